Background: an optimization exercise with open tools, aiming at small area, a short achievable clock period and few clock cycles. Do not read the settings as production practice. Only simulation tests tie the RTL to the original design; equivalence was not proved. Order is by start time. A run may have started before the one above it ended, and the first run may already hold edits. The series may have gaps, and a smaller design here may also do less where the tests do not look. Power figures rest on the tool's default switching activity, not on a simulated workload.

<file path="flow/design.v">
`timescale 1ns / 1ps
module Simple_Dual_BRAM #(
    parameter BRAM_DATA_WIDTH = 96,
    parameter BRAM_DEPTH = 256,
    parameter BRAM_ADDR_WIDTH = $clog2(BRAM_DEPTH)
)
(
    input clk,
    input we_a,
    input en_a,
    input [BRAM_ADDR_WIDTH - 1 : 0] addr_a,
    input [BRAM_DATA_WIDTH - 1 : 0] din_a,
    input en_b,
    input [BRAM_ADDR_WIDTH - 1 : 0] addr_b,
    output [BRAM_DATA_WIDTH - 1 : 0] dout_b
);
reg [BRAM_DATA_WIDTH - 1 : 0] dout_b_r;
assign dout_b = dout_b_r;
(* RAM_STYLE = "BLOCK" *) reg [BRAM_DATA_WIDTH - 1 : 0] ram [BRAM_DEPTH - 1 : 0];
always @(posedge clk) begin
    if (en_a)
        if (we_a)
            ram[addr_a] <= din_a;
    if (en_b)
        dout_b_r <= ram[addr_b];
end
endmodule
`timescale 1ns/1ps
module ddr_axi_read #(
    parameter DATA_WIDTH = 64,
    parameter ADDR_WIDTH = 29,
    parameter BURST_LEN_WIDTH = 8,
    parameter NUM_BURST_WIDTH = 8
)
(
    input ACLK,
    input ARESETN,
    input rd_start,
    input [BURST_LEN_WIDTH - 1 : 0] rd_burst_len, 
    input [ADDR_WIDTH - 1 : 0] rd_start_addr,
    input [NUM_BURST_WIDTH - 1 : 0] rd_num_burst,  
    output rd_ready,  
    output [DATA_WIDTH - 1 : 0] rd_fifo_data,
    output rd_fifo_we,
    output rd_done,  
    output [3 : 0] m_axi_arid,
    output [ADDR_WIDTH - 1 : 0] m_axi_araddr,
    output [BURST_LEN_WIDTH - 1 : 0] m_axi_arlen,
    output [2 : 0] m_axi_arsize,
    output [1 : 0] m_axi_arburst,
    output [0 : 0] m_axi_arlock,
    output [3 : 0] m_axi_arcache,
    output [2 : 0] m_axi_arprot,
    output [3 : 0] m_axi_arqos,
    output m_axi_arvalid,
    input m_axi_arready,
    output m_axi_rready,
    input m_axi_rlast,
    input m_axi_rvalid,
    input [1 : 0] m_axi_rresp,
    input [3 : 0] m_axi_rid,
    input [DATA_WIDTH - 1 : 0] m_axi_rdata
);
    localparam S_RD_IDLE = 3'd0;
    localparam S_RA_START = 3'd1;
    localparam S_RA_WAIT = 3'd2;
    localparam S_RD_PROC = 3'd3;
    localparam S_RD_DONE = 3'd4;
    reg [2 : 0] rd_state;
    reg [2 : 0] rd_state_d1;
    always @(posedge ACLK) begin
        rd_state_d1 <= rd_state;
    end
    reg [ADDR_WIDTH - 1 : 0] m_axi_araddr_reg;
    reg [BURST_LEN_WIDTH - 1 : 0] m_axi_arlen_reg;
    reg m_axi_arvalid_reg;
    assign m_axi_arid = 4'b1111;
    assign m_axi_arsize = 3'b011;  
    assign m_axi_arburst = 2'b01;  
    assign m_axi_arlock = 1'b0;  
    assign m_axi_arcache = 4'b0011;  
    assign m_axi_arprot = 3'b000;  
    assign m_axi_arqos = 4'b0000;  
    assign m_axi_rready = 1'b1;
    reg [NUM_BURST_WIDTH - 1 : 0] num_burst_counter;  
    reg [NUM_BURST_WIDTH - 1 : 0] num_burst_rd_counter;  
    always @(posedge ACLK or negedge ARESETN) begin
        if (~ARESETN) begin
            num_burst_counter <= 0;
        end else if (rd_state == S_RD_IDLE & rd_start) begin
            num_burst_counter <= rd_num_burst - 1;
        end else if (rd_state == S_RA_WAIT & (m_axi_arvalid & m_axi_arready)) begin
            num_burst_counter <= num_burst_counter - 1;
        end
    end
    always @(posedge ACLK or negedge ARESETN) begin
        if (~ARESETN) begin
            num_burst_rd_counter <= 0;
        end else if (rd_state == S_RD_IDLE & rd_start) begin
            num_burst_rd_counter <= rd_num_burst;
        end else if (rd_state != S_RD_IDLE & (m_axi_rlast & m_axi_rvalid & m_axi_rready)) begin
            num_burst_rd_counter <= num_burst_rd_counter - 1;
        end
    end
    always @(posedge ACLK or negedge ARESETN) begin
        if (!ARESETN) begin
            rd_state <= S_RD_IDLE;
            m_axi_araddr_reg <= 0;
            m_axi_arlen_reg <= 0;
            m_axi_arvalid_reg <= 0;
        end else begin
            case (rd_state)
                S_RD_IDLE: begin
                    if (rd_start) begin
                        rd_state <= S_RA_START;
                        m_axi_araddr_reg <= rd_start_addr;
                        m_axi_arlen_reg <= rd_burst_len - 1;
                    end
                end
                S_RA_START: begin
                    rd_state <= S_RA_WAIT;
                    m_axi_arvalid_reg <= 1;
                end
                S_RA_WAIT: begin
                    if (m_axi_arvalid & m_axi_arready) begin
                        if (num_burst_counter == 0) begin
                            rd_state <= S_RD_PROC;
                            m_axi_arvalid_reg <= 0;
                        end else if (num_burst_counter > 0) begin
                            rd_state <= S_RA_START;
                            m_axi_arvalid_reg <= 0;
                            m_axi_araddr_reg <= m_axi_araddr_reg + ((m_axi_arlen_reg + 1) << m_axi_arsize);
                        end
                    end
                end
                S_RD_PROC: begin
                    if (num_burst_rd_counter == 0) begin
                        rd_state <= S_RD_DONE;
                    end
                end
                S_RD_DONE: begin
                    rd_state <= S_RD_IDLE;
                end
            endcase
        end
    end
    assign rd_ready = (rd_state == S_RD_IDLE);
    assign m_axi_arvalid = m_axi_arvalid_reg;
    assign m_axi_araddr = m_axi_araddr_reg;
    assign m_axi_arlen = m_axi_arlen_reg;
    assign rd_done = (rd_state == S_RD_DONE);
    assign rd_fifo_we = m_axi_rvalid & m_axi_rready;
    assign rd_fifo_data = m_axi_rdata;
endmodule
`timescale 1ns / 1ps
module pp_buffer_wrapper #(
    parameter BRAM0_DEPTH = 32,
    parameter BRAM0_DW = 64,
    parameter BRAM1_DEPTH = 32,
    parameter BRAM1_DW = 64,
    parameter BURST_LEN_WIDTH = 8,
    parameter NUM_BURST_WIDTH = 8,
    parameter DDR_ADDR_WIDTH = 29,
    parameter DDR_DW = 64,
    parameter BRAM0_ADDR_WIDTH = $clog2(BRAM0_DEPTH),
    parameter BRAM1_ADDR_WIDTH = $clog2(BRAM1_DEPTH)
)
(
    input clk,
    input rst_n,
    input rd_start,
    input [BURST_LEN_WIDTH - 1 : 0] rd_burst_len,
    input [NUM_BURST_WIDTH - 1 : 0] rd_num_burst,
    input [DDR_ADDR_WIDTH - 1 : 0] rd_start_addr,    
    output rd_ready,
    output rd_done,
    input [BRAM0_ADDR_WIDTH - 1 : 0] rd_start_bram_addr,
    input bram0_r_en,
    input bram1_r_en,
    output [BRAM0_DW - 1 : 0] bram0_rdata,
    output [BRAM1_DW - 1 : 0] bram1_rdata,
    input [BRAM0_ADDR_WIDTH - 1 : 0] bram0_r_addr,
    input [BRAM1_ADDR_WIDTH - 1 : 0] bram1_r_addr,
    output [3: 0] m_axi_arid,
    output [DDR_ADDR_WIDTH - 1 : 0] m_axi_araddr,
    output [BURST_LEN_WIDTH - 1 : 0] m_axi_arlen,
    output [2 : 0] m_axi_arsize,
    output [1 : 0] m_axi_arburst,
    output         m_axi_arlock,
    output [3 : 0] m_axi_arcache,
    output [2 : 0] m_axi_arprot,
    output [3 : 0] m_axi_arqos,
    output         m_axi_arvalid,
    input          m_axi_arready,
    output m_axi_rready,
    input m_axi_rlast,
    input m_axi_rvalid,
    input [1 : 0] m_axi_rresp,
    input [3 : 0] m_axi_rid,
    input [DDR_DW - 1 : 0] m_axi_rdata
);
reg [1 : 0] d2b_active_bram;  
reg [BRAM0_ADDR_WIDTH - 1 : 0] d2b_bram_addr;
wire [BRAM0_ADDR_WIDTH - 1 : 0] bram0_w_addr;
wire [BRAM1_ADDR_WIDTH - 1 : 0] bram1_w_addr;
wire [BRAM0_DW - 1 : 0] bram0_wdata;
wire [BRAM1_DW - 1 : 0] bram1_wdata;
wire [BRAM0_DW - 1 : 0] rd_fifo_data;
wire rd_fifo_we;
wire bram0_w_en, bram1_w_en;
wire bram0_we, bram1_we;
always @(posedge clk or negedge rst_n) begin
    if (~rst_n) begin
        d2b_active_bram <= 2'b01;  
    end else if (rd_done) begin
        d2b_active_bram <= ~d2b_active_bram;  
    end
end
always @(posedge clk or negedge rst_n) begin
    if (~rst_n) begin
        d2b_bram_addr <= 0;
    end else if (rd_start & rd_ready) begin
        d2b_bram_addr <= rd_start_bram_addr;
    end else if (rd_fifo_we) begin
        d2b_bram_addr <= d2b_bram_addr + 1;
    end
end
assign bram0_w_en = 1;
assign bram1_w_en = 1;
assign bram0_wdata = (d2b_active_bram[0])? rd_fifo_data : 0;
assign bram1_wdata = (d2b_active_bram[1])? rd_fifo_data : 0;
assign bram0_we = (d2b_active_bram[0])? rd_fifo_we : 0;
assign bram1_we = (d2b_active_bram[1])? rd_fifo_we : 0;
assign bram0_w_addr = (d2b_active_bram[0])? d2b_bram_addr : 0;
assign bram1_w_addr = (d2b_active_bram[1])? d2b_bram_addr : 0;
ddr_axi_read #(
    .DATA_WIDTH(DDR_DW), 
    .ADDR_WIDTH(DDR_ADDR_WIDTH), 
    .BURST_LEN_WIDTH(BURST_LEN_WIDTH), 
    .NUM_BURST_WIDTH(NUM_BURST_WIDTH) 
)
inst_ddr_axi_read
(
    .ACLK(clk), 
    .ARESETN(rst_n), 
    .rd_start(rd_start), 
    .rd_burst_len(rd_burst_len), 
    .rd_start_addr(rd_start_addr), 
    .rd_num_burst(rd_num_burst), 
    .rd_ready(rd_ready), 
    .rd_fifo_data(rd_fifo_data), 
    .rd_fifo_we(rd_fifo_we), 
    .rd_done(rd_done), 
    .m_axi_arid(m_axi_arid), 
    .m_axi_araddr(m_axi_araddr), 
    .m_axi_arlen(m_axi_arlen), 
    .m_axi_arsize(m_axi_arsize), 
    .m_axi_arburst(m_axi_arburst), 
    .m_axi_arlock(m_axi_arlock), 
    .m_axi_arcache(m_axi_arcache), 
    .m_axi_arprot(m_axi_arprot), 
    .m_axi_arqos(m_axi_arqos), 
    .m_axi_arvalid(m_axi_arvalid), 
    .m_axi_arready(m_axi_arready), 
    .m_axi_rready(m_axi_rready), 
    .m_axi_rlast(m_axi_rlast), 
    .m_axi_rvalid(m_axi_rvalid), 
    .m_axi_rresp(m_axi_rresp), 
    .m_axi_rid(m_axi_rid), 
    .m_axi_rdata(m_axi_rdata) 
);
Simple_Dual_BRAM #(
    .BRAM_DATA_WIDTH(BRAM0_DW),
    .BRAM_DEPTH(BRAM0_DEPTH),
    .BRAM_ADDR_WIDTH(BRAM0_ADDR_WIDTH)
)
inst0_Simple_Dual_BRAM
(
    .clk(clk),
    .we_a(bram0_we),
    .en_a(bram0_w_en),
    .addr_a(bram0_w_addr),
    .din_a(bram0_wdata),
    .en_b(bram0_r_en),
    .addr_b(bram0_r_addr),
    .dout_b(bram0_rdata)
);
Simple_Dual_BRAM #(
    .BRAM_DATA_WIDTH(BRAM1_DW),
    .BRAM_DEPTH(BRAM1_DEPTH),
    .BRAM_ADDR_WIDTH(BRAM1_ADDR_WIDTH)
)
inst1_Simple_Dual_BRAM
(
    .clk(clk),
    .we_a(bram1_we),
    .en_a(bram1_w_en),
    .addr_a(bram1_w_addr),
    .din_a(bram1_wdata),
    .en_b(bram1_r_en),
    .addr_b(bram1_r_addr),
    .dout_b(bram1_rdata)
);
endmodule
</file>
<file path="flow/run.sh">
#!/bin/bash
# synth_recipe.tcl (not shown) runs the flow's synth.tcl, then flattens the netlist and writes it again
# the make line also repeats each setting of config.mk as NAME=value (left out here)
make -C /OpenROAD-flow-scripts/flow DESIGN_CONFIG=/design/flow/config.mk WORK_HOME=/design/flow/orfs CLKGATE_MAP_FILE= SYNTH_SCRIPT=/design/flow/synth_recipe.tcl finish
</file>
<file path="flow/config.mk">
export PLATFORM = sky130hd
export DESIGN_NAME = pp_buffer_wrapper
export DESIGN_NICKNAME = pp_buffer_wrapper
export VERILOG_FILES = /design/flow/design.v
export SDC_FILE = /design/flow/constraint.sdc
export NUM_CORES = 4
export LEC_CHECK = 0
export CAP_MARGIN = 20
export CORE_MARGIN = 2
export CORE_UTILIZATION = 40
export PLACE_DENSITY = 0.6
export SLEW_MARGIN = 20
</file>
<file path="flow/constraint.sdc">
create_clock -name core_clock -period 4.0 [get_ports {clk}]
set_input_delay 0.8000 -clock core_clock [delete_from_list [all_inputs] [get_ports {clk}]]
set_output_delay 0.8000 -clock core_clock [all_outputs]
set_load 0.01 [all_outputs]
</file>
==> results of run 1 <==
stage by stage:
stage | power [W] | std cells
finish | 0.1092 | 13740
global route | 0.1126 | 13720
floorplan | 0.06365 | 7136
detailed placement | 0.07027 | 12930
CTS | 0.1099 | 13710
global placement | 0.06968 | 12930
how the worst min path moves through the flow:
stage	from	depth (start not counted)	endpoint	slack, ns
after floorplan	inst_ddr_axi_read.num_burst_counter[5]	2	inst_ddr_axi_read.num_burst_counter[5]	0.43
after global placement	inst_ddr_axi_read.m_axi_araddr_reg[0]	2	inst_ddr_axi_read.m_axi_araddr_reg[0]	0.48
after detailed placement	inst_ddr_axi_read.m_axi_araddr_reg[2]	2	inst_ddr_axi_read.m_axi_araddr_reg[2]	0.47
after CTS	rd_start_addr[2]	3	inst_ddr_axi_read.m_axi_araddr_reg[2]	0.25
after global routing	bram1_r_en	1	inst1_Simple_Dual_BRAM.dout_b_r[48]	0.27
final	rd_start_addr[2]	3	inst_ddr_axi_read.m_axi_araddr_reg[2]	0.31
power groups by stage:
stage / logic, W / registers, W / clock network (W)
5_1_grt: 0.0142 / 0.0562 / 0.0422
4_1_cts: 0.0134 / 0.0560 / 0.0406
2_1_floorplan: 0.00695 / 0.0567 / 0
6_report: 0.0132 / 0.0560 / 0.0400
3_3_place_gp: 0.0129 / 0.0567 / 0
3_5_place_dp: 0.0133 / 0.0569 / 0
cells by family (layout without fill, tap and decap cells):
family	after synthesis	count (layout)	share of synthesized area, %
other	2	42	0.004571
AOI/OAI and AO/OA	386	386	1.883
xor gates and xnor gates	31	31	0.1653
and+or+nand+nor	433	433	1.345
muxes	1540	1540	17.18
adders and majority gates	16	16	0.1264
DFF	4288	4288	78.18
buffers and inverters	420	1551	1.112
worst reg2reg max path, cell delays in order, from the launching register on:
cell and delay (ns):
dfrtp_1 0.43, ha_1 0.22, nand3_1 0.14, xnor2_1 0.17
ha_1 0.36, o211ai_1 0.10, o21bai_1 0.38, o21ai_0 0.25
a21boi_1 0.61, nand4_1 0.17, a31o_2 0.27
per-layer routing:
| layer | part of all wire (%) | GRT usage (%) |
|---|---|---|
| met5 | 0.0034 | 0 |
| met4 | 2.3 | 5.258 |
| met3 | 7.4 | 2.896 |
| met2 | 50 | 34.93 |
| met1 | 40 | 28.51 |
layout make-up:
type | count | area (µm²) | area share, %
antenna | 20 | 50.05 | 0.02595
clock inverter | 262 | 2688 | 1.394
clock buffer | 519 | 11210 | 5.813
sequential | 4288 | 128500 | 66.61
multi-input combinational | 2428 | 34690 | 17.99
tap | 5451 | 6820 | 3.537
timing repair buffer | 756 | 8889 | 4.609
inverter | 14 | 52.55 | 0.02725
Yosys cell counts, types with 18 or more instances:
| master | count | area, µm² |
|---|---|---|
| nor3_1 | 24 | 120.1 |
| nand2_1 | 83 | 311.6 |
| a221oi_1 | 128 | 1121 |
| buf_2 | 125 | 625.6 |
| nor2_1 | 100 | 375.4 |
| buf_1 | 64 | 240.2 |
| dfrtp_1 | 63 | 1577 |
| xor2_1 | 18 | 157.7 |
| edfxtp_1 | 4224 | 126800 |
| o21ai_0 | 35 | 175.2 |
| clkbuf_1 | 193 | 724.4 |
| buf_4 | 23 | 172.7 |
| nand3_1 | 28 | 140.1 |
| a21oi_1 | 27 | 135.1 |
| and2_1 | 133 | 832.1 |
| mux2i_1 | 515 | 5155 |
| a22o_1 | 130 | 1139 |
| nor2b_1 | 18 | 112.6 |
| mux4_2 | 1024 | 23060 |
==> impl_metrics.tcl, run 1 <==
set metrics [dict create \
    gp_congestion 0.7914 \
    maxCapViolCount 0 \
    clk_latency_ns 1.04 \
    path_cells "inv_1 > and3_1 > clkdlybuf4s50_1" \
    final_core_util_pct 47.12 \
    critPathLaunchType "flip-flop" \
    grt_pass1_wl_mm 614.8 \
    slew_violations 0 \
    crit_path_max_fanout 11 \
    synth_cell_types 63 \
    p_per_area_nw_per_um2 566.1 \
    hpwlAfterDp_mm 248.7 \
    ys_async_sr_fraction_pct 1.493 \
    drt_iter0_drc 9192 \
    grt_pass1_vias 80950 \
    crit_end "rd_done" \
    cp.required_ns 3.20 \
    leakage_nw 61.61 \
    ios 328 \
    rsz0062_at_grt "false" \
    fin_area_um2 192900 \
    cts_max_level 5 \
    clockBufferDepth 4 \
    tns_ns 0 \
    yosys_warnings 3 \
    ys_ff_latch 4288 \
    final_common_cell "edfxtp_1" \
    power_frac_seq_pct 51.3 \
    finalCritPeriodShare_pct 85.59 \
    drcViolationCount 0 \
    cts_resized 0 \
    portBuffers 299 \
    place_ws_ns 0.7597 \
    routedWlPerCell_um 31.79 \
    fin_crit_ns 3.424 \
    ys_seq_area_share_pct 78.18 \
    tritoncts "done" \
    hold_viol 0 \
    grt_start_max_net_pins 65 \
    crit_cells 3 \
    p_clk_share_pct 36.6 \
    ant_nets 0 \
    clkTransAtPathRegs_ns 0.06 \
    routed_wirelength_mm 436.7 \
    rrSetupSlack_ns 0.76 \
    cts_setup_buffers 0 \
    hp-class "in -> reg" \
    critPathCaptureType "primary output" \
    place_area_um2 178800 \
    worstMarginPinSlew_ns 1.087 \
    start_util_pct 40.14 \
    critPathBufInv 2 \
    die_x_um 644.9 \
    root_buffer "clkbuf_16" \
    swShare_pct 24.71 \
    r2r_cells 10 \
    core_area_um2 409300 \
    rows 235 \
    final_cell_mix "4,224 x edfxtp_1, 1,024 x mux4_2, 515 x mux2i_1" \
    synth-edff-count 4224 \
    first_pass_iters 7 \
    r2r-start "inst_ddr_axi_read.m_axi_arlen_reg[1]" \
    fmax_mhz 292.1 \
    r2r_end "inst_ddr_axi_read.m_axi_araddr_reg[26]" \
    internal_power_w 0.08220 \
    overflow 0 \
    grt_usage_pct 20.72 \
    postCtsHoldBufs 1 \
    syn_to_final_growth_pct 17.39 \
    yosys_most_used_dff "edfxtp_1" \
    antenna_found_initial 58 \
    finalSetupViolations 0 \
    skew_ns 0.06930 \
    worstSetupPathType "reg -> out" \
    vias_per_cell 5.778 \
    synth_cells 7116 \
    top_regs "inst0_Simple_Dual_BRAM.ram (2048), inst1_Simple_Dual_BRAM.ram (2048)" \
    holdWs_ns 0.3091 \
    slew_headroom_pct 27.53 \
    crit_family "buffers and inverters" \
    syn_area_um2 164300 \
    die_area_um2 415900 \
    power_switching_w 0.02698 \
    vias 79390 \
    fillers 33280 \
    layout_setup_ws_ns 0.5763 \
    p_comb_share_pct 12.1 \
    cts_sinks 4288 \
    vdd_ir_drop_max_mv 0.4527 \
    drive_gt1_share_pct 26.43 \
    final_nets 8072 \
    die_y_um 644.9 \
    crit_start "inst_ddr_axi_read.rd_state[1]" \
    slowest_stage "clkdlybuf4s50_1" \
    numCtsBuffers 430 \
    avgSynthCellArea_um2 23.09 \
    status "timing/DRC/antenna clean" \
    slowest_delay_ns 0.60 \
    worstPathArrival_ns 2.62 \
]
Testbench counts, summed over its fixed seeds: cycles 18,508.
==> run 2: changes to the inputs <==
==> flow/design.v (replaced) <==
`timescale 1ns / 1ps
module Simple_Dual_BRAM #(
    parameter BRAM_DATA_WIDTH = 96,
    parameter BRAM_DEPTH = 256,
    parameter BRAM_ADDR_WIDTH = $clog2(BRAM_DEPTH)
)
(
    input clk,
    input we_a,
    input en_a,
    input [BRAM_ADDR_WIDTH - 1 : 0] addr_a,
    input [BRAM_DATA_WIDTH - 1 : 0] din_a,
    input en_b,
    input [BRAM_ADDR_WIDTH - 1 : 0] addr_b,
    output [BRAM_DATA_WIDTH - 1 : 0] dout_b
);
reg [BRAM_DATA_WIDTH - 1 : 0] dout_b_r;
assign dout_b = dout_b_r;
(* RAM_STYLE = "BLOCK" *) reg [BRAM_DATA_WIDTH - 1 : 0] ram [BRAM_DEPTH - 1 : 0];
always @(posedge clk) begin
    if (en_a)
        if (we_a)
            ram[addr_a] <= din_a;
    if (en_b)
        dout_b_r <= ram[addr_b];
end
endmodule
`timescale 1ns/1ps
module ddr_axi_read #(
    parameter DATA_WIDTH = 64,
    parameter ADDR_WIDTH = 29,
    parameter BURST_LEN_WIDTH = 8,
    parameter NUM_BURST_WIDTH = 8,
    parameter BRAM_ADDR_WIDTH = 5,
    parameter COMB_AR = 0
)
(
    input ACLK,
    input ARESETN,
    input rd_start,
    input [BURST_LEN_WIDTH - 1 : 0] rd_burst_len,
    input [ADDR_WIDTH - 1 : 0] rd_start_addr,
    input [NUM_BURST_WIDTH - 1 : 0] rd_num_burst,
    input [BRAM_ADDR_WIDTH - 1 : 0] rd_start_bram_addr,
    output rd_ready,
    output [DATA_WIDTH - 1 : 0] rd_fifo_data,
    output rd_fifo_we,
    output [BRAM_ADDR_WIDTH - 1 : 0] rd_fifo_addr,
    output rd_fifo_bank,
    output rd_done,
    output [3 : 0] m_axi_arid,
    output [ADDR_WIDTH - 1 : 0] m_axi_araddr,
    output [BURST_LEN_WIDTH - 1 : 0] m_axi_arlen,
    output [2 : 0] m_axi_arsize,
    output [1 : 0] m_axi_arburst,
    output [0 : 0] m_axi_arlock,
    output [3 : 0] m_axi_arcache,
    output [2 : 0] m_axi_arprot,
    output [3 : 0] m_axi_arqos,
    output m_axi_arvalid,
    input m_axi_arready,
    output m_axi_rready,
    input m_axi_rlast,
    input m_axi_rvalid,
    input [1 : 0] m_axi_rresp,
    input [3 : 0] m_axi_rid,
    input [DATA_WIDTH - 1 : 0] m_axi_rdata
);
    assign m_axi_arid = 4'b1111;
    assign m_axi_arsize = 3'b011;
    assign m_axi_arburst = 2'b01;
    assign m_axi_arlock = 1'b0;
    assign m_axi_arcache = 4'b0011;
    assign m_axi_arprot = 3'b000;
    assign m_axi_arqos = 4'b0000;
    assign m_axi_rready = 1'b1;
    reg [1:0] ncmd;
    reg ar_busy;
    reg [ADDR_WIDTH - 1 : 0] ar_addr;
    reg [BURST_LEN_WIDTH - 1 : 0] ar_len;
    reg [NUM_BURST_WIDTH - 1 : 0] ar_nb;      
    reg [NUM_BURST_WIDTH - 1 : 0] h_nb;       
    reg [BRAM_ADDR_WIDTH - 1 : 0] waddr;
    reg bank;
    reg [NUM_BURST_WIDTH - 1 : 0] n_nb;
    reg [BRAM_ADDR_WIDTH - 1 : 0] n_baddr;
    assign rd_ready = ~ar_busy & ~ar_step & ~ncmd[1];
    wire acc = rd_start & rd_ready;
    wire beat = m_axi_rvalid;
    wire last = beat & m_axi_rlast;
    wire done = last & (h_nb == 1);
    wire arv, ar_hs;
    generate if (COMB_AR) begin : g_comb
        assign arv = ar_busy | acc;
        assign m_axi_araddr = ar_busy ? ar_addr : rd_start_addr;
        assign m_axi_arlen = ar_busy ? ar_len : rd_burst_len - 1'b1;
    end else begin : g_reg
        assign arv = ar_busy;
        assign m_axi_araddr = ar_addr;
        assign m_axi_arlen = ar_len;
    end endgenerate
    assign m_axi_arvalid = arv;
    assign ar_hs = arv & m_axi_arready;
    reg ar_step;
    always @(posedge ACLK or negedge ARESETN) begin
        if (~ARESETN) begin
            ar_busy <= 1'b0;
            ar_step <= 1'b0;
            ar_addr <= 0;
            ar_len <= 0;
            ar_nb <= 0;
        end else begin
            if (acc) begin
                ar_addr <= rd_start_addr;
                ar_len <= rd_burst_len - 1'b1;
                if (COMB_AR && m_axi_arready) begin
                    ar_nb <= rd_num_burst - 1'b1;
                    ar_busy <= 1'b0;
                    ar_step <= (rd_num_burst != 1);
                end else begin
                    ar_nb <= rd_num_burst;
                    ar_busy <= 1'b1;
                end
            end else if (ar_step) begin
                ar_step <= 1'b0;
                ar_busy <= 1'b1;
                ar_addr <= ar_addr + ({{(ADDR_WIDTH-BURST_LEN_WIDTH){1'b0}}, ar_len} + 1'b1) * 8;
            end else if (ar_busy & m_axi_arready) begin
                ar_nb <= ar_nb - 1'b1;
                ar_busy <= (ar_nb != 1);
                ar_addr <= ar_addr + ({{(ADDR_WIDTH-BURST_LEN_WIDTH){1'b0}}, ar_len} + 1'b1) * 8;
            end
        end
    end
    always @(posedge ACLK or negedge ARESETN) begin
        if (~ARESETN) begin
            ncmd <= 0;
            h_nb <= 0;
            waddr <= 0;
            bank <= 1'b0;
            n_nb <= 0;
            n_baddr <= 0;
        end else begin
            ncmd <= ncmd + acc - done;
            if (done)
                bank <= ~bank;
            if (acc & (ncmd == 0 | (ncmd == 1 & done))) begin
                h_nb <= rd_num_burst;
                waddr <= rd_start_bram_addr;
            end else if (done) begin
                h_nb <= n_nb;
                waddr <= n_baddr;
            end else begin
                if (last)
                    h_nb <= h_nb - 1'b1;
                if (beat)
                    waddr <= waddr + 1'b1;
            end
            if (acc) begin
                n_nb <= rd_num_burst;
                n_baddr <= rd_start_bram_addr;
            end
        end
    end
    assign rd_done = done;
    assign rd_fifo_we = beat;
    assign rd_fifo_addr = waddr;
    assign rd_fifo_bank = bank;
    assign rd_fifo_data = m_axi_rdata;
endmodule
`timescale 1ns / 1ps
module pp_buffer_wrapper #(
    parameter BRAM0_DEPTH = 32,
    parameter BRAM0_DW = 64,
    parameter BRAM1_DEPTH = 32,
    parameter BRAM1_DW = 64,
    parameter BURST_LEN_WIDTH = 8,
    parameter NUM_BURST_WIDTH = 8,
    parameter DDR_ADDR_WIDTH = 29,
    parameter DDR_DW = 64,
    parameter BRAM0_ADDR_WIDTH = $clog2(BRAM0_DEPTH),
    parameter BRAM1_ADDR_WIDTH = $clog2(BRAM1_DEPTH)
)
(
    input clk,
    input rst_n,
    input rd_start,
    input [BURST_LEN_WIDTH - 1 : 0] rd_burst_len,
    input [NUM_BURST_WIDTH - 1 : 0] rd_num_burst,
    input [DDR_ADDR_WIDTH - 1 : 0] rd_start_addr,    
    output rd_ready,
    output rd_done,
    input [BRAM0_ADDR_WIDTH - 1 : 0] rd_start_bram_addr,
    input bram0_r_en,
    input bram1_r_en,
    output [BRAM0_DW - 1 : 0] bram0_rdata,
    output [BRAM1_DW - 1 : 0] bram1_rdata,
    input [BRAM0_ADDR_WIDTH - 1 : 0] bram0_r_addr,
    input [BRAM1_ADDR_WIDTH - 1 : 0] bram1_r_addr,
    output [3: 0] m_axi_arid,
    output [DDR_ADDR_WIDTH - 1 : 0] m_axi_araddr,
    output [BURST_LEN_WIDTH - 1 : 0] m_axi_arlen,
    output [2 : 0] m_axi_arsize,
    output [1 : 0] m_axi_arburst,
    output         m_axi_arlock,
    output [3 : 0] m_axi_arcache,
    output [2 : 0] m_axi_arprot,
    output [3 : 0] m_axi_arqos,
    output         m_axi_arvalid,
    input          m_axi_arready,
    output m_axi_rready,
    input m_axi_rlast,
    input m_axi_rvalid,
    input [1 : 0] m_axi_rresp,
    input [3 : 0] m_axi_rid,
    input [DDR_DW - 1 : 0] m_axi_rdata
);
wire [DDR_DW - 1 : 0] rd_fifo_data;
wire rd_fifo_we;
wire [BRAM0_ADDR_WIDTH - 1 : 0] rd_fifo_addr;
wire rd_fifo_bank;
ddr_axi_read #(
    .DATA_WIDTH(DDR_DW),
    .ADDR_WIDTH(DDR_ADDR_WIDTH),
    .BURST_LEN_WIDTH(BURST_LEN_WIDTH),
    .NUM_BURST_WIDTH(NUM_BURST_WIDTH),
    .BRAM_ADDR_WIDTH(BRAM0_ADDR_WIDTH)
)
inst_ddr_axi_read
(
    .ACLK(clk),
    .ARESETN(rst_n),
    .rd_start(rd_start),
    .rd_burst_len(rd_burst_len),
    .rd_start_addr(rd_start_addr),
    .rd_num_burst(rd_num_burst),
    .rd_start_bram_addr(rd_start_bram_addr),
    .rd_ready(rd_ready),
    .rd_fifo_data(rd_fifo_data),
    .rd_fifo_we(rd_fifo_we),
    .rd_fifo_addr(rd_fifo_addr),
    .rd_fifo_bank(rd_fifo_bank),
    .rd_done(rd_done),
    .m_axi_arid(m_axi_arid),
    .m_axi_araddr(m_axi_araddr),
    .m_axi_arlen(m_axi_arlen),
    .m_axi_arsize(m_axi_arsize),
    .m_axi_arburst(m_axi_arburst),
    .m_axi_arlock(m_axi_arlock),
    .m_axi_arcache(m_axi_arcache),
    .m_axi_arprot(m_axi_arprot),
    .m_axi_arqos(m_axi_arqos),
    .m_axi_arvalid(m_axi_arvalid),
    .m_axi_arready(m_axi_arready),
    .m_axi_rready(m_axi_rready),
    .m_axi_rlast(m_axi_rlast),
    .m_axi_rvalid(m_axi_rvalid),
    .m_axi_rresp(m_axi_rresp),
    .m_axi_rid(m_axi_rid),
    .m_axi_rdata(m_axi_rdata)
);
Simple_Dual_BRAM #(
    .BRAM_DATA_WIDTH(BRAM0_DW),
    .BRAM_DEPTH(BRAM0_DEPTH),
    .BRAM_ADDR_WIDTH(BRAM0_ADDR_WIDTH)
)
inst0_Simple_Dual_BRAM
(
    .clk(clk),
    .we_a(rd_fifo_we & ~rd_fifo_bank),
    .en_a(1'b1),
    .addr_a(rd_fifo_addr),
    .din_a(rd_fifo_data),
    .en_b(bram0_r_en),
    .addr_b(bram0_r_addr),
    .dout_b(bram0_rdata)
);
Simple_Dual_BRAM #(
    .BRAM_DATA_WIDTH(BRAM1_DW),
    .BRAM_DEPTH(BRAM1_DEPTH),
    .BRAM_ADDR_WIDTH(BRAM1_ADDR_WIDTH)
)
inst1_Simple_Dual_BRAM
(
    .clk(clk),
    .we_a(rd_fifo_we & rd_fifo_bank),
    .en_a(1'b1),
    .addr_a(rd_fifo_addr),
    .din_a(rd_fifo_data),
    .en_b(bram1_r_en),
    .addr_b(bram1_r_addr),
    .dout_b(bram1_rdata)
);
endmodule
==> impl_metrics.tcl, run 2 <==
set metrics [dict create \
    drt_iter0_drc 9938 \
    grt_pass1_vias 80220 \
    fin_crit_ns 3.865 \
    drive_gt1_share_pct 29.63 \
    final_cell_mix "4,224 x edfxtp_1, 1,032 x mux4_2, 432 x clkbuf_16" \
    syn_to_final_growth_pct 16.56 \
    fin_area_um2 191300 \
    netlist.area_leader.share_pct 77.29 \
    die_y_um 644.5 \
    vdd_ir_drop_max_mv 0.3770 \
    maxCapViolCount 0 \
    crit_path_max_fanout 18 \
    final_nets 7985 \
    worstMarginPinSlew_ns 1.147 \
    gp_congestion 0.7886 \
    power_w 0.09954 \
    rows 235 \
    final_common_cell "edfxtp_1" \
    yosysMostFrequentCell "edfxtp_1" \
    leakage_nw 60.46 \
    critPathCaptureType "primary output" \
    crit_family "simple AND/OR/NAND/NOR gates" \
    p_per_area_nw_per_um2 520.4 \
    hold_viol 0 \
    slew_headroom_pct 23.56 \
    place_area_um2 177700 \
    finalSetupViolations 0 \
    synth_top_cell_by_area "edfxtp_1" \
    vias 78160 \
    cts_max_level 5 \
    rsz0062_at_grt "false" \
    yosys_most_used_dff "edfxtp_1" \
    tritoncts "done" \
    hp-class "in -> reg" \
    cts_sinks 4300 \
    die_x_um 644.5 \
    synth_cell_types 58 \
    vias_per_cell 5.736 \
    critPathLaunchType "flip-flop" \
    syn_area_um2 164100 \
    ys_seq_area_share_pct 78.45 \
    fillers 33280 \
    antenna_found_initial 40 \
    clk_latency_ns 0.98 \
    slew_violations 0 \
    core_area_um2 409000 \
    root_buffer "clkbuf_16" \
    finalCritPeriodShare_pct 96.63 \
    worstSetupPathType "reg -> out" \
    fmax_mhz 258.7 \
    ys_ff_latch 4300 \
    grt_usage_pct 20.26 \
    synth_cells 7051 \
    path_cells "or4_4 > or3_4 > clkinv_4 > clkdlybuf4s50_1" \
    ys_async_sr_fraction_pct 1.767 \
    skew_ns 0.02939 \
    drcViolationCount 0 \
    numCtsBuffers 429 \
    ant_nets 0 \
    cp.required_ns 3.20 \
    worstPathArrival_ns 3.07 \
    synthTopCellsByArea "edfxtp_1 77%, mux4_2 14%, mux2i_1 1.9%, mux2_2 1.3%, dfrtp_1 1.2%" \
    grt_start_max_net_pins 77 \
    first_pass_iters 5 \
    synth-edff-count 4224 \
    clockBufferDepth 4 \
    routed_wirelength_mm 428.0 \
    synth_commonest_cells "4,224 x edfxtp_1, 1,032 x mux4_2, 317 x mux2i_1" \
    status "timing/DRC/antenna clean" \
    start_util_pct 40.12 \
    grt_pass1_wl_mm 600.3 \
    ios 328 \
    slowest_stage "or4_4" \
    avgSynthCellArea_um2 23.27 \
    clkTransAtPathRegs_ns 0.06 \
    hpwlAfterDp_mm 236.8 \
    slowest_delay_ns 0.57 \
    portBuffers 299 \
    die_area_um2 415400 \
    critPathBufInv 2 \
    yosys_warnings 2 \
    overflow 0 \
    routedWlPerCell_um 31.41 \
    top_regs "inst0_Simple_Dual_BRAM.ram (2048), inst1_Simple_Dual_BRAM.ram (2048)" \
    final_core_util_pct 46.77 \
]
-- run 2: cell types whose count changed in the layout (fill, tap and decap cells not counted), moves of 19 or more --
cell,previous run,this run
buf_2,1,24
clkdlybuf4s50_1,288,224
or2_2,0,32
nand2_1,83,102
buf_12,192,169
o22ai_1,3,156
a22o_1,130,8
mux2_2,1,186
a221oi_1,128,95
buf_4,261,293
mux2i_1,515,317
and2_1,118,1
-- run 2: where the power goes --
part | internal (W) | switching, W
registers | 0.0514 | 0.000750
clock network | 0.0219 | 0.0169
logic | 0.00333 | 0.00517
-- run 2: worst paths after layout --
path,startpoint,endpoint,slack [ns],cells past startpoint
max in group asynchronous,rst_n,inst_ddr_axi_read.h_nb[0],2.98,2
setup / recovery,inst_ddr_axi_read.h_nb[2],rd_done,0.13,4
min in group asynchronous,rst_n,inst_ddr_axi_read.ar_addr[6],0.43,2
hold reg to reg,inst_ddr_axi_read.n_nb[4],inst_ddr_axi_read.n_nb[4],0.48,2
hold / removal,m_axi_rdata[38],inst0_Simple_Dual_BRAM.ram[18][38],0.07,1
setup reg to reg,inst_ddr_axi_read.ar_len[0],inst_ddr_axi_read.ar_addr[27],0.78,9
-- run 2: stage by stage --
step / cells / hold WS (ns) / TNS, ns / worst slack (ns)
global route: 13620 / 0.04879 / 0 / 0.04330
CTS: 13610 / 0.01452 / 0 / 0.002294
global placement: 12840 / 0.4708 / 0 / 0.3941
floorplan: 7072 / 0.4401 / -3079.39 / -0.8425
finish: 13630 / 0.07347 / 0 / 0.1349
detailed placement: 12840 / 0.4703 / 0 / 0.3850
-- run 2: cell families after synthesis --
group                    Yosys count  share of synthesized area [%]
adder cells (fa/ha/maj)           22                         0.1723
other                              2                       0.004576
AO/OA/AOI/OAI                    396                          1.671
XOR/XNOR                          27                         0.1441
AND/OR/NAND/NOR                  350                          1.007
multiplexers                    1535                          17.37
buffers and inverters            419                          1.173
flip-flops                      4300                          78.45
-- run 2: area by class of cell --
| cell class | count | area [µm²] | share of cell area [%] |
|---|---|---|---|
| multi-input combinational | 2353 | 34080 | 17.82 |
| sequential | 4300 | 128700 | 67.31 |
| tap | 5451 | 6820 | 3.566 |
| clock inverter | 269 | 2362 | 1.235 |
| timing repair buffer | 720 | 8085 | 4.227 |
| clock buffer | 502 | 11070 | 5.789 |
| inverter | 21 | 83.83 | 0.04383 |
| antenna | 11 | 27.53 | 0.01439 |
-- run 2: repair_timing --
action | in CTS | in global routing
hold endpoints to repair | 38 | 0
resized for setup | 2 | 1
hold buffers | 1 | 0
pin swaps | 0 | 1
buffers inserted | 0 | 1
setup endpoints to repair | 1 | 1
-- run 2: per-layer routing --
layer | track usage (%) | wire (µm)
met1 | 27.42 | 169700
met2 | 34.14 | 213600
met3 | 2.993 | 31860
met4 | 5.959 | 12770
met5 | 0 | 35
Testbench counts for the RTL of run 2, summed over its fixed seeds: cycles 15,498.
==> run 3: changes to the inputs <==
--- a/flow/design.v
+++ b/flow/design.v
@@ -9,5 +9,5 @@
     input we_a,
     input en_a,
-    input [BRAM_ADDR_WIDTH - 1 : 0] addr_a,
+    input [BRAM_DEPTH - 1 : 0] addr_a,        
     input [BRAM_DATA_WIDTH - 1 : 0] din_a,
     input en_b,
@@ -17,12 +17,21 @@
 reg [BRAM_DATA_WIDTH - 1 : 0] dout_b_r;
 assign dout_b = dout_b_r;
-(* RAM_STYLE = "BLOCK" *) reg [BRAM_DATA_WIDTH - 1 : 0] ram [BRAM_DEPTH - 1 : 0];
-always @(posedge clk) begin
-    if (en_a)
-        if (we_a)
-            ram[addr_a] <= din_a;
-    if (en_b)
-        dout_b_r <= ram[addr_b];
+reg [BRAM_DATA_WIDTH - 1 : 0] ram [BRAM_DEPTH - 1 : 0];
+genvar i;
+generate for (i = 0; i < BRAM_DEPTH; i = i + 1) begin : g_word
+    always @(posedge clk)
+        if (en_a & we_a & addr_a[i])
+            ram[i] <= din_a;
+end endgenerate
+reg [BRAM_DATA_WIDTH - 1 : 0] rd;
+integer k;
+always @* begin
+    rd = {BRAM_DATA_WIDTH{1'b0}};
+    for (k = 0; k < BRAM_DEPTH; k = k + 1)
+        rd = rd | ({BRAM_DATA_WIDTH{addr_b == k}} & ram[k]);
 end
+always @(posedge clk)
+    if (en_b)
+        dout_b_r <= rd;
 endmodule
 `timescale 1ns/1ps
@@ -32,6 +41,5 @@
     parameter BURST_LEN_WIDTH = 8,
     parameter NUM_BURST_WIDTH = 8,
-    parameter BRAM_ADDR_WIDTH = 5,
-    parameter COMB_AR = 0
+    parameter BRAM_ADDR_WIDTH = 5
 )
 (
@@ -46,5 +54,5 @@
     output [DATA_WIDTH - 1 : 0] rd_fifo_data,
     output rd_fifo_we,
-    output [BRAM_ADDR_WIDTH - 1 : 0] rd_fifo_addr,
+    output [(1 << BRAM_ADDR_WIDTH) - 1 : 0] rd_fifo_addr,    
     output rd_fifo_bank,
     output rd_done,
@@ -76,4 +84,5 @@
     assign m_axi_rready = 1'b1;
     reg [1:0] ncmd;
+    reg rdy;                                      
     reg ar_busy;
     reg [ADDR_WIDTH - 1 : 0] ar_addr;
@@ -81,79 +90,82 @@
     reg [NUM_BURST_WIDTH - 1 : 0] ar_nb;      
     reg [NUM_BURST_WIDTH - 1 : 0] h_nb;       
-    reg [BRAM_ADDR_WIDTH - 1 : 0] waddr;
+    reg h_last;                               
+    reg [(1 << BRAM_ADDR_WIDTH) - 1 : 0] waddr;   
     reg bank;
     reg [NUM_BURST_WIDTH - 1 : 0] n_nb;
     reg [BRAM_ADDR_WIDTH - 1 : 0] n_baddr;
-    assign rd_ready = ~ar_busy & ~ar_step & ~ncmd[1];
-    wire acc = rd_start & rd_ready;
+    assign rd_ready = rdy;
+    wire acc = rd_start & rdy;
     wire beat = m_axi_rvalid;
     wire last = beat & m_axi_rlast;
-    wire done = last & (h_nb == 1);
-    wire arv, ar_hs;
-    generate if (COMB_AR) begin : g_comb
-        assign arv = ar_busy | acc;
-        assign m_axi_araddr = ar_busy ? ar_addr : rd_start_addr;
-        assign m_axi_arlen = ar_busy ? ar_len : rd_burst_len - 1'b1;
-    end else begin : g_reg
-        assign arv = ar_busy;
-        assign m_axi_araddr = ar_addr;
-        assign m_axi_arlen = ar_len;
-    end endgenerate
-    assign m_axi_arvalid = arv;
-    assign ar_hs = arv & m_axi_arready;
-    reg ar_step;
+    wire done = last & h_last;
+    assign m_axi_araddr = ar_addr;
+    assign m_axi_arlen = ar_len;
+    reg ar_gap;     
+    reg ar_cy;      
+    wire ar_carry;
+    wire [BURST_LEN_WIDTH - 1 : 0] ar_addr_lo_nx;
+    assign {ar_carry, ar_addr_lo_nx} = {1'b0, ar_addr[BURST_LEN_WIDTH + 2 : 3]} + {1'b0, ar_len} + 1'b1;
+    wire ar_hs = ar_busy & ~ar_gap & m_axi_arready;
+    assign m_axi_arvalid = ar_busy & ~ar_gap;
     always @(posedge ACLK or negedge ARESETN) begin
         if (~ARESETN) begin
             ar_busy <= 1'b0;
-            ar_step <= 1'b0;
+            ar_gap <= 1'b0;
+            ar_cy <= 1'b0;
             ar_addr <= 0;
             ar_len <= 0;
             ar_nb <= 0;
-        end else begin
-            if (acc) begin
-                ar_addr <= rd_start_addr;
-                ar_len <= rd_burst_len - 1'b1;
-                if (COMB_AR && m_axi_arready) begin
-                    ar_nb <= rd_num_burst - 1'b1;
-                    ar_busy <= 1'b0;
-                    ar_step <= (rd_num_burst != 1);
-                end else begin
-                    ar_nb <= rd_num_burst;
-                    ar_busy <= 1'b1;
-                end
-            end else if (ar_step) begin
-                ar_step <= 1'b0;
-                ar_busy <= 1'b1;
-                ar_addr <= ar_addr + ({{(ADDR_WIDTH-BURST_LEN_WIDTH){1'b0}}, ar_len} + 1'b1) * 8;
-            end else if (ar_busy & m_axi_arready) begin
-                ar_nb <= ar_nb - 1'b1;
-                ar_busy <= (ar_nb != 1);
-                ar_addr <= ar_addr + ({{(ADDR_WIDTH-BURST_LEN_WIDTH){1'b0}}, ar_len} + 1'b1) * 8;
-            end
+        end else if (acc) begin
+            ar_busy <= 1'b1;
+            ar_addr <= rd_start_addr;
+            ar_len <= rd_burst_len - 1'b1;
+            ar_nb <= rd_num_burst;
+        end else if (ar_gap) begin
+            ar_gap <= 1'b0;
+            ar_addr[ADDR_WIDTH - 1 : BURST_LEN_WIDTH + 3] <= ar_addr[ADDR_WIDTH - 1 : BURST_LEN_WIDTH + 3] + ar_cy;
+        end else if (ar_hs) begin
+            ar_busy <= (ar_nb != 1);
+            ar_gap <= (ar_nb != 1);
+            ar_nb <= ar_nb - 1'b1;
+            ar_addr[BURST_LEN_WIDTH + 2 : 3] <= ar_addr_lo_nx;
+            ar_cy <= ar_carry;
         end
     end
+    wire ar_busy_nx = acc | (ar_busy & ~(ar_hs & (ar_nb == 1)));
+    wire [1:0] ncmd_nx = ncmd + acc - done;
+    always @(posedge ACLK or negedge ARESETN)
+        if (~ARESETN)
+            rdy <= 1'b1;
+        else
+            rdy <= ~ar_busy_nx & ~ncmd_nx[1];
     always @(posedge ACLK or negedge ARESETN) begin
         if (~ARESETN) begin
             ncmd <= 0;
             h_nb <= 0;
-            waddr <= 0;
+            h_last <= 1'b0;
+            waddr <= 1;
             bank <= 1'b0;
             n_nb <= 0;
             n_baddr <= 0;
         end else begin
-            ncmd <= ncmd + acc - done;
+            ncmd <= ncmd_nx;
             if (done)
                 bank <= ~bank;
             if (acc & (ncmd == 0 | (ncmd == 1 & done))) begin
                 h_nb <= rd_num_burst;
-                waddr <= rd_start_bram_addr;
+                h_last <= (rd_num_burst == 1);
+                waddr <= 1 << rd_start_bram_addr;
             end else if (done) begin
                 h_nb <= n_nb;
-                waddr <= n_baddr;
+                h_last <= (n_nb == 1);
+                waddr <= 1 << n_baddr;
             end else begin
-                if (last)
+                if (last) begin
                     h_nb <= h_nb - 1'b1;
+                    h_last <= (h_nb == 2);
+                end
                 if (beat)
-                    waddr <= waddr + 1'b1;
+                    waddr <= {waddr[(1 << BRAM_ADDR_WIDTH) - 2 : 0], waddr[(1 << BRAM_ADDR_WIDTH) - 1]};
             end
             if (acc) begin
@@ -218,5 +230,5 @@
 wire [DDR_DW - 1 : 0] rd_fifo_data;
 wire rd_fifo_we;
-wire [BRAM0_ADDR_WIDTH - 1 : 0] rd_fifo_addr;
+wire [BRAM0_DEPTH - 1 : 0] rd_fifo_addr;
 wire rd_fifo_bank;
 ddr_axi_read #(
--- a/flow/config.mk
+++ b/flow/config.mk
@@ -8,5 +8,9 @@
 export CAP_MARGIN = 20
 export CORE_MARGIN = 2
-export CORE_UTILIZATION = 40
-export PLACE_DENSITY = 0.6
+export CORE_UTILIZATION = 60
+export CTS_CLUSTER_DIAMETER = 80
+export CTS_CLUSTER_SIZE = 25
+export HOLD_SLACK_MARGIN = 0.03
+export PLACE_DENSITY = 0.72
+export SETUP_SLACK_MARGIN = 1.7
 export SLEW_MARGIN = 20
==> impl_metrics.tcl, run 3 <==
set metrics [dict create \
    critPathBufInv 1 \
    slowest_stage "edfxtp_1" \
    rrSetupSlack_ns 1.73 \
    min_from "m_axi_rdata[21]" \
    maxCapViolCount 0 \
    final_cell_mix "4,224 x edfxtp_1, 1,885 x a22oi_1, 492 x buf_4" \
    clk_latency_ns 0.93 \
    yosys_warnings 3 \
    die_area_um2 264500 \
    rows 187 \
    final_common_cell "edfxtp_1" \
    drt_iter0_drc 20170 \
    synth_compound_area_share_pct 10.60 \
    yosys_most_used_dff "edfxtp_1" \
    gp_congestion 0.8741 \
    r2r_cells 4 \
    rsz0062_at_grt "true" \
    ios 328 \
    drive_gt1_share_pct 15.90 \
    power_w 0.1056 \
    syn_to_final_growth_pct 12.98 \
    overflow 0 \
    synth_xor_area_share_pct 0.2355 \
    numCtsBuffers 196 \
    routedWlPerCell_um 40.49 \
    power_switching_w 0.03071 \
    ys_async_sr_fraction_pct 2.448 \
    r2r_end "inst0_Simple_Dual_BRAM.ram[23][45]" \
    vdd_ir_drop_max_mv 0.6070 \
    fillers 16180 \
    synthMuxAreaShare_pct 0.03924 \
    grt_usage_pct 38.45 \
    finalSetupViolations 0 \
    syn_area_um2 156200 \
    r2r-start "inst_ddr_axi_read.bank" \
    synth-edff-count 4224 \
    ys_ff_latch 4330 \
    antenna_found_initial 32 \
    clockBufferDepth 3 \
    first_pass_iters 8 \
    slew_violations 0 \
    min_to "inst0_Simple_Dual_BRAM.ram[24][21]" \
    synth_cell_types 63 \
    holdPathStages 1 \
    synth_top_family_by_area "compound AO/OA/AOI/OAI gates" \
    crit_path_max_fanout 1 \
    fmax_mhz 366.6 \
    die_y_um 514.3 \
    cts_max_level 4 \
    fin_crit_ns 2.728 \
    status "timing/DRC/antenna clean" \
    skew_ns 0.03333 \
    synth_cells 8490 \
    cp.required_ns 3.20 \
    root_buffer "clkbuf_16" \
    cts_sinks 4330 \
    clkTransAtPathRegs_ns 0.10 \
    final_nets 9462 \
    grt_start_max_net_pins 65 \
    drcViolationCount 0 \
    grt_pass1_vias 89940 \
    power_frac_seq_pct 60.3 \
    p_clk_share_pct 21.6 \
    hpwlAfterDp_mm 279.5 \
    internal_power_w 0.07490 \
    die_x_um 514.3 \
    final_core_util_pct 68.09 \
    grt_pass1_wl_mm 700.7 \
    critPathLaunchType "flip-flop" \
    synth_commonest_cells "4,224 x edfxtp_1, 1,900 x a22oi_1, 494 x nand2_1" \
    netlist.area_leader.share_pct 81.19 \
    worstSetupPathType "reg -> out" \
    yosysMostFrequentCell "edfxtp_1" \
    place_ws_ns 0.04119 \
    portBuffers 299 \
    critPathCaptureType "primary output" \
    routed_wirelength_mm 517.5 \
    core_area_um2 259200 \
    finalCritPeriodShare_pct 68.19 \
    crit_family "flip-flops" \
    hold_viol 0 \
    swShare_pct 29.08 \
    ant_nets 0 \
    layout_setup_ws_ns 1.272 \
    start_util_pct 60.27 \
    synthTopCellsByArea "edfxtp_1 81%, a22oi_1 9.1%, dfrtp_1 1.7%, nand4_1 1.3%, nand2_1 1.2%" \
    ys_seq_area_share_pct 82.89 \
    p_per_area_nw_per_um2 598.3 \
    slowest_delay_ns 0.79 \
    worstPathArrival_ns 1.93 \
    holdWs_ns 0.3035 \
    tritoncts "done" \
    vias 95790 \
    hp-class "in -> reg" \
    synth_top_cell_by_area "edfxtp_1" \
    tns_ns 0 \
    top_regs "inst0_Simple_Dual_BRAM.ram (2048), inst1_Simple_Dual_BRAM.ram (2048)" \
    synth_fa_ha_area_share_pct 0.1490 \
    vias_per_cell 7.496 \
    slew_headroom_pct 20.37 \
    leakage_nw 57.41 \
    worstMarginPinSlew_ns 1.194 \
    path_cells "buf_6" \
    yosys.area_share.simple_pct 4.593 \
    p_comb_share_pct 18.1 \
    avgSynthCellArea_um2 18.40 \
]
-- run 3: cell count changes after synthesis, moves of 68 or more --
cell	delta
mux2i_1	-312
mux2_2	-185
buf_2	+93
nand2_1	+390
nand4_1	+310
a22oi_1	+1893
mux4_2	-1032
nor3_1	+68
o22ai_1	-156
-- run 3: layout make-up --
class / count / area (µm²) / share of cell area (%)
Timing Repair Buffer: 1065 / 11370 / 6.444
Sequential cell: 4330 / 129500 / 73.37
Inverter: 17 / 73.82 / 0.04182
Clock buffer: 221 / 5146 / 2.915
Multi-Input combinational cell: 3696 / 25750 / 14.59
Tap cell: 3402 / 4257 / 2.411
Clock inverter: 26 / 352.8 / 0.1999
Antenna cell: 22 / 55.05 / 0.03119
-- run 3: worst max-delay path by stage --
stage,startpoint,end,cells past startpoint
after floorplan,bram0_r_addr[0],inst0_Simple_Dual_BRAM.dout_b_r[45],8
after global placement,bram0_r_addr[4],inst0_Simple_Dual_BRAM.dout_b_r[29],8
after detailed placement,bram1_r_addr[0],inst1_Simple_Dual_BRAM.dout_b_r[29],7
after CTS,inst1_Simple_Dual_BRAM.dout_b_r[32],bram1_rdata[32],1
after global routing,inst1_Simple_Dual_BRAM.dout_b_r[32],bram1_rdata[32],1
final,inst1_Simple_Dual_BRAM.dout_b_r[32],bram1_rdata[32],1
-- run 3: stage by stage --
| step | area (µm²) | instances |
|---|---|---|
| floorplan | 157400 | 8510 |
| global placement | 168400 | 12260 |
| detailed placement | 168400 | 12270 |
| CTS | 175400 | 12700 |
| global route | 176500 | 12760 |
| finish | 176500 | 12780 |
-- run 3: power groups by stage --
stage                     sequential, W  combinational, W  clock (W)
after CTS                        0.0636            0.0182     0.0226
after floorplan                  0.0638           0.00645          0
after global placement           0.0642            0.0173          0
final                            0.0637            0.0191     0.0228
after detailed placement         0.0647            0.0176          0
after global routing             0.0644            0.0191     0.0240
-- run 3: repair_timing --
item                       4_1_cts  5_1_grt
hold endpoints to repair        47        0
pin swaps                       43       31
gates cloned                    13        6
hold buffers                     1        0
setup endpoints to repair     3506      456
resized for setup              824       96
buffers inserted               172       47
-- run 3: cell families (layout without fill, tap and decap cells) --
logic type	after synthesis	count (layout)
DFF	4330	4330
AOI/OAI and AO/OA	2220	2220
and+or+nand+nor	1380	1388
buffers and inverters	492	1329
xor gates and xnor gates	42	42
adders and majority gates	18	18
muxes	6	6
other	2	44
-- run 3: layer usage --
layer | track usage, % | wire, µm | vias up
li1 | - | - | 36660
met1 | 53.79 | 171400 | 47880
met2 | 57.87 | 230000 | 9640
met3 | 10.25 | 88330 | 1582
met4 | 16.27 | 27510 | 38
met5 | 0 | 282 | -
Testbench counts for the RTL of run 3, summed over its fixed seeds: cycles 15,526.
==> run 4: changes to the inputs <==
--- a/flow/design.v
+++ b/flow/design.v
@@ -107,6 +107,12 @@
     wire [BURST_LEN_WIDTH - 1 : 0] ar_addr_lo_nx;
     assign {ar_carry, ar_addr_lo_nx} = {1'b0, ar_addr[BURST_LEN_WIDTH + 2 : 3]} + {1'b0, ar_len} + 1'b1;
-    wire ar_hs = ar_busy & ~ar_gap & m_axi_arready;
-    assign m_axi_arvalid = ar_busy & ~ar_gap;
+    reg ar_valid;   
+    wire ar_hs = ar_valid & m_axi_arready;
+    assign m_axi_arvalid = ar_valid;
+    always @(posedge ACLK or negedge ARESETN)
+        if (~ARESETN)
+            ar_valid <= 1'b0;
+        else
+            ar_valid <= acc | ar_gap | (ar_valid & ~m_axi_arready);
     always @(posedge ACLK or negedge ARESETN) begin
         if (~ARESETN) begin
--- a/flow/config.mk
+++ b/flow/config.mk
@@ -8,9 +8,9 @@
 export CAP_MARGIN = 20
 export CORE_MARGIN = 2
-export CORE_UTILIZATION = 60
+export CORE_UTILIZATION = 70
 export CTS_CLUSTER_DIAMETER = 80
 export CTS_CLUSTER_SIZE = 25
 export HOLD_SLACK_MARGIN = 0.03
-export PLACE_DENSITY = 0.72
-export SETUP_SLACK_MARGIN = 1.7
+export PLACE_DENSITY = 0.8
+export SETUP_SLACK_MARGIN = 1.8
 export SLEW_MARGIN = 20
==> impl_metrics.tcl, run 4 <==
set metrics [dict create \
    leakage_nw 57.98 \
    tns_ns 0 \
    drcViolationCount 0 \
    grt_usage_pct 45.28 \
    routed_wirelength_mm 525.4 \
    yosys_warnings 3 \
    status "timing/DRC/antenna clean" \
    overflow 0 \
    antenna_found_initial 37 \
    first_pass_iters 7 \
    synth_cells 8639 \
    final_nets 9602 \
    fillers 10920 \
    final_core_util_pct 79.35 \
    worstMarginPinSlew_ns 1.334 \
    grt_pass1_vias 94960 \
    root_buffer "clkbuf_16" \
    hp-class "in -> async" \
    ant_nets 0 \
    clockBufferDepth 3 \
    swShare_pct 29.13 \
    r2r_end "inst1_Simple_Dual_BRAM.ram[23][14]" \
    critPathLaunchType "flip-flop" \
    p_per_area_nw_per_um2 595.6 \
    crit_path_max_fanout 2 \
    hold_viol 0 \
    yosysMostFrequentCell "edfxtp_1" \
    grt_start_max_net_pins 75 \
    crit_cells 1 \
    top_regs "inst0_Simple_Dual_BRAM.ram (2048), inst1_Simple_Dual_BRAM.ram (2048)" \
    numCtsBuffers 194 \
    cts_max_level 4 \
    r2r-start "inst_ddr_axi_read.waddr[23]" \
    synth-edff-count 4224 \
    crit_end "bram0_rdata[15]" \
    p_comb_share_pct 18.1 \
    final_common_cell "edfxtp_1" \
    power_frac_seq_pct 60.5 \
    syn_area_um2 156800 \
    fmax_mhz 396.5 \
    vdd_ir_drop_max_mv 0.5810 \
    clkTransAtPathRegs_ns 0.10 \
    routedWlPerCell_um 42.08 \
    synth_cell_types 72 \
    drt_iter0_drc 22790 \
    critPathBufInv 1 \
    fin_area_um2 176600 \
    worstSetupPathType "reg -> out" \
    drive_gt1_share_pct 15.94 \
    avgSynthCellArea_um2 18.16 \
    start_util_pct 70.49 \
    crit_start "inst0_Simple_Dual_BRAM.dout_b_r[15]" \
    die_x_um 477.4 \
    ys_ff_latch 4331 \
    critPathCaptureType "primary output" \
    slowest_stage "edfxtp_1" \
    synthTopCellsByArea "edfxtp_1 81%, a22oi_1 9.4%, dfrtp_1 1.7%, nand2_1 1.6%, nand4_1 1.1%" \
    internal_power_w 0.07453 \
    die_area_um2 227900 \
    postCtsHoldBufs 0 \
    rows 173 \
    path_cells "buf_6" \
    netlist.area_leader.share_pct 80.87 \
    cts_sinks 4331 \
    maxCapViolCount 0 \
    rsz0062_at_grt "true" \
    layout_setup_ws_ns 1.478 \
    synth_commonest_cells "4,224 x edfxtp_1, 1,954 x a22oi_1, 648 x nand2_1" \
    die_y_um 477.4 \
    gp_congestion 0.8887 \
    yosys_most_used_dff "edfxtp_1" \
    tritoncts "done" \
    r2r_cells 2 \
    crit_family "flip-flops" \
    fin_crit_ns 2.522 \
    rrSetupSlack_ns 1.78 \
    core_area_um2 222500 \
    slew_headroom_pct 11.10 \
    cp.required_ns 3.20 \
    hpwlAfterDp_mm 272.4 \
    place_area_um2 167700 \
    finalSetupViolations 0 \
    worstPathArrival_ns 1.72 \
    vias_per_cell 7.879 \
    skew_ns 0.04261 \
    power_switching_w 0.03063 \
    clk_latency_ns 0.92 \
    place_ws_ns 0.03635 \
    portBuffers 299 \
    final_cell_mix "4,224 x edfxtp_1, 1,911 x a22oi_1, 638 x nand2_1" \
    syn_to_final_growth_pct 12.57 \
    vias 98380 \
    ys_seq_area_share_pct 82.58 \
    ios 328 \
    ys_async_sr_fraction_pct 2.471 \
    slowest_delay_ns 0.60 \
    slew_violations 0 \
    holdWs_ns 0.06040 \
    p_clk_share_pct 21.4 \
    grt_pass1_wl_mm 712.6 \
    synth_top_cell_by_area "edfxtp_1" \
    finalCritPeriodShare_pct 63.05 \
]
[run 4: changes by cell type after synthesis, moves of 18 or more]
cell	change
and4_1	-19
a22o_1	-45
nand4_1	-28
a22oi_1	+54
nor3_1	+40
clkbuf_1	-74
a221oi_1	-43
nor4_1	+18
nand2_1	+154
buf_4	+18
buf_2	+65
[run 4: power groups by stage]
stage	clock network, W	logic, W	registers [W]
after floorplan	0	0.00630	0.0635
after global routing	0.0235	0.0188	0.0642
after CTS	0.0221	0.0175	0.0634
after global placement	0	0.0161	0.0638
after detailed placement	0	0.0163	0.0644
final	0.0225	0.0190	0.0636
[run 4: layout make-up]
class / instances / area [µm²] / area share [%]
clock inverter: 17 / 210.2 / 0.1191
multi-input combinational: 3841 / 26270 / 14.88
inverter: 28 / 108.9 / 0.06165
timing repair buffer: 1050 / 11580 / 6.558
clock buffer: 223 / 5092 / 2.884
antenna: 22 / 55.05 / 0.03118
sequential: 4331 / 129500 / 73.36
tap: 2975 / 3722 / 2.108
[run 4: worst min path at each step]
stage / endpoint / slack [ns] / cells after the start
after floorplan: inst_ddr_axi_read.rdy / 0.39 / 1
after global placement: inst_ddr_axi_read.rdy / 0.40 / 1
after detailed placement: inst_ddr_axi_read.rdy / 0.43 / 1
after CTS: inst_ddr_axi_read.ar_addr[23] / 0.07 / 1
after global routing: inst_ddr_axi_read.ar_addr[11] / 0.13 / 1
final: inst_ddr_axi_read.ar_addr[22] / 0.06 / 1
[run 4: cell families (layout without fill, tap and decap cells)]
| family | after synthesis | in the layout | synth area share [%] |
|---|---|---|---|
| DFF | 4331 | 4331 | 82.58 |
| AOI/OAI and AO/OA | 2205 | 2205 | 10.45 |
| and+or+nand+nor | 1530 | 1544 | 4.917 |
| buffers and inverters | 501 | 1318 | 1.602 |
| xor gates and xnor gates | 42 | 42 | 0.2345 |
| adders and majority gates | 18 | 18 | 0.1484 |
| muxes | 10 | 10 | 0.06462 |
| other | 2 | 44 | 0.004788 |
[run 4: what timing repair did]
action | in CTS | in global routing
cloned | 25 | 3
endpoints found under the setup margin | 4098 | 834
pin swaps | 66 | 53
setup buffers | 191 | 74
gates resized for setup | 894 | 102
[run 4: metrics by stage]
stage	total power (W)	cells
finish	0.1052	12490
global placement	0.07984	11930
global route	0.1066	12470
CTS	0.1030	12390
detailed placement	0.08074	11930
floorplan	0.06976	8659
[run 4: layer usage]
metal | global-route usage (%) | routed length (µm) | vias up
met3 | 13.60 | 97890 | 2614
met4 | 29.40 | 43380 | 20
met1 | 58.27 | 149600 | 47310
li1 | - | - | 36930
met5 | 0 | 112 | -
met2 | 68.08 | 234400 | 11510
Testbench counts for the RTL of run 4, summed over its fixed seeds: cycles 15,526.
==> run 5: changes to the inputs <==
==> flow/flow/run.sh (new file) <==
#!/bin/bash
# Standard layout (standard.sh: standard synthesis, floorplan, placement,
# CTS, routing) with one hook after global placement: each output port's buffer
# is moved from the port toward the cell that drives it (move_obuf.tcl), so the
# long wire to the port is driven by the port buffer instead of the register.
set -e
WORK=$PWD
export POST_GLOBAL_PLACE_TCL=$WORK/flow/move_obuf.tcl
echo "export POST_GLOBAL_PLACE_TCL = $WORK/flow/move_obuf.tcl" >> config.mk
bash standard.sh > $WORK/standard.log 2>&1
grep -h "move_obuf" $WORK/standard.log orfs/logs/*/*/*/3_3_place_gp.log 2>/dev/null | tee $WORK/move_obuf.log || true
==> flow/flow/move_obuf.tcl (new file) <==
# Move each output port's buffer from the port toward the cell that drives it,
# so that the long wire to the port is driven by the (sizable) port buffer.
set block [ord::get_db_block]
set frac 0.2
set moved 0
foreach bt [$block getBTerms] {
  if {[$bt getIoType] != "OUTPUT"} continue
  set net [$bt getNet]
  if {$net == "NULL"} continue
  set buf ""
  foreach it [$net getITerms] { if {[$it isOutputSignal]} { set buf [$it getInst] } }
  if {$buf == ""} continue
  set n2 ""
  foreach it [$buf getITerms] { if {[$it isInputSignal] && [$it getNet] != "NULL"} { set n2 [$it getNet] } }
  if {$n2 == ""} continue
  set drv ""
  foreach it [$n2 getITerms] { if {[$it isOutputSignal]} { set drv [$it getInst] } }
  if {$drv == ""} continue
  set dl [$drv getLocation]
  set pb [$bt getBBox]
  set px [expr {([$pb xMin] + [$pb xMax]) / 2}]
  set py [expr {([$pb yMin] + [$pb yMax]) / 2}]
  set x [expr {int([lindex $dl 0] + $frac * ($px - [lindex $dl 0]))}]
  set y [expr {int([lindex $dl 1] + $frac * ($py - [lindex $dl 1]))}]
  $buf setLocation $x $y
  incr moved
}
puts "move_obuf: moved $moved output buffers"
==> flow/standard.sh (new file) <==
#!/bin/bash
# synth_recipe.tcl (not shown) runs the flow's synth.tcl, then flattens the netlist and writes it again
# the make line also repeats each setting of config.mk as NAME=value (left out here)
make -C /OpenROAD-flow-scripts/flow DESIGN_CONFIG=/design/flow/config.mk WORK_HOME=/design/flow/orfs CLKGATE_MAP_FILE= SYNTH_SCRIPT=/design/flow/synth_recipe.tcl "${@:-finish}"
--- a/flow/config.mk
+++ b/flow/config.mk
@@ -15,2 +15,3 @@
 export SETUP_SLACK_MARGIN = 1.8
 export SLEW_MARGIN = 20
+export POST_GLOBAL_PLACE_TCL = /design/flow/flow/move_obuf.tcl
removed: flow/run.sh
==> impl_metrics.tcl, run 5 <==
set metrics [dict create \
    crit_family "flip-flops" \
    grt_start_max_net_pins 75 \
    yosysMostFrequentCell "edfxtp_1" \
    slew_headroom_pct 13.57 \
    final_nets 9626 \
    hp-class "in -> reg" \
    cp.required_ns 3.20 \
    vias 99640 \
    yosys_most_used_dff "edfxtp_1" \
    regArea_um2 129500 \
    fin_crit_ns 2.428 \
    hold_viol 0 \
    status "timing/DRC/antenna clean" \
    synth-edff-count 4224 \
    tns_ns 0 \
    hpwlAfterDp_mm 271.0 \
    rsz0062_at_grt "true" \
    multi_input_area_um2 26460 \
    worstPathArrival_ns 1.63 \
    final_cell_mix "4,224 x edfxtp_1, 1,900 x a22oi_1, 639 x nand2_1" \
    rrSetupSlack_ns 1.82 \
    slowest_stage "edfxtp_1" \
    ys_async_sr_fraction_pct 2.471 \
    worstMarginPinSlew_ns 1.296 \
    ios 328 \
    final_common_cell "edfxtp_1" \
    r2r_cells 4 \
    core_area_um2 222500 \
    top_regs "inst0_Simple_Dual_BRAM.ram (2048), inst1_Simple_Dual_BRAM.ram (2048)" \
    synth_commonest_cells "4,224 x edfxtp_1, 1,954 x a22oi_1, 648 x nand2_1" \
    ant_nets 0 \
    critPathBufInv 1 \
    holdPathStages 3 \
    finalSetupViolations 0 \
    drt_iter0_drc 23880 \
    cts_max_level 4 \
    maxCapViolCount 0 \
    grt_pass1_wl_mm 709.2 \
    synthTopCellsByArea "edfxtp_1 81%, a22oi_1 9.4%, dfrtp_1 1.7%, nand2_1 1.6%, nand4_1 1.1%" \
    die_y_um 477.4 \
    portBuffers 299 \
    finalCritPeriodShare_pct 60.69 \
    critPathLaunchType "flip-flop" \
    rows 173 \
    dpl.cell_count 11930 \
    syn_to_final_growth_pct 12.96 \
    clk_latency_ns 0.93 \
    syn_area_um2 156800 \
    avgSynthCellArea_um2 18.16 \
    ys_ff_latch 4331 \
    clockBufferDepth 3 \
    min_to "inst_ddr_axi_read.ar_addr[1]" \
    fmax_mhz 411.9 \
    cts_sinks 4331 \
    die_x_um 477.4 \
    yosys_warnings 3 \
    die_area_um2 227900 \
    synth_cells 8639 \
    clkTransAtPathRegs_ns 0.10 \
    antenna_found_initial 50 \
    routed_wirelength_mm 533.4 \
    synth_cell_types 72 \
    instances_no_fill 12510 \
    tritoncts "done" \
    slew_violations 0 \
    synth_top_cell_by_area "edfxtp_1" \
    r2r-start "inst_ddr_axi_read.bank" \
    first_pass_iters 9 \
    final_core_util_pct 79.62 \
    r2r_end "inst0_Simple_Dual_BRAM.ram[9][47]" \
    drcViolationCount 0 \
    leakage_nw 58.22 \
    min_from "rd_start_addr[1]" \
    numCtsBuffers 194 \
    routedWlPerCell_um 42.63 \
    grt_pass1_vias 94390 \
    skew_ns 0.06378 \
    netlist.area_leader.share_pct 80.87 \
    slowest_delay_ns 0.52 \
    start_util_pct 70.49 \
    worstSetupPathType "reg -> out" \
    ys_seq_area_share_pct 82.58 \
    path_cells "buf_6" \
    critPathCaptureType "primary output" \
    fillers 10610 \
    p_per_area_nw_per_um2 595.0 \
    vdd_ir_drop_max_mv 0.5610 \
    root_buffer "clkbuf_16" \
    grt_usage_pct 44.95 \
    overflow 0 \
    vias_per_cell 7.964 \
    drive_gt1_share_pct 16.45 \
    crit_path_max_fanout 1 \
]
-- run 5: cell types whose count changed in the layout (fill, tap and decap cells not counted), sizes merged, moves of 2 or more --
cell,change
buf,+15
bufbuf,-2
clkbuf,+7
inv,+2
nor2,+2
diode,-2
clkinv,+4
-- run 5: cell type report --
cell class	instances	area share, %
multi-input combinational	3842	14.93
antenna	20	0.02825
tap	2975	2.101
sequential	4331	73.11
clock buffer	221	2.845
clock inverter	21	0.1525
inverter	28	0.06003
timing repair buffer	1073	6.773
-- run 5: worst reg2reg max path, cell delays in order (launching register included) --
cell	delay, ns
dfrtp_4	0.60
nor2_2	0.21
buf_12	0.25
and2_4	0.52
buf_12	0.29
-- run 5: power breakdown --
| group | internal [W] | switching, W | total (W) |
|---|---|---|---|
| clock | 0.00911 | 0.0135 | 0.0226 |
| combinational | 0.00481 | 0.0144 | 0.0192 |
| sequential | 0.0605 | 0.00310 | 0.0636 |
-- run 5: how the worst max path moves through the flow --
stage	from	end	cells past startpoint
final	inst0_Simple_Dual_BRAM.dout_b_r[46]	bram0_rdata[46]	1
after global routing	inst_ddr_axi_read.h_last	rd_done	3
after CTS	m_axi_rlast	rd_done	4
after detailed placement	bram1_r_addr[3]	inst1_Simple_Dual_BRAM.dout_b_r[10]	9
after global placement	bram1_r_addr[3]	inst1_Simple_Dual_BRAM.dout_b_r[10]	9
after floorplan	bram0_r_addr[2]	inst0_Simple_Dual_BRAM.dout_b_r[42]	7
-- run 5: layer usage --
layer | part of all wire [%] | vias to the layer above | track usage [%]
li1 | - | 36990 | -
met1 | 28 | 47750 | 58.50
met2 | 44 | 12010 | 68.46
met3 | 19 | 2868 | 13.11
met4 | 8.4 | 26 | 26.40
met5 | 0.033 | - | 0
-- run 5: cells by family (layout without fill, tap and decap cells) --
family                     Yosys count  in the layout  synth area share (%)
adders and majority gates           18             18                0.1484
other                                2             42              0.004788
AOI/OAI and AO/OA                 2205           2205                 10.45
xor gates and xnor gates            42             42                0.2345
and+or+nand+nor                   1530           1545                 4.917
muxes                               10             10               0.06462
buffers and inverters              501           1343                 1.602
DFF                               4331           4331                 82.58
-- run 5: timing repair --
action | 4_1_cts | 5_1_grt
endpoints found under the setup margin | 4063 | 762
buffers inserted | 197 | 83
hold buffers | 0 | 1
pin swaps | 70 | 67
endpoints found under the hold margin | 0 | 54
cloned | 22 | 14
gates resized for setup | 941 | 143
-- run 5: metrics by stage --
| step | setup slack (ns) | cell area (µm²) | power, W | hold slack [ns] |
|---|---|---|---|---|
| final | 1.572 | 177200 | 0.1054 | 0.4239 |
| after CTS | 1.579 | 175300 | 0.1030 | 0.09450 |
| after global routing | 1.576 | 177100 | 0.1067 | 0.4371 |
| after detailed placement | 0.03413 | 167700 | 0.08072 | 0.4243 |
| after global placement | 0.1272 | 167600 | 0.07984 | 0.4010 |
| after floorplan | 1.520 | 157800 | 0.06976 | 0.3892 |

separate check: timing with driven ports:
No port has a modelled driver above. Below, the same layouts with a new extraction and two added sets of constraints. Step 1 (the two cells are an assumption about what drives the block):
set clk [get_ports {clk}]
set_driving_cell -lib_cell sky130_fd_sc_hd__clkbuf_16 $clk
set_driving_cell -lib_cell sky130_fd_sc_hd__buf_2 [delete_from_list [all_inputs] $clk]
Step 2 times the ports against the registers' clock, not the clock port: input delays grow and output delays shrink by t, the midpoint of the rising clock arrivals with the driver on. Slacks: ideal / step 1 / step 2; pairs: ideal / step 1.
run	t, ns	setup WS [ns]	hold WS [ns]	latest minus earliest clock arrival (ns)	pins driven straight from the clock port
run 1	1.100	0.576 / 0.478 / 0.736	0.309 / 0.237 / 0.483	0.080 / 0.079	1
run 2	1.073	0.135 / 0.023 / 0.488	0.073 / 0.032 / 0.481	0.042 / 0.043	1
run 3	1.016	1.272 / 1.164 / 0.725	0.303 / 0.228 / 0.492	0.050 / 0.051	1
run 4	1.004	1.478 / 1.376 / 0.675	0.060 / -0.017 / 0.463	0.046 / 0.046	1
run 5	1.002	1.572 / 1.472 / 0.671	0.424 / 0.348 / 0.450	0.065 / 0.065	1
After both steps every run listed still meets setup and hold. For run 5, which loses most, drivers alone change the setup slack by -0.100 ns; drivers and shift together by -0.901 ns.
